This is an optimization exercise on Yosys and OpenROAD, whose aim is small area, not a production implementation.
Function was checked by simulation only, so behaviour that the tests miss may differ from the original.
Runs are listed by start time; runs that overlapped did not see each other's results, and the first one shown may already differ from the original design.
Some runs may be left out. An edit can pass the tests and still lose a function that they never use.
Power figures rest on the tool's default switching activity, not on a simulated workload.

File: flow/run.sh
#!/bin/bash
# synth_recipe.tcl (not shown) runs the flow's synth.tcl, then flattens the netlist and writes it again
# the make line also repeats each setting of config.mk as NAME=value (left out here)
make -C /OpenROAD-flow-scripts/flow DESIGN_CONFIG=/design/flow/config.mk WORK_HOME=/design/flow/orfs CLKGATE_MAP_FILE= SYNTH_SCRIPT=/design/flow/synth_recipe.tcl finish
File: flow/design.v
typedef enum logic [6:0] {
  OP_LOAD   = 7'b0000011,
  OP_ITYPE  = 7'b0010011,
  OP_STORE  = 7'b0100011,
  OP_RTYPE  = 7'b0110011,
  OP_BRANCH = 7'b1100011,
  OP_JALR   = 7'b1100111,
  OP_JAL    = 7'b1101111
} opcode_t;
typedef struct packed {
  logic [24:0] upper;
  opcode_t     opcode;
} common_fields_t;
typedef struct packed {
  logic [6:0] funct7;
  logic [4:0] rs2;
  logic [4:0] rs1;
  logic [2:0] funct3;
  logic [4:0] rd;
  logic [6:0] opcode;
} r_type_t;
typedef struct packed {
  logic [11:0] imm;
  logic [4:0]  rs1;
  logic [2:0]  funct3;
  logic [4:0]  rd;
  logic [6:0]  opcode;
} i_type_t;
typedef struct packed {
  logic [6:0] imm_11_5;
  logic [4:0] rs2;
  logic [4:0] rs1;
  logic [2:0] funct3;
  logic [4:0] imm_4_0;
  logic [6:0] opcode;
} s_type_t;
typedef struct packed {
  logic       imm_12;
  logic [5:0] imm_10_5;
  logic [4:0] rs2;
  logic [4:0] rs1;
  logic [2:0] funct3;
  logic [3:0] imm_4_1;
  logic       imm_11;
  logic [6:0] opcode;
} b_type_t;
typedef struct packed {
  logic [19:0] imm;
  logic [4:0]  rd;
  logic [6:0]  opcode;
} u_type_t;
typedef struct packed {
  logic       imm_20;
  logic [9:0] imm_10_1;
  logic       imm_11;
  logic [7:0] imm_19_12;
  logic [4:0] rd;
  logic [6:0] opcode;
} j_type_t;
typedef union packed {
  logic [31:0]    raw;
  common_fields_t common;
  r_type_t        r_type;
  i_type_t        i_type;
  s_type_t        s_type;
  b_type_t        b_type;
  u_type_t        u_type;
  j_type_t        j_type;
} insn_t;
function automatic logic [31:0] get_i_imm(insn_t insn);
  get_i_imm = {{20{insn.i_type.imm[11]}}, insn.i_type.imm};
endfunction
function automatic logic [31:0] get_s_imm(insn_t insn);
  get_s_imm = {{20{insn.s_type.imm_11_5[6]}}, insn.s_type.imm_11_5, insn.s_type.imm_4_0};
endfunction
function automatic logic [31:0] get_b_imm(insn_t insn);
  get_b_imm = {
    {19{insn.b_type.imm_12}},
    insn.b_type.imm_12,
    insn.b_type.imm_11,
    insn.b_type.imm_10_5,
    insn.b_type.imm_4_1,
    1'b0
  };
endfunction
function automatic logic [31:0] get_u_imm(insn_t insn);
  get_u_imm = {insn.u_type.imm, 12'b0};
endfunction
function automatic logic [31:0] get_j_imm(insn_t insn);
  get_j_imm = {
    {11{insn.j_type.imm_20}},
    insn.j_type.imm_20,
    insn.j_type.imm_19_12,
    insn.j_type.imm_11,
    insn.j_type.imm_10_1,
    1'b0
  };
endfunction
typedef enum logic [1:0] {
  ALUOP_ADD     = 2'b00,
  ALUOP_SLTU    = 2'b01,
  ALUOP_FUNCT   = 2'b10,
  ALUOP_INVALID = 2'b11
} alu_ctrl_t;
typedef enum logic [3:0] {
  OP_ADD     = 4'b0000,
  OP_SLL     = 4'b0001,
  OP_SLT     = 4'b0010,
  OP_SLTU    = 4'b0011,
  OP_XOR     = 4'b0100,
  OP_SRL     = 4'b0101,
  OP_OR      = 4'b0110,
  OP_AND     = 4'b0111,
  OP_SUB     = 4'b1000,
  OP_SRA     = 4'b1101,
  OP_INVALID = 4'b1111
} alu_op_t;
typedef enum logic {
  ALUSRC_IMM = 1'b0,
  ALUSRC_REG = 1'b1
} alu_src_t;
typedef struct packed {logic is_jal;} cpu_ctrl_p2_t;
typedef struct packed {
  alu_ctrl_t alu_ctrl;
  alu_src_t  alu_src;
} cpu_ctrl_p3_t;
typedef struct packed {
  logic is_branch;
  logic mem_rd_en;
  logic mem_wr_en;
  logic is_mem_to_reg;
} cpu_ctrl_p4_t;
typedef struct packed {logic reg_wr_en;} cpu_ctrl_p5_t;
typedef struct packed {
  cpu_ctrl_p2_t p2;
  cpu_ctrl_p3_t p3;
  cpu_ctrl_p4_t p4;
  cpu_ctrl_p5_t p5;
} cpu_ctrl_t;
typedef struct packed {
  logic [31:0] pc;
  logic [31:0] pc_plus_4;
} p1p2_t;
typedef struct packed {
  logic [31:0] pc;
  logic [31:0] pc_plus_4;
  logic [31:0] reg_rd_data1;
  logic [31:0] reg_rd_data2;
  cpu_ctrl_t   ctrl;
  insn_t       insn;
} p2p3_t;
typedef struct packed {
  logic [31:0] pc_next;
  logic [31:0] reg_rd_data2;
  logic [31:0] alu_out;
  cpu_ctrl_t   ctrl;
  insn_t       insn;
} p3p4_t;
typedef struct packed {
  logic [31:0] reg_wr_data;
  cpu_ctrl_t   ctrl;
  insn_t       insn;
} p4p5_t;
module alu (
    input  logic    [31:0] i_alu_a,
    input  logic    [31:0] i_alu_b,
    input  alu_op_t        i_alu_ctrl,
    output logic    [31:0] o_alu_out,
    output logic           o_alu_exception
);
  logic [31:0] diff;
  logic [ 4:0] shamt;
  logic [31:0] result;
  assign diff  = i_alu_a - i_alu_b;
  assign shamt = i_alu_b[4:0];
  always_comb begin : alu_result
    case (i_alu_ctrl)
      OP_ADD: result = i_alu_a + i_alu_b;
      OP_SUB: result = diff;
      OP_SLT: begin
        if (i_alu_a[31] ^ i_alu_b[31]) begin
          result = {31'b0, i_alu_a[31]};
        end else begin
          result = {31'b0, diff[31]};
        end
      end
      OP_SLTU: result = {31'b0, (i_alu_a < i_alu_b)};
      OP_AND: result = i_alu_a & i_alu_b;
      OP_OR: result = i_alu_a | i_alu_b;
      OP_XOR: result = i_alu_a ^ i_alu_b;
      OP_SLL: result = i_alu_a << shamt;
      OP_SRL: result = i_alu_a >> shamt;
      OP_SRA: result = $signed(i_alu_a) >>> shamt;
      OP_INVALID: result = '0;
      default: result = '0;
    endcase
  end
  always_comb begin : alu_controller
    if (i_alu_ctrl == OP_INVALID) begin
      o_alu_exception = '1;
    end else begin
      o_alu_exception = '0;
    end
  end
  assign o_alu_out = result;
endmodule
module aluctrl (
    input  alu_ctrl_t       i_aluop,
    input  logic      [2:0] i_funct3,
    input  logic            i_funct7_5,
    output alu_op_t         o_alu_ctrl
);
  alu_op_t ctrl;
  always_comb begin
    case (i_aluop)
      ALUOP_ADD: begin
        ctrl = OP_ADD;
      end
      ALUOP_SLTU: begin
        ctrl = OP_SLTU;
      end
      ALUOP_FUNCT: begin
        ctrl = alu_op_t'({i_funct7_5, i_funct3});
      end
      ALUOP_INVALID: begin
        ctrl = OP_INVALID;
      end
    endcase
  end
  assign o_alu_ctrl = ctrl;
endmodule
module control (
    input  opcode_t   i_opcode,
    output cpu_ctrl_t o_ctrl
);
  alu_ctrl_t aluop;
  logic      mem_rd_en;
  logic      mem_wr_en;
  logic      reg_wr_en;
  logic      is_mem_to_reg;
  logic      is_branch;
  logic      is_jal;   
  logic      is_jalr;   
  alu_src_t  alu_src;
  always_comb begin
    mem_rd_en     = '0;
    mem_wr_en     = '0;
    reg_wr_en     = '0;
    is_mem_to_reg = '0;
    is_branch     = '0;
    is_jal        = '0;
    is_jalr       = '0;
    alu_src       = ALUSRC_IMM;
    aluop         = ALUOP_ADD;
    case (i_opcode)
      OP_RTYPE: begin
        reg_wr_en = '1;
        alu_src   = ALUSRC_REG;
        aluop     = ALUOP_FUNCT;
      end
      OP_ITYPE: begin
        reg_wr_en = '1;
        aluop     = ALUOP_FUNCT;
      end
      OP_LOAD: begin
        mem_rd_en     = '1;
        reg_wr_en     = '1;
        is_mem_to_reg = '1;
      end
      OP_STORE: begin
        mem_wr_en = '1;
      end
      OP_BRANCH: begin
        is_branch = '1;
      end
      OP_JAL: begin
        is_jal    = '1;
        reg_wr_en = '1;
      end
      OP_JALR: begin
        is_jalr   = '1;
        reg_wr_en = '1;
      end
    endcase
    o_ctrl                  = '0;
    o_ctrl.p2.is_jal        = is_jal;
    o_ctrl.p3.alu_ctrl      = aluop;
    o_ctrl.p3.alu_src       = alu_src;
    o_ctrl.p4.is_branch     = is_branch;
    o_ctrl.p4.mem_rd_en     = mem_rd_en;
    o_ctrl.p4.mem_wr_en     = mem_wr_en;
    o_ctrl.p4.is_mem_to_reg = is_mem_to_reg;
    o_ctrl.p5.reg_wr_en     = reg_wr_en;
  end
endmodule
module regfile #(
    parameter int XW = 32
) (
    input  logic          i_clk,
    input  logic          i_rst_n,
    input  logic [   4:0] i_rd_addr1,   
    input  logic [   4:0] i_rd_addr2,   
    output logic [XW-1:0] o_rd_data1,
    output logic [XW-1:0] o_rd_data2,
    input  logic [XW-1:0] i_wr_data,
    input  logic [   4:0] i_wr_addr,    
    input  logic          i_wr_en
);
  logic   [XW-1:0] x        [31];
  logic   [XW-1:0] rd_data1;
  logic   [XW-1:0] rd_data2;
  integer          i;
  always_ff @(posedge i_clk or negedge i_rst_n) begin
    if (~i_rst_n) begin
      for (i = 0; i < 31; i++) begin
        x[i] <= '0;
      end
      rd_data1 <= '0;
      rd_data2 <= '0;
    end else begin
      if (i_wr_en) begin
        if (i_wr_addr != 5'b0) begin   
          x[i_wr_addr-1] <= i_wr_data;
        end
      end
      rd_data1 <= i_rd_addr1 == 0 ? '0 : x[i_rd_addr1-1];
      rd_data2 <= i_rd_addr2 == 0 ? '0 : x[i_rd_addr2-1];
    end
  end
  assign o_rd_data1 = rd_data1;
  assign o_rd_data2 = rd_data2;
endmodule
module insnmem #(
    parameter int SIZE = 512
) (
    input  logic         i_clk,
    input  logic         i_rst_n,
    input  logic  [31:0] i_pc,
    output insn_t        o_insn,
    output logic         o_imem_exception,
    output logic  [31:0] o_imem_addr,
    input  logic  [31:0] i_imem_rdata
);
  logic [31:0] next_insn;
  logic [31:0] addr;
  logic [ 1:0] align_bits;
  assign align_bits = i_pc[1:0];
  always_comb begin : imem_controller
    if (align_bits == 2'b0) begin
      o_imem_exception = 1'b0;
      addr             = i_pc;
    end else begin
      o_imem_exception = 1'b1;
      addr             = '0;
    end
  end
  always_ff @(posedge i_clk or negedge i_rst_n) begin : fetch_insn
    if (~i_rst_n) begin
      next_insn <= 32'h00000013;   
    end else begin
      next_insn <= i_imem_rdata;
    end
  end
  assign o_insn      = next_insn;
  assign o_imem_addr = addr;
endmodule
module memory (
    input         i_rst_n,
    input         i_clk,
    input         i_ctrl_mem_rd_en,
    input         i_ctrl_mem_wr_en,
    input  [31:0] i_mem_addr,
    input  [31:0] i_mem_wdata,
    output [31:0] o_mem_rdata,
    output [31:0] o_dmem_addr,
    output [31:0] o_dmem_wdata,
    output        o_dmem_rd_en,
    output        o_dmem_wr_en,
    input  [31:0] i_dmem_rdata
);
  logic [31:0] next_rdata;
  always_ff @(posedge i_clk or negedge i_rst_n) begin
    if (~i_rst_n) begin
      next_rdata <= 0;
    end else begin
      if (i_ctrl_mem_rd_en) begin
        next_rdata <= i_dmem_rdata;
      end
    end
  end
  assign o_mem_rdata  = next_rdata;
  assign o_dmem_addr  = i_mem_addr;
  assign o_dmem_wdata = i_mem_wdata;
  assign o_dmem_rd_en = i_ctrl_mem_rd_en;
  assign o_dmem_wr_en = i_ctrl_mem_wr_en & ~i_ctrl_mem_rd_en;
endmodule
module p1p2 (
    input  logic  i_clk,
    input  logic  i_rst_n,
    input  p1p2_t i_p1p2,
    output p1p2_t o_p1p2
);
  p1p2_t p1p2_next;
  always_ff @(posedge i_clk or negedge i_rst_n) begin
    if (~i_rst_n) begin
      p1p2_next <= '0;
    end else begin
      p1p2_next <= i_p1p2;
    end
  end
  assign o_p1p2 = p1p2_next;
endmodule
module p2p3 (
    input  logic  i_clk,
    input  logic  i_rst_n,
    input  p2p3_t i_p2p3,
    output p2p3_t o_p2p3
);
  p2p3_t p2p3_next;
  always_ff @(posedge i_clk or negedge i_rst_n) begin
    if (~i_rst_n) begin
      p2p3_next      <= '0;
      p2p3_next.insn <= 32'h00000013;   
    end else begin
      p2p3_next <= i_p2p3;
    end
  end
  assign o_p2p3 = p2p3_next;
endmodule
module p3p4 (
    input         i_clk,
    input         i_rst_n,
    input  p3p4_t i_p3p4,
    output p3p4_t o_p3p4
);
  p3p4_t p3p4_next;
  always @(posedge i_clk or negedge i_rst_n) begin
    if (~i_rst_n) begin
      p3p4_next      <= '0;
      p3p4_next.insn <= 32'h00000013;   
    end else begin
      p3p4_next <= i_p3p4;
    end
  end
  assign o_p3p4 = p3p4_next;
endmodule
module p4p5 (
    input         i_clk,
    input         i_rst_n,
    input  p4p5_t i_p4p5,
    output p4p5_t o_p4p5
);
  p4p5_t p4p5_next;
  always @(posedge i_clk or negedge i_rst_n) begin
    if (~i_rst_n) begin
      p4p5_next      <= '0;
      p4p5_next.insn <= 32'h00000013;   
    end else begin
      p4p5_next <= i_p4p5;
    end
  end
  assign o_p4p5 = p4p5_next;
endmodule
module cpu_core #(
    parameter int HAZARD_TECHNIQUE           = 0,
    parameter int ENABLE_LOAD_USE_FORWARDING = 1
) (
    input i_clk,
    input i_rst_n,
    output logic [31:0] o_imem_addr,
    input  logic [31:0] i_imem_rdata,
    output logic [31:0] o_dmem_addr,
    output logic [31:0] o_dmem_wdata,
    output logic        o_dmem_rd_en,
    output logic        o_dmem_wr_en,
    input  logic [31:0] i_dmem_rdata,
    output logic        o_wb_en,
    output logic [ 4:0] o_wb_addr,
    output logic [31:0] o_wb_data
);
  p1p2_t p1p2, p1p2_q;
  p2p3_t p2p3, p2p3_q;
  p3p4_t p3p4, p3p4_q;
  p4p5_t p4p5, p4p5_q;
  insn_t p2_insn, p3_insn;
  logic [31:0] p2_pc_next;   
  assign p3_insn = p2p3_q.insn;
  logic    [31:0] p3_imm_se;
  logic    [31:0] p3_pc_next;   
  logic    [31:0] p4_reg_wr_data;
  logic    [31:0] alu_in1;
  logic    [31:0] alu_in2;
  alu_op_t        alu_ctrl;
  logic    [31:0] alu_in2_pre;
  logic    [31:0] p3_alu_out;
  logic    [31:0] mem_wdata;
  logic    [31:0] mem_rdata;
  logic    [31:0] mem_wdata_forwarded;
  logic stall_if, stall_id, stall_ex;
  logic flush_id, flush_ex;
  logic        enable_forwarding;
  logic [31:0] pc;
  logic [31:0] pc_plus_4_next;
  logic [31:0] pc_plus_4_q;
  logic        p2_pc_jal;
  logic [31:0] alu_in1_forwarded;
  logic [31:0] alu_in2_forwarded;
  always_comb begin
    pc = pc_plus_4_q;
    if (p2p3.ctrl.p2.is_jal) begin
      pc = p2_pc_next;
    end else if (p3p4_q.ctrl.p4.is_branch) begin
      pc = p3p4_q.pc_next;
    end
  end
  always_ff @(posedge i_clk or negedge i_rst_n) begin
    if (~i_rst_n) begin
      pc_plus_4_q <= '0;
    end else begin
      pc_plus_4_q <= pc_plus_4_next;
    end
  end
  assign pc_plus_4_next = pc + 4;
  insnmem #(
      .SIZE(4096)
  ) insnmem_u (
      .i_clk           (i_clk),
      .i_rst_n         (i_rst_n),
      .i_pc            (pc),
      .o_insn          (p2_insn),
      .o_imem_exception(   ),
      .o_imem_addr     (o_imem_addr),
      .i_imem_rdata    (i_imem_rdata)
  );
  assign p1p2.pc        = pc;
  assign p1p2.pc_plus_4 = pc_plus_4_q;
  p1p2 p1p2_u (
      .i_clk  (i_clk),
      .i_rst_n(i_rst_n),
      .i_p1p2 (p1p2),
      .o_p1p2 (p1p2_q)
  );
  regfile regfile_u (
      .i_clk     (i_clk),
      .i_rst_n   (i_rst_n),
      .i_rd_addr1(p2_insn.r_type.rs1),
      .i_rd_addr2(p2_insn.r_type.rs2),
      .o_rd_data1(p2p3.reg_rd_data1),
      .o_rd_data2(p2p3.reg_rd_data2),
      .i_wr_addr (p4p5_q.insn.r_type.rd),
      .i_wr_data (p4p5_q.reg_wr_data),
      .i_wr_en   (p4p5_q.ctrl.p5.reg_wr_en)
  );
  control control_u (
      .i_opcode(p2_insn.common.opcode),
      .o_ctrl  (p2p3.ctrl)
  );
  always_comb begin
    p2p3.pc        = p1p2_q.pc;
    p2p3.pc_plus_4 = p1p2_q.pc_plus_4;
    p2p3.insn      = p2_insn;
  end
  p2p3 p2p3_u (
      .i_clk  (i_clk),
      .i_rst_n(i_rst_n),
      .i_p2p3 (p2p3),
      .o_p2p3 (p2p3_q)
  );
  always_comb begin : sign_extend_immediate
    case (p2p3_q.insn.common.opcode)
      OP_ITYPE, OP_LOAD, OP_JALR: p3_imm_se = get_i_imm(p3_insn);
      OP_STORE:                   p3_imm_se = get_s_imm(p3_insn);
      OP_BRANCH:                  p3_imm_se = get_b_imm(p3_insn);
      OP_JAL:                     p3_imm_se = get_j_imm(p3_insn);
      default:                    p3_imm_se = get_i_imm(p3_insn);
    endcase
  end
  aluctrl alucontrol_u (
      .i_aluop   (p2p3_q.ctrl.p3.alu_ctrl),
      .i_funct3  (p2p3_q.insn.r_type.funct3),
      .i_funct7_5(p2p3_q.insn.r_type.funct7[5]),
      .o_alu_ctrl(alu_ctrl)
  );
  alu alu_u (
      .i_alu_a        (alu_in1),
      .i_alu_b        (alu_in2),
      .i_alu_ctrl     (alu_ctrl),
      .o_alu_out      (p3_alu_out),
      .o_alu_exception(   )
  );
  always_comb begin
    p3p4.pc_next      = p3_pc_next;
    p3p4.alu_out      = p3_alu_out;
    p3p4.reg_rd_data2 = p2p3_q.reg_rd_data2;
    p3p4.ctrl         = p2p3_q.ctrl;
    p3p4.insn         = p2p3_q.insn;
  end
  p3p4 p3p4_u (
      .i_clk  (i_clk),
      .i_rst_n(i_rst_n),
      .i_p3p4 (p3p4),
      .o_p3p4 (p3p4_q)
  );
  memory memory_u (
      .i_rst_n         (i_rst_n),
      .i_clk           (i_clk),
      .i_ctrl_mem_rd_en(p3p4_q.ctrl.p4.mem_rd_en),
      .i_ctrl_mem_wr_en(p3p4_q.ctrl.p4.mem_wr_en),
      .i_mem_addr      (p3_alu_out),
      .i_mem_wdata     (mem_wdata),
      .o_mem_rdata     (mem_rdata),
      .o_dmem_addr     (o_dmem_addr),
      .o_dmem_wdata    (o_dmem_wdata),
      .o_dmem_rd_en    (o_dmem_rd_en),
      .o_dmem_wr_en    (o_dmem_wr_en),
      .i_dmem_rdata    (i_dmem_rdata)
  );
  always_comb begin
    p4p5.reg_wr_data = p4_reg_wr_data;
    p4p5.ctrl        = p3p4_q.ctrl;
    p4p5.insn        = p3p4_q.insn;
  end
  p4p5 p4p5_u (
      .i_clk  (i_clk),
      .i_rst_n(i_rst_n),
      .i_p4p5 (p4p5),
      .o_p4p5 (p4p5_q)
  );
  assign enable_forwarding   = 1'b0;
  assign alu_in1_forwarded   = p2p3_q.reg_rd_data1;
  assign alu_in2_forwarded   = alu_in2_pre;
  assign mem_wdata_forwarded = p3p4_q.reg_rd_data2;
  assign o_wb_en   = p4p5_q.ctrl.p5.reg_wr_en;
  assign o_wb_addr = p4p5_q.insn.r_type.rd;
  assign o_wb_data = p4p5_q.reg_wr_data;
  assign p4_reg_wr_data = p3p4_q.ctrl.p4.is_mem_to_reg ? mem_rdata : p3p4_q.alu_out;
  assign alu_in1        = enable_forwarding ? alu_in1_forwarded : p2p3_q.reg_rd_data1;
  assign alu_in2        = enable_forwarding ? alu_in2_forwarded : alu_in2_pre;
  assign alu_in2_pre    = p2p3_q.ctrl.p3.alu_src == ALUSRC_REG ? p2p3_q.reg_rd_data2 : p3_imm_se;
  assign mem_wdata      = mem_wdata_forwarded;
  assign p2_pc_next     = p1p2_q.pc + get_j_imm(p2_insn);
  assign p3_pc_next     = p2p3_q.pc + p3_imm_se;
endmodule
File: flow/constraint.sdc
create_clock -name core_clock -period 12.0 [get_ports {i_clk}]
set_input_delay 2.4000 -clock core_clock [delete_from_list [all_inputs] [get_ports {i_clk}]]
set_output_delay 2.4000 -clock core_clock [all_outputs]
set_load 0.01 [all_outputs]
File: flow/config.mk
export PLATFORM = sky130hd
export DESIGN_NAME = cpu_core
export DESIGN_NICKNAME = cpu_core
export VERILOG_FILES = /design/flow/design.v
export SDC_FILE = /design/flow/constraint.sdc
export NUM_CORES = 4
export LEC_CHECK = 0
export CAP_MARGIN = 20
export CORE_MARGIN = 2
export CORE_UTILIZATION = 40
export PLACE_DENSITY = 0.6
export SLEW_MARGIN = 20
==> impl.org, run 1 <==
** Synth
- Avg Cell Area, Syn :: 11.1 sq um
- The Yosys step of the flow raised 12 warnings.
- Among all flip-flop cells after synthesis, the most frequent one is sky130_fd_sc_hd__dfrtp_1.
- Number of synthesized flops with an enable pin :: 0
- The netlist uses 98 different library cells.
- Number of storage elements in the synthesis netlist :: 1459
- Synthesized instance count :: 6837
- For this run, the register share of the synthesized area comes to 0.481.
- Asr flop ratio synth :: 1.00
- Cell Area, Synth :: ~76000 sq um

** Setup path
- Crit-path cells :: and4b_1 > mux2i_1 > and2_1 > buf_4 > inv_2 > ha_1 > nor2b_1 > a31oi_1 > a211oi_1 > o211ai_1 > a2111oi_1 > buf_4 > nand2_1 > nand3_1 > a221oi_1 > fa_1 > o22ai_1 > a211oi_1 > o21ai_0 > a221oi_1 > o21ai_0 > clkdlybuf4s50_1
- The slowest stage of the critical path belongs to the cell sky130_fd_sc_hd__and4b_1.
- The critical path is of the reg2out type.
- In this run the register-to-register setup slack is 5320 ps.
- The worst register-to-register path ends at p3p4_u.p3p4_next[72].
- Depth of the most critical reg-to-reg path :: 21
- Delay of the slowest cell on the worst path :: 660 ps
- Combined buffer and inverter count along the critical path :: 4
- Critical path peak fanout :: 46
- Top Family by Delay on Critical Path :: compound AO/OA/AOI/OAI gates
- In this run the critical register-to-register path is launched from p2p3_u.p2p3_next[1].
- Critical Path RT :: 9600 ps
- Arr. time, crit path :: 7870 ps
- STA classifies the critical path endpoint as an output pin.
- The worst setup path is launched from a register.

** Floorplan
- Measured along the x axis, the die boundary spans 440 um.
- The die covers 193000 sq um.
- Core Rows :: ~160
- For this configuration, the core starts out at a cell density of 0.404.
- Count of boundary I/O pins :: 202
- In this run the vertical extent of the chip is 440 um.
- Area of the core region :: 188000 sq um

** Finish
- Area delta synth->final :: 13.4%
- Number of nets in the final layout :: about 7000
- Post-route core utilization :: 0.458
- Number of filler instances in the final layout :: 17400
- Fraction of layout cells with a size suffix above 1 :: 0.247

** Timing
- At the pin with the least slew margin, the transition time is 1170 ps.
- Crit path setup slack, layout :: around 1700 ps
- For the finished layout, the period the worst path requires is 10270 ps.
- Sum of negative setup slack :: 0 ps
- Final hold analysis gives a worst-case slack of 342 ps.
- Measured against its own limit, the worst slew margin works out to 0.214.
- The final number of hold-violating endpoints is 0.
- Final clock skew :: around 47 ps
- Tcrit/Tclk final :: 0.856
- Number of pins with negative max-slew slack in the final report :: 0
- Timing would allow up to 97.4 MHz.
- Setup violations remaining at the end of the flow were counted as 0.
- Setup repair after global routing left no endpoint under its margin.

** Hold path
- The worst hold path passes through 0 cells.
- Hold path start :: regfile_u.rd_data1[24]
- Class of the worst hold path :: reg2reg
- Worst min-delay path endpoint :: p2p3_u.p2p3_next[97]

** Clock network
- Clock tree from TritonCTS :: yes
- For this design, the CTS-stage hold fixing added 0 buffers.
- Clock Pin Slew Worst Setup and Hold Paths :: approximately 60 ps
- H-tree lvl count :: 4
- Buffers inserted during post-CTS setup optimization :: 0
- The clock drives 1459 sinks.
- Clock latency on the worst-skew pair, taken at its later pin, is 850 ps.
- CTS buffer count :: between 150 and 200
- Number of resized instances in the post-cts repair step :: 0
- Worst-case clock buffer depth :: 3
- The tree is rooted in a sky130_fd_sc_hd__clkbuf_16.

** Global routing
- Pin count of the biggest net entering global routing :: ~160
- For this run, the total global-route usage over all layers was measured as 0.353.
- Wire length of the first global-routing pass :: 486000 um
- The number of antenna violations at the first check in global routing is 16.
- The number of global-route vias before repair is 62700.
- After global routing the overflow that remains totals 0.

** Routing
- Vias per Instance :: 6.99
- Number of violations reported at the end of detailed-routing iteration 0 :: 12000
- Final Routed Wirelength :: 351000 um
- After detailed routing, the number of remaining DRC violations is 0.
- Post-DRT Antenna Nets :: 0
- The detailed router placed 65700 vias in this run.
- Routed wirelength normalized by instance count :: 37.4 um
- The first detailed-routing pass ran for 10 iterations.

** Placement
- Worst setup timing slack at the placement stage :: approximately 2800 ps
- Number of port buffers :: 199
- Placed wire-length estimate after detailed placement :: 209000 um
- Gp weighted congestion :: around 0.99

** Power and ir drop
- Total power consumption of the routed design :: 13300 uW
- The analysis attributes to cell leakage a power of roughly 0.04 uW.
- IR analysis of the VDD net gives a maximum drop of between 0.15 and 0.2 mV.
- For this design the ratio of total power to cell area is 154 nW/um^2.

** Outcome
- Result of the run :: complete, no violations

** Job
- The tool flagged a number of max-cap violations equal to 0.
==> per-layer routing <==
layer / track usage / up-vias / wire length (um)
met1: 0.457 / 33200 / 134000
met3: 0.134 / 1483 / 47400
li1: - / 25700 / -
met5: 0.00298 / - / 157
met4: 0.199 / 14 / 24400
met2: 0.506 / 5273 / 145000
==> synthesized netlist by cell type, drive strengths merged (44+ instances only) <==
cell	n	share of area
mux2	1078	0.16
nand3	138	0.0091
nor3	143	0.0096
ha	152	0.025
nor4	48	0.0041
a22oi	372	0.037
buf	141	0.011
clkbuf	503	0.025
dfrtp	1453	0.48
a22o	263	0.030
mux2i	170	0.022
xnor2	73	0.0084
a221oi	242	0.028
nor2	353	0.017
a21oi	302	0.020
a222oi	44	0.0058
nand4	143	0.012
nand2	252	0.012
a21o	49	0.0048
a211oi	75	0.0074
inv	136	0.0067
o22ai	50	0.0041
o21ai	198	0.013
==> flip-flops by register name (all words and copies together) (netlist names) <==
| signal | count |
|---|---|
| p2p3_u.p2p3_next | 132 |
| regfile_u.rd_data1 | 32 |
| pc_plus_4_q | 30 |
| insnmem_u.next_insn | 32 |
| p4p5_u.p4p5_next | 38 |
| regfile_u.rd_data2 | 32 |
| regfile_u.x | 992 |
| p1p2_u.p1p2_next | 34 |
| p3p4_u.p3p4_next | 105 |
| memory_u.next_rdata | 32 |
==> cell type report <==
type,count,area [sq um],share of cell area
Multi-Input combinational cell,4596,36900,0.428
Clock buffer,222,4550,0.0528
Timing Repair Buffer,408,3660,0.0425
Tap cell,2495,3120,0.0362
Antenna cell,10,25.0,0.000290
Inverter,139,527,0.00611
Clock inverter,67,886,0.0103
Sequential cell,1459,36500,0.424
==> worst max-delay path by stage <==
stage | slack, ps | startpoint | cells after the start | to
final | 1730 | p2p3_u.p2p3_next[1] | 22 | o_dmem_addr[31]
after global routing | 1370 | p2p3_u.p2p3_next[1] | 22 | o_dmem_addr[31]
after CTS | 1830 | p2p3_u.p2p3_next[1] | 22 | o_dmem_addr[31]
after detailed placement | 2760 | p2p3_u.p2p3_next[1] | 22 | o_dmem_addr[31]
after global placement | 2690 | p2p3_u.p2p3_next[1] | 22 | o_dmem_addr[31]
after floorplan | 3670 | p2p3_u.p2p3_next[4] | 27 | o_dmem_addr[0]
==> report_power, final <==
group | internal (uW) | leakage [uW] | switching [uW]
Combinational | 897 | 0.0168 | 1510
Clock | 2970 | 0.00265 | 2180
Sequential | 5320 | 0.0196 | 384
Total | 9190 | 0.0390 | 4070
==> cells in the final DEF, fill, tap and decap left out, types with 22 or more instances in the layout <==
cell / count
sky130_fd_sc_hd__dfrtp_1: 1439
sky130_fd_sc_hd__mux2_2: 1077
sky130_fd_sc_hd__a22oi_1: 372
sky130_fd_sc_hd__a21oi_1: 301
sky130_fd_sc_hd__nor2_1: 294
sky130_fd_sc_hd__a22o_1: 263
sky130_fd_sc_hd__nand2_1: 246
sky130_fd_sc_hd__a221oi_1: 242
sky130_fd_sc_hd__buf_4: 199
sky130_fd_sc_hd__clkdlybuf4s50_1: 198
sky130_fd_sc_hd__o21ai_0: 176
sky130_fd_sc_hd__mux2i_1: 170
sky130_fd_sc_hd__clkbuf_16: 161
sky130_fd_sc_hd__ha_1: 152
sky130_fd_sc_hd__nand4_1: 142
sky130_fd_sc_hd__nand3_1: 134
sky130_fd_sc_hd__nor3_1: 133
sky130_fd_sc_hd__inv_1: 131
sky130_fd_sc_hd__a211oi_1: 75
sky130_fd_sc_hd__xnor2_1: 72
sky130_fd_sc_hd__nor2_4: 58
sky130_fd_sc_hd__o22ai_1: 50
sky130_fd_sc_hd__a21o_1: 49
sky130_fd_sc_hd__a222oi_1: 44
sky130_fd_sc_hd__nor4_1: 40
sky130_fd_sc_hd__nor2b_1: 40
sky130_fd_sc_hd__a31oi_1: 33
sky130_fd_sc_hd__clkbuf_1: 32
sky130_fd_sc_hd__clkbuf_8: 29
sky130_fd_sc_hd__o211ai_1: 26
sky130_fd_sc_hd__clkinv_2: 23
sky130_fd_sc_hd__o21bai_1: 22
==> metrics by stage <==
stage          cell area [sq um]  instances
6_report                   86200       9396
5_1_grt                    86200       9387
4_1_cts                    86100       9386
3_5_place_dp               80700       9097
3_3_place_gp               80700       9094
2_1_floorplan              76000       6838
==> cells by family after synthesis <==
group                    share of synthesized area
AO/OA/AOI/OAI                                0.179
XOR/XNOR                                    0.0105
adder cells (fa/ha/maj)                     0.0260
buffers and inverters                       0.0423
flip-flops                                   0.481
multiplexers                                 0.182
other                                    0.0000494
AND/OR/NAND/NOR                             0.0796
==> inputs of run 2 (changes only) <==
==> flow/design.v (replaced) <==
module add_bk #(
    parameter int N = 32
) (
    input  logic [N-1:0] i_a,
    input  logic [N-1:0] i_b,
    input  logic         i_cin,
    output logic [N-1:0] o_s,
    output logic         o_cout,
    output logic [N-1:0] o_p,
    output logic [N-1:0] o_g
);
  localparam int M = N + 1;   
  localparam int L = (M > 32) ? 6 : (M > 16) ? 5 : (M > 8) ? 4 : (M > 4) ? 3 : 2;
  logic [M-1:0] gs[0:2*L];
  logic [M-1:0] ps[0:2*L];
  assign o_p = i_a ^ i_b;
  assign o_g = i_a & i_b;
  always_comb begin
    gs[0] = {o_g, i_cin};
    ps[0] = {o_p, 1'b0};
    for (int l = 0; l < L; l++) begin
      gs[l+1] = gs[l];
      ps[l+1] = ps[l];
      for (int i = 0; i < M; i++)
        if ((i + 1) % (2 << l) == 0) begin
          gs[l+1][i] = gs[l][i] | (ps[l][i] & gs[l][i-(1<<l)]);
          ps[l+1][i] = ps[l][i] & ps[l][i-(1<<l)];
        end
    end
    for (int l = L - 1; l >= 0; l--) begin
      gs[2*L-l] = gs[2*L-l-1];
      ps[2*L-l] = ps[2*L-l-1];
      for (int i = 0; i < M; i++)
        if ((i + 1) % (2 << l) == (1 << l) && i >= (2 << l)) begin
          gs[2*L-l][i] = gs[2*L-l-1][i] | (ps[2*L-l-1][i] & gs[2*L-l-1][i-(1<<l)]);
          ps[2*L-l][i] = ps[2*L-l-1][i] & ps[2*L-l-1][i-(1<<l)];
        end
    end
  end
  assign o_s    = o_p ^ gs[2*L][N-1:0];
  assign o_cout = gs[2*L][N];
endmodule
module alu (
    input  logic [31:0] i_a,
    input  logic [31:0] i_b,
    input  logic [ 3:0] i_op,
    output logic [31:0] o_y
);
  logic        sub;
  logic [31:0] sum, p, g;
  logic        cout, lt, ltu;
  logic        left, fill;
  logic [31:0] sh_in, sh_out, sh_rev;
  assign sub = (i_op[2:1] == 2'b01) | i_op[3];
  add_bk #(.N(32)) add_u (
      .i_a   (i_a),
      .i_b   (i_b ^ {32{sub}}),
      .i_cin (sub),
      .o_s   (sum),
      .o_cout(cout),
      .o_p   (p),
      .o_g   (g)
  );
  assign ltu = ~cout;
  assign lt  = (i_a[31] ^ i_b[31]) ? i_a[31] : sum[31];
  assign left = ~i_op[2];
  always_comb for (int i = 0; i < 32; i++) sh_in[i] = left ? i_a[31-i] : i_a[i];
  assign fill   = i_op[3] & i_a[31];
  assign sh_out = $signed({fill, sh_in}) >>> i_b[4:0];
  always_comb for (int i = 0; i < 32; i++) sh_rev[i] = sh_out[31-i];
  always_comb begin
    case (i_op)
      4'b0000, 4'b1000: o_y = sum;
      4'b0001:          o_y = sh_rev;
      4'b0010:          o_y = {31'b0, lt};
      4'b0011:          o_y = {31'b0, ltu};
      4'b0100:          o_y = p;
      4'b0101, 4'b1101: o_y = sh_out;
      4'b0110:          o_y = p | g;
      4'b0111:          o_y = g;
      default:          o_y = '0;
    endcase
  end
endmodule
module regfile (
    input  logic        i_clk,
    input  logic        i_rst_n,
    input  logic [ 4:0] i_ra1_next,
    input  logic [ 4:0] i_ra2_next,
    output logic [31:0] o_rd1,
    output logic [31:0] o_rd2,
    input  logic        i_we,
    input  logic [ 4:0] i_wa,
    input  logic [31:0] i_wd
);
  logic [31:0] x[1:31];
  logic [31:1] valid;
  logic [31:1] wsel, sel1, sel2;
  always_comb
    for (int k = 1; k < 32; k++) wsel[k] = i_we & (i_wa == 5'(k));
  always_ff @(posedge i_clk or negedge i_rst_n)
    if (~i_rst_n) valid <= '0;
    else valid <= valid | wsel;
  always_ff @(posedge i_clk)
    for (int k = 1; k < 32; k++) if (wsel[k]) x[k] <= i_wd;
  always_ff @(posedge i_clk)
    for (int k = 1; k < 32; k++) begin
      sel1[k] <= (i_ra1_next == 5'(k)) & (valid[k] | wsel[k]);
      sel2[k] <= (i_ra2_next == 5'(k)) & (valid[k] | wsel[k]);
    end
  always_comb begin
    o_rd1 = '0;
    o_rd2 = '0;
    for (int k = 1; k < 32; k++) begin
      o_rd1 = o_rd1 | ({32{sel1[k]}} & x[k]);
      o_rd2 = o_rd2 | ({32{sel2[k]}} & x[k]);
    end
  end
endmodule
module cpu_core #(
    parameter int HAZARD_TECHNIQUE           = 0,
    parameter int ENABLE_LOAD_USE_FORWARDING = 1
) (
    input i_clk,
    input i_rst_n,
    output logic [31:0] o_imem_addr,
    input  logic [31:0] i_imem_rdata,
    output logic [31:0] o_dmem_addr,
    output logic [31:0] o_dmem_wdata,
    output logic        o_dmem_rd_en,
    output logic        o_dmem_wr_en,
    input  logic [31:0] i_dmem_rdata,
    output logic        o_wb_en,
    output logic [ 4:0] o_wb_addr,
    output logic [31:0] o_wb_data
);
  localparam logic [6:0] OP_LOAD = 7'b0000011;
  localparam logic [6:0] OP_ITYPE = 7'b0010011;
  localparam logic [6:0] OP_STORE = 7'b0100011;
  localparam logic [6:0] OP_RTYPE = 7'b0110011;
  localparam logic [6:0] OP_BRANCH = 7'b1100011;
  localparam logic [6:0] OP_JALR = 7'b1100111;
  localparam logic [6:0] OP_JAL = 7'b1101111;
  logic [31:0] f_insn;   
  logic [31:0] f_pc;   
  logic [31:0] pc;
  logic [31:0] tgt;
  logic        d_jal;
  logic        p4_br;
  logic [31:0] p4_data;
  assign d_jal = f_insn[6:0] == OP_JAL;
  logic [31:0] f_jimm, f_bimm;
  assign f_jimm = {{12{f_insn[31]}}, f_insn[19:12], f_insn[20], f_insn[30:21], 1'b0};
  assign f_bimm = {{20{f_insn[31]}}, f_insn[7], f_insn[30:25], f_insn[11:8], 1'b0};
  add_bk #(.N(32)) tgt_add_u (
      .i_a   (f_pc),
      .i_b   (d_jal ? f_jimm : f_bimm),
      .i_cin (1'b0),
      .o_s   (tgt),
      .o_cout(),
      .o_p   (),
      .o_g   ()
  );
  always_comb begin
    if (d_jal) pc = tgt;
    else if (p4_br) pc = p4_data;
    else pc = f_pc + 32'd4;
  end
  assign o_imem_addr = (pc[1:0] == 2'b00) ? pc : 32'd0;
  always_ff @(posedge i_clk or negedge i_rst_n)
    if (~i_rst_n) f_pc <= 32'hFFFF_FFFC;
    else f_pc <= pc;
  always_ff @(posedge i_clk or negedge i_rst_n)
    if (~i_rst_n) begin
      f_insn[31:20] <= '0;
      f_insn[14:0]  <= 15'h0013;   
    end else begin
      f_insn[31:20] <= i_imem_rdata[31:20];
      f_insn[14:0]  <= i_imem_rdata[14:0];
    end
  always_ff @(posedge i_clk) f_insn[19:15] <= i_imem_rdata[19:15];
  logic [6:0] d_op;
  logic d_r, d_i, d_ld, d_st, d_br, d_jalr;
  assign d_op   = f_insn[6:0];
  assign d_r    = d_op == OP_RTYPE;
  assign d_i    = d_op == OP_ITYPE;
  assign d_ld   = d_op == OP_LOAD;
  assign d_st   = d_op == OP_STORE;
  assign d_br   = d_op == OP_BRANCH;
  assign d_jalr = d_op == OP_JALR;
  logic p3_wr, p3_ld, p3_st, p3_br;   
  logic p3_fn, p3_sr, p3_j;
  logic [31:7] p3_insn;
  logic [31:0] p3_tgt;
  always_ff @(posedge i_clk or negedge i_rst_n)
    if (~i_rst_n) begin
      p3_wr <= 1'b0;
      p3_ld <= 1'b0;
      p3_st <= 1'b0;
      p3_br <= 1'b0;
    end else begin
      p3_wr <= d_r | d_i | d_ld | d_jal | d_jalr;
      p3_ld <= d_ld;
      p3_st <= d_st;
      p3_br <= d_br;
    end
  always_ff @(posedge i_clk) begin
    p3_fn   <= d_r | d_i;
    p3_sr   <= d_r;
    p3_j    <= d_jal;
    p3_insn <= f_insn[31:7];
    p3_tgt  <= tgt;
  end
  logic [31:0] imm;
  always_comb begin
    if (p3_st) imm = {{21{p3_insn[31]}}, p3_insn[30:25], p3_insn[11:7]};
    else if (p3_br) imm = {{20{p3_insn[31]}}, p3_insn[7], p3_insn[30:25], p3_insn[11:8], 1'b0};
    else if (p3_j) imm = {{12{p3_insn[31]}}, p3_insn[19:12], p3_insn[20], p3_insn[30:21], 1'b0};
    else imm = {{21{p3_insn[31]}}, p3_insn[30:20]};
  end
  logic [31:0] rs1v, rs2v;
  logic        w2_en;
  logic [ 4:0] w2_rd;
  logic [31:0] w2_data;
  regfile regfile_u (
      .i_clk  (i_clk),
      .i_rst_n(i_rst_n),
      .i_ra1_next(p3_insn[19:15]),
      .i_ra2_next(p3_insn[24:20]),
      .o_rd1  (rs1v),
      .o_rd2  (rs2v),
      .i_we   (w2_en),
      .i_wa   (w2_rd),
      .i_wd   (w2_data)
  );
  logic [31:0] alu_y;
  alu alu_u (
      .i_a (rs1v),
      .i_b (p3_sr ? rs2v : imm),
      .i_op(p3_fn ? {p3_insn[30], p3_insn[14:12]} : 4'b0000),
      .o_y (alu_y)
  );
  assign o_dmem_addr = alu_y;
  logic p4_wr, p4_ld, p4_st;   
  logic [4:0] p4_rd;
  always_ff @(posedge i_clk or negedge i_rst_n)
    if (~i_rst_n) begin
      p4_wr <= 1'b0;
      p4_ld <= 1'b0;
      p4_st <= 1'b0;
      p4_br <= 1'b0;
    end else begin
      p4_wr <= p3_wr;
      p4_ld <= p3_ld;
      p4_st <= p3_st;
      p4_br <= p3_br;
    end
  always_ff @(posedge i_clk) begin
    p4_rd   <= p3_insn[11:7];
    p4_data <= p3_br ? p3_tgt : (p3_st ? rs2v : alu_y);
  end
  assign o_dmem_rd_en = p4_ld;
  assign o_dmem_wr_en = p4_st;
  assign o_dmem_wdata = p4_data;
  logic [31:0] ld_data;
  logic        ld_valid;
  always_ff @(posedge i_clk or negedge i_rst_n)
    if (~i_rst_n) ld_valid <= 1'b0;
    else if (p4_ld) ld_valid <= 1'b1;
  always_ff @(posedge i_clk) if (p4_ld) ld_data <= i_dmem_rdata;
  logic        p5_wr;
  logic [ 4:0] p5_rd;
  logic [31:0] p5_data;
  logic        w1_en;
  logic [ 4:0] w1_rd;
  logic [31:0] w1_data;
  always_ff @(posedge i_clk or negedge i_rst_n)
    if (~i_rst_n) begin
      p5_wr <= 1'b0;
      w1_en <= 1'b0;
      w2_en <= 1'b0;
    end else begin
      p5_wr <= p4_wr;
      w1_en <= p5_wr;
      w2_en <= w1_en;
    end
  always_ff @(posedge i_clk) begin
    p5_rd   <= p4_rd;
    p5_data <= p4_ld ? (ld_valid ? ld_data : 32'd0) : p4_data;
    w1_rd   <= p5_rd;
    w1_data <= p5_data;
    w2_rd   <= w1_rd;
    w2_data <= w1_data;
  end
  assign o_wb_en   = p5_wr;
  assign o_wb_addr = p5_rd;
  assign o_wb_data = p5_data;
endmodule
==> run 2 against run 1 <==
Against the previous run: combinational power is 55% lower; final cell count is 26% lower; routed wire length is 16% lower; die area is 20% lower; synthesized cell count is 32% lower; hold slack worse by 21 ps; first-iteration DRC count is 6.5% higher.
==> impl.org, run 2 <==
** Timing
- Final Hold Viols :: 0
- Unrepaired setup endpoints after global routing :: false
- Sum of negative setup slack :: 0 ps
- Maximum clock rate :: around 90 MHz
- Headroom to the max-slew limit came out at 0.106.
- In the finished design, the share of the clock period the worst path needs comes to 0.914.
- Setup violations remaining at the end of the flow were counted as 0.
- At the pin with the least slew margin, the transition time is between 1000 and 1500 ps.
- Post-layout min period :: about 11000 ps
- Smallest hold slack :: 321 ps
- The number of pins exceeding their max-slew limit in the final report is 0.
- Final clock skew :: 63.1 ps

** Floorplan
- Core Rows :: 142
- Count of boundary I/O pins :: around 200
- For this configuration, the core starts out at a cell density of 0.403.
- The floorplan step defined a die boundary enclosing 154000 sq um.
- Height of the die :: 393 um
- The total area inside the core boundary comes to around 150000 sq um.
- The die is 393 um wide.

** Clock network
- H-tree lvl count :: 4
- TritonCTS built the clock tree.
- Hold Buf Count CTS :: 0
- CTS buffer count :: 148
- The clock drives 1401 sinks.
- After clock tree synthesis, the clock-pin slew on the worst setup and hold paths is 60 ps.
- CTS root buffer :: sky130_fd_sc_hd__clkbuf_16
- Buffers inserted during post-CTS setup optimization :: 0
- Worst-case clock buffer depth :: 3
- Latest clock arrival within the worst-skew pair :: roughly 830 ps
- Number of resized instances in the post-cts repair step :: 0

** Synth
- The share of the Yosys chip area taken by registers is 0.643.
- Synthesis handed over a netlist of 4633 instances.
- Biggest area consumer among synthesized cells :: sky130_fd_sc_hd__edfxtp_1
- Counting flops with an async set or reset pin after synthesis yields a share of 0.0728.
- Area share of the largest cell type after synthesis :: 0.509
- Avg Cell Area, Syn :: 13.0 sq um
- By instance count, the leading cell after synthesis is sky130_fd_sc_hd__edfxtp_1.
- In the synthesized netlist the dominant register cell turns out to be sky130_fd_sc_hd__edfxtp_1.
- Synth top area cells :: sky130_fd_sc_hd__edfxtp_1 (51%), sky130_fd_sc_hd__dfxtp_1 (9.1%), sky130_fd_sc_hd__a22oi_1 (7.8%)
- Cell Area, Synth :: 60500 sq um
- Number of synthesized flops with an enable pin :: 1024
- Most frequent cells after synthesis :: sky130_fd_sc_hd__edfxtp_1 (1024), sky130_fd_sc_hd__a22oi_1 (629), sky130_fd_sc_hd__dfxtp_1 (275)
- During synthesis, Yosys emitted a total of 7 warnings.
- Distinct cells, synth :: 95
- Number of storage elements in the synthesis netlist :: around 1400

** Routing
- Detailed-route via count :: 50600
- Using the TritonRoute via totals, the vias-per-cell ratio works out to 7.24.
- Number of violations reported at the end of detailed-routing iteration 0 :: 12700
- Pre-Repair DR Iteration Count :: 17
- Post-DRT Antenna Nets :: 0
- Final Routed Wirelength :: around 300000 um
- Dividing the detail-routed wire length by the instance count gives 42.1 um.
- Total DRC errors in the routed layout :: 0

** Finish
- Area occupied by multi-input gates :: 19900 sq um
- Of the cells placed in the final design, the portion with a size suffix greater than 1 is 0.121.
- Across the whole layout, storage elements account for 38900 sq um.
- The layout has 13300 filler cells.
- Commonest non-fill, non-tap cell in the layout :: sky130_fd_sc_hd__edfxtp_1
- Area delta synth->final :: 16.1%
- Number of nets in the final layout :: between 5000 and 6000
- Post-route core utilization :: 0.468
- Number of flip-flops in the largest register :: 992
- Register bank with the most flops :: regfile_u.x
- In the layout the commonest cells are sky130_fd_sc_hd__edfxtp_1 (1024), sky130_fd_sc_hd__a22oi_1 (629), sky130_fd_sc_hd__nand2_1 (224), sky130_fd_sc_hd__dfxtp_1 (204), sky130_fd_sc_hd__clkdlybuf4s50_1 (198).

** Setup path
- Startpoint of the worst-slack reg-to-reg timing path :: regfile_u.sel2[27]
- Counting both buffers and inverters, the worst setup path holds a total of 3.
- Critical Path RT :: 9600 ps
- Critical path peak fanout :: 33
- Walking the worst path, the cells encountered are a22oi_1 > nand4_1 > nor2_1 > a31o_2 > buf_4 > xnor2_1 > ha_1 > a21o_1 > a21o_1 > a21oi_1 > o21ai_1 > a31oi_1 > o211ai_1 > a21o_1 > a41o_1 > a41oi_1 > a21oi_1 > fa_1 > inv_1 > maj3_1 > nor4b_1 > a211oi_1 > o21ai_0 > clkdlybuf4s50_1.
- Top Family by Delay on Critical Path :: compound AO/OA/AOI/OAI gates
- STA classifies the critical path endpoint as an output pin.
- Critical path class :: reg2out
- Cell depth of the worst setup path :: 24
- Start point of the critical path :: regfile_u.sel2[27]
- The slowest stage of the critical path is the sky130_fd_sc_hd__dfxtp_2 cell.
- For this run, the slowest stage of the critical path takes 700 ps.
- In this design, the critical path's most frequently occurring cell is sky130_fd_sc_hd__a21o_1.
- Startpoint type of the worst setup path :: register
- Internal reg-to-reg setup slack :: 4470 ps
- Arr. time, crit path :: 8570 ps
- Counting cells, the worst reg-to-reg path comes to 24.

** Global routing
- For this run, global-route usage on met1 was measured as 0.477.
- Global Route met3 Usage :: 0.165
- Across every metal layer, demand over resource in global routing totals 0.373.
- The first global-routing pass estimated 392000 um of wire.
- The layer flagged by global routing as most heavily used is met2.
- In the global route stage, met2 resource usage came out at 0.515.
- Antenna violations before repair :: 21
- The number of global-route vias before repair is 47100.
- Pin count of the biggest net entering global routing :: between 60 and 70
- GRT overflow :: 0

** Power and ir drop
- Ratio of total power to cell area :: between 150 and 200 nW/um^2
- For this design the static power due to leakage is 0.0244 uW.
- IR analysis of the VDD net gives a maximum drop of 0.159 mV.

** Placement
- After legalization and detailed placement, the total HPWL measured 180000 um.
- Gp weighted congestion :: 1.02
- Buffers placed on the I/O ports in this run total 199.

** Hold path
- In this run the most critical hold path is launched from w1_data[28].
- Cell depth of the worst min-delay path :: 0
- Class of the worst hold path :: reg2reg

** Job
- The tool flagged a number of max-cap violations equal to 0.

** Outcome
- The run finished with no timing, DRC or antenna violations.
[run 2: changes by cell type in the layout (fill, tap and decap cells not counted), sizes merged, moves of 48 or more]
cell	previous run	this run
mux2i	170	91
dfxtp	0	275
a221oi	242	145
buf	210	162
mux2	1078	6
a21oi	302	101
a22o	263	142
dfrtp	1453	69
a22oi	372	629
nor3	143	85
edfxtp	0	1024
a211oi	75	18
ha	152	94
nor2	353	196
[run 2: routing by layer]
layer | vias to the layer above | share of wire
li1 | 18900 | -
met1 | 24500 | 0.35
met5 | - | 0.00097
met3 | 1512 | 0.17
met4 | 21 | 0.083
met2 | 5631 | 0.40
[run 2: kinds of logic after synthesis]
family,Yosys count,share of synthesized area
other,1,0.0000620
xor gates and xnor gates,75,0.0110
DFF,1401,0.643
adders and majority gates,126,0.0299
muxes,100,0.0182
AOI/OAI and AO/OA,1477,0.185
buffers and inverters,476,0.0331
and+or+nand+nor,977,0.0805
[run 2: worst reg2reg max path: cells and delay by family (launching register included)]
| kind | cells | cell delay (ps) |
|---|---|---|
| fa+ha+maj | 3 | 1350 |
| flops | 1 | 700 |
| xor+xnor | 1 | 160 |
| simple gates | 3 | 1100 |
| compound gates | 15 | 3690 |
| buf+inv | 2 | 470 |
[run 2: per-stage QoR]
stage	total power [uW]	setup WS [ps]	cells	instance area, sq um
floorplan	6320	3930	4634	60500
global placement	6930	2010	6702	65200
detailed placement	6940	2280	6703	65200
CTS	11500	1380	6977	70200
global route	11900	888	6977	70200
finish	11600	1030	6986	70200
[run 2: report_power, final]
part | total, uW | internal (uW) | switching [uW]
clock network | 4680 | 2680 | 2000
logic | 1070 | 448 | 620
registers | 5810 | 5500 | 311
total | 11600 | 8620 | 2930
[run 2: area by class of cell]
type,instances,area share
Tap cell,2016,0.0359
Sequential cell,1401,0.555
Timing Repair Buffer,360,0.0457
Clock buffer,201,0.0584
Multi-Input combinational cell,2757,0.284
Clock inverter,73,0.0121
Antenna cell,9,0.000321
Inverter,169,0.00904
[run 2: final timing paths]
kind | to
worst max-delay path | o_dmem_addr[0]
worst min-delay path | w2_data[28]
worst max register to register | p4_data[0]
worst min register to register | w2_data[28]
max in group asynchronous | p4_ld
min in group asynchronous | regfile_u.valid[19]
==> inputs of run 3 (changes only) <==
==> flow/flow/run.sh (new file) <==
#!/bin/bash
# The standard layout (standard.sh) with these changes to how the
# layout is made:
# - synthesis: the standard flow's synthesis script unchanged, except that its one call
#   of abc (the cell mapping of the combinational logic; registers are mapped
#   before it and are not touched) uses flow/area.abc, an area-oriented
#   mapping with a delay target, instead of ORFS's speed script;
# - port buffers are the smallest buffer (buf_1) instead of the default cell;
# - clock tree: clkbuf_4/clkbuf_8 only, sink clusters of up to 12 flops within
#   60 um, and no dummy loads.
# The make output goes to flow_finish.log; ORFS's own per-step logs stay under
# orfs/logs/.
set -euo pipefail
here=$(pwd)
{
  cat <<'TCL'
proc abc {args} {
  set i [lsearch -exact $args -script]
  if {$i >= 0} { lset args [expr {$i + 1}] $::env(FLOW_ABC_SCRIPT) }
  yosys abc {*}$args
}
TCL
  cat synth_recipe.tcl
} > flow_synth.tcl
export FLOW_ABC_SCRIPT="$here/flow/area.abc"
bash standard.sh \
  "SYNTH_SCRIPT=$here/flow_synth.tcl" \
  "BUFFER_PORTS_ARGS=-buffer_cell sky130_fd_sc_hd__buf_1" \
  "CTS_ARGS=-sink_clustering_enable -repair_clock_nets -dont_use_dummy_load -buf_list {sky130_fd_sc_hd__clkbuf_4 sky130_fd_sc_hd__clkbuf_8} -sink_clustering_size 12 -sink_clustering_max_diameter 60" \
  finish > flow_finish.log 2>&1
==> flow/flow/area.abc (new file) <==
strash
&get -n
&st
&dch
&nf -R 1000
&st
&dch
&nf -R 1000
&st
&dch
&nf -R 1000
&put
topo
stime -c
upsize -D 4000
dnsize -D 4000
==> flow/standard.sh (new file) <==
#!/bin/bash
# synth_recipe.tcl (not shown) runs the flow's synth.tcl, then flattens the netlist and writes it again
# the make line also repeats each setting of config.mk as NAME=value (left out here)
make -C /OpenROAD-flow-scripts/flow DESIGN_CONFIG=/design/flow/config.mk WORK_HOME=/design/flow/orfs CLKGATE_MAP_FILE= SYNTH_SCRIPT=/design/flow/synth_recipe.tcl "${@:-finish}"
removed: flow/run.sh
==> run 3 against run 2 <==
Against the previous run: global-route usage decreased by 0.63 points; clock power decreased by 43%; still clean on timing, DRC and antenna; clock skew up 50 ps; highest routed layer unchanged.
==> impl.org, run 3 <==
** Timing
- Clock skew on the completed layout was measured at approximately 110 ps.
- Crit path setup slack, layout :: 1370 ps
- Based on the critical path, the design can be clocked at up to 94.0 MHz.
- Tcrit/Tclk final :: 0.886
- Post-layout min period :: between 10000 and 15000 ps
- Headroom to the max-slew limit :: 0.107
- Endpoints failing setup :: 0
- Final Hold Viols :: 0
- Setup repair after global routing left no endpoint under its margin.
- Number of pins with negative max-slew slack in the final report :: 0
- Sum of negative setup slack :: 0 ps
- Least-Margin Pin Slew :: 1330 ps

** Setup path
- The worst setup path is of the reg2out kind.
- The slowest stage of the critical path is the sky130_fd_sc_hd__nor3_1 cell.
- Critical path peak fanout :: 29
- Category of the worst setup path capture point :: output pin
- Critical Path RT :: 9600 ps
- STA classifies the critical path startpoint as a register.
- The cell that appears most often on the critical path is sky130_fd_sc_hd__nor2_1.
- Arr. time, crit path :: 8230 ps
- In this design, the stage delay of the slowest critical-path cell is ~860 ps.

** Floorplan
- For this configuration, the core starts out at a cell density of 0.402.
- The floorplan step defined a die boundary enclosing 147000 sq um.
- Count of boundary I/O pins :: roughly 200
- Die X-Extent :: 383 um
- From bottom edge to top edge, the die measures 383 um.
- Core Rows :: roughly 140
- Area of the core region :: roughly 140000 sq um

** Clock network
- CTS root buffer :: sky130_fd_sc_hd__clkbuf_8
- Clock Pin Slew Worst Setup and Hold Paths :: 80 ps
- CTS buffer count :: 143
- Buffers inserted during post-CTS setup optimization :: 0
- The H-tree was split into 4 levels.
- The clock passes through at most 3 buffers.
- Post-CTS repair changed the size of 0 cells.
- Clock tree from TritonCTS :: yes
- # clock sinks :: 1401
- At the later pin of the worst-skew pair, clock insertion delay measures 950 ps.
- Hold Buf Count CTS :: 0

** Synth
- Number of synthesized flops with an enable pin :: 1024
- Among all flip-flop cells after synthesis, the most frequent one is sky130_fd_sc_hd__edfxtp_1.
- Area share of the largest cell type after synthesis :: 0.534
- Distinct cells, synth :: between 60 and 70
- During synthesis, Yosys emitted a total of 7 warnings.
- Cell Area, Synth :: 57500 sq um
- sky130_fd_sc_hd__edfxtp_1 takes more of the synthesized area than any other cell.
- Synth top area cells :: sky130_fd_sc_hd__edfxtp_1 (53%), sky130_fd_sc_hd__dfxtp_1 (9.6%), sky130_fd_sc_hd__a222oi_1 (6.0%)
- The average instance in the mapped netlist occupies approximately 14 sq um.
- After technology mapping, the gate count stands at a little over 4000.
- Number of storage elements in the synthesis netlist :: 1401
- Counting flops with an async set or reset pin after synthesis yields a share of 0.0728.
- Most frequent cells after synthesis :: sky130_fd_sc_hd__edfxtp_1 (1024), sky130_fd_sc_hd__nand2_1 (364), sky130_fd_sc_hd__a222oi_1 (346)
- Most used standard cell by instance count after synthesis :: sky130_fd_sc_hd__edfxtp_1
- Of the synthesized area, sequential elements account for 0.675.

** Global routing
- The number of global-route vias before repair is 45100.
- Entering global routing, the biggest net connects 69 pins.
- The number of antenna violations at the first check in global routing came to 15.
- The first global-routing pass estimated 371000 um of wire.
- Global routing usage summed across all routing layers :: 0.366
- GRT overflow :: 0

** Routing
- After detailed routing, the average wire length per cell comes to 42.1 um.
- The final layout contains routed wiring with a total length of approximately 280000 um.
- In the routed layout, each cell is associated on average with a via count of about 7.4.
- Detailed-route via count :: between 40000 and 50000
- For this run, design rule violations remaining after detail routing come to 0.
- The detailed router finished its first iteration with 14800 violations.
- The first detailed-routing pass took 22 iterations.
- Post-DRT Antenna Nets :: 0

** Finish
- Number of flip-flops in the largest register :: 992
- Top library cells by usage in the layout, fill and taps aside :: sky130_fd_sc_hd__edfxtp_1 (1024), sky130_fd_sc_hd__nand2_1 (363), sky130_fd_sc_hd__a222oi_1 (346), sky130_fd_sc_hd__a22oi_1 (318), sky130_fd_sc_hd__dfxtp_1 (210)
- Commonest non-fill, non-tap cell in the layout :: sky130_fd_sc_hd__edfxtp_1
- Compared with the post-synthesis result, the final layout area differs by 11.9%.
- Number of filler instances in the final layout :: between 10000 and 15000
- Number of nets in the final layout :: roughly 4800
- Register bank with the most flops :: regfile_u.x
- Of the cells placed in the final design, the portion with a size suffix greater than 1 is 0.102.
- In the final layout, the multi-input gates occupy 18500 sq um.
- Summing all flip-flop and latch instances after layout gives a little under 40000 sq um.

** Power and ir drop
- Largest voltage drop on the vdd net :: ~0.084 mV
- Leakage :: 0.0214 uW
- Ratio of total power to cell area :: 146 nW/um^2

** Placement
- In this run the tool buffered the top-level ports with around 200 buffer cells.
- The congestion estimate from routability-driven global placement came to between 0.9 and 1.
- Placed wire-length estimate after detailed placement :: ~160000 um
- Before CTS, the worst setup slack after placement is about 2400 ps.

** Outcome
- The flow ran to the end and the layout has no timing, DRC or antenna violations.

** Job
- Across the run, the number of max-cap violations was 0.

** Hold path
- Class of the worst hold path :: reg2reg
## run 3: cell count changes in the layout (fill, tap and decap cells not counted), sizes merged, moves of 88 or more
cell	delta
a21oi	+88
a222oi	+282
a22o	-94
a22oi	-311
buf	+192
clkdlybuf4s50	-198
clkinv	+94
inv	-171
nand2	+140
## run 3: kinds of logic (layout without fill, tap and decap cells)
group / after synthesis / in the layout / share of synthesized area
flip-flops: 1401 / 1401 / 0.675
AO/OA/AOI/OAI: 1312 / 1312 / 0.175
AND/OR/NAND/NOR: 991 / 991 / 0.0837
buffers and inverters: 148 / 644 / 0.00979
adder cells (fa/ha/maj): 125 / 125 / 0.0312
multiplexers: 83 / 83 / 0.0146
XOR/XNOR: 68 / 68 / 0.0104
other: 1 / 45 / 0.0000652
## run 3: cell type report
| type | instances | share of cell area |
|---|---|---|
| Antenna cell | 43 | 0.00167 |
| Multi-Input combinational cell | 2581 | 0.287 |
| Clock buffer | 143 | 0.0306 |
| Timing Repair Buffer | 355 | 0.0306 |
| Tap cell | 1903 | 0.0370 |
| Inverter | 146 | 0.00851 |
| Sequential cell | 1401 | 0.605 |
## run 3: power breakdown
part	total [uW]	leakage (uW)	switching [uW]	internal (uW)
Combinational	939	0.00761	605	334
Sequential	5820	0.0128	305	5510
Clock	2650	0.00103	1590	1060
Total	9410	0.0214	2500	6910
## run 3: worst paths after layout
| check | start | cells past startpoint | slack (ps) | end |
|---|---|---|---|---|
| max | regfile_u.sel2[24] | 30 | 1370 | o_dmem_addr[0] |
| min in group asynchronous | i_rst_n | 1 | 1530 | f_insn[31] |
| min reg2reg | w1_data[20] | 0 | 300 | w2_data[20] |
| max reg2reg | regfile_u.sel2[24] | 31 | 4430 | p4_data[30] |
| min | w1_data[20] | 0 | 300 | w2_data[20] |
| max in group asynchronous | i_rst_n | 2 | 9080 | p4_ld |
## run 3: metrics by stage
step	util	hold WS, ps	instances	area, sq um	total power [uW]
after floorplan	-	310	4130	57500	6330
after global placement	0.434	311	6380	62200	6810
after detailed placement	0.434	312	6381	62200	6820
after CTS	0.448	321	6524	64200	9370
after global routing	0.449	334	6553	64300	9690
final	0.450	302	6572	64400	9410
## run 3: worst max-delay path, delay by kind of cell (launching register included)
family / cells / cell delay [ps]
simple gates: 9 / 1710
fa+ha+maj: 2 / 870
buf+inv: 4 / 1000
xor+xnor: 1 / 150
flops: 1 / 470
compound gates: 14 / 3100
## run 3: routing by layer
| metal | share of wire | vias up | global-route usage | wire (um) |
|---|---|---|---|---|
| li1 | - | 18200 | - | - |
| met1 | 0.34 | 23200 | 0.482 | 95100 |
| met2 | 0.39 | 5546 | 0.498 | 108000 |
| met3 | 0.18 | 1526 | 0.153 | 49100 |
| met4 | 0.088 | 6 | 0.225 | 24400 |
| met5 | 0.00031 | - | 0.00298 | 85 |
==> inputs of run 4 (changes only) <==
--- a/flow/design.v
+++ b/flow/design.v
@@ -85,8 +85,8 @@
 module regfile (
     input  logic        i_clk,
     input  logic        i_rst_n,
-    input  logic [ 4:0] i_ra1_next,
-    input  logic [ 4:0] i_ra2_next,
+    input  logic [ 4:0] i_ra1,
+    input  logic [ 4:0] i_ra2,
     output logic [31:0] o_rd1,
     output logic [31:0] o_rd2,
     input  logic        i_we,
@@ -97,17 +97,16 @@
   logic [31:1] valid;
   logic [31:1] wsel, sel1, sel2;
   always_comb
-    for (int k = 1; k < 32; k++) wsel[k] = i_we & (i_wa == 5'(k));
+    for (int k = 1; k < 32; k++) begin
+      wsel[k] = i_we & (i_wa == 5'(k));
+      sel1[k] = valid[k] & (i_ra1 == 5'(k));
+      sel2[k] = valid[k] & (i_ra2 == 5'(k));
+    end
   always_ff @(posedge i_clk or negedge i_rst_n)
     if (~i_rst_n) valid <= '0;
     else valid <= valid | wsel;
   always_ff @(posedge i_clk)
     for (int k = 1; k < 32; k++) if (wsel[k]) x[k] <= i_wd;
-  always_ff @(posedge i_clk)
-    for (int k = 1; k < 32; k++) begin
-      sel1[k] <= (i_ra1_next == 5'(k)) & (valid[k] | wsel[k]);
-      sel2[k] <= (i_ra2_next == 5'(k)) & (valid[k] | wsel[k]);
-    end
   always_comb begin
     o_rd1 = '0;
     o_rd2 = '0;
@@ -218,6 +217,7 @@
     else if (p3_j) imm = {{12{p3_insn[31]}}, p3_insn[19:12], p3_insn[20], p3_insn[30:21], 1'b0};
     else imm = {{21{p3_insn[31]}}, p3_insn[30:20]};
   end
+  logic [4:0] p4_rs1, p4_rs2;
   logic [31:0] rs1v, rs2v;
   logic        w2_en;
   logic [ 4:0] w2_rd;
@@ -225,8 +225,8 @@
   regfile regfile_u (
       .i_clk  (i_clk),
       .i_rst_n(i_rst_n),
-      .i_ra1_next(p3_insn[19:15]),
-      .i_ra2_next(p3_insn[24:20]),
+      .i_ra1  (p4_rs1),
+      .i_ra2  (p4_rs2),
       .o_rd1  (rs1v),
       .o_rd2  (rs2v),
       .i_we   (w2_en),
@@ -257,6 +257,8 @@
     end
   always_ff @(posedge i_clk) begin
     p4_rd   <= p3_insn[11:7];
+    p4_rs1  <= p3_insn[19:15];
+    p4_rs2  <= p3_insn[24:20];
     p4_data <= p3_br ? p3_tgt : (p3_st ? rs2v : alu_y);
   end
   assign o_dmem_rd_en = p4_ld;
==> run 4 against run 3 <==
Against the previous run: clock power is 3% lower; sequential share of layout area is 0.99 points lower; final cell count fell by 1.6%; synthesized cell count shrank 2.0%; maximum frequency shrank 6.7%; largest cell class unchanged; die area is 1.4% lower; register-to-register slack got worse by 810 ps; via count shrank 2.1%.
==> impl.org, run 4 <==
** Timing
- Smallest hold slack :: 290 ps
- Setup violations remaining at the end of the flow were counted as 0.
- Tcrit/Tclk final :: 0.950
- The final number of hold-violating endpoints was 0.
- Headroom to the max-slew limit :: 0.0918
- Sum of negative setup slack :: 0 ps
- Unrepaired setup endpoints after global routing :: false
- Derived from the worst setup path, the maximum achievable clock frequency is 87.7 MHz.
- Least-Margin Pin Slew :: 1350 ps
- Final clock skew :: 126 ps
- Number of pins with negative max-slew slack in the final report :: 0
- Post-layout min period :: 11400 ps

** Finish
- Commonest non-fill, non-tap cell in the layout :: sky130_fd_sc_hd__edfxtp_1
- Once layout is complete, the cells apart from fillers number 6467.
- Number of flip-flops in the largest register :: about 1000
- Number of nets in the final layout :: 4746
- From synthesis to final layout, the design area changed by 12.0%.
- Counting the fill cells in the layout gives around 13000.
- Post-route standard cell area excluding fillers :: about 64000 sq um
- Fraction of layout cells with a size suffix above 1 :: 0.104
- Ranked by flip-flop count, first place goes to regfile_u.x.
- In the layout the commonest cells are sky130_fd_sc_hd__edfxtp_1 (1024), sky130_fd_sc_hd__nand2_1 (350), sky130_fd_sc_hd__a222oi_1 (346), sky130_fd_sc_hd__a22oi_1 (325), sky130_fd_sc_hd__dfxtp_1 (216).

** Floorplan
- Core Rows :: between 100 and 150
- Die X-Extent :: approximately 380 um
- The die covers 145000 sq um.
- Height of the die :: 381 um
- 202 I/O pins were placed.
- Area of the core region :: 141000 sq um
- Initial Util :: 0.402

** Clock network
- Counting along the longest clock path gives a buffer depth of 3.
- H-tree lvl count :: 4
- # clock sinks :: 1349
- Clock-pin slew was measured on the worst setup and hold paths at ~80 ps.
- The number of clock buffers added by TritonCTS is 139.
- CTS root buffer :: sky130_fd_sc_hd__clkbuf_8
- TritonCTS built the clock tree.
- Latest clock arrival within the worst-skew pair :: between 900 and 1000 ps

** Setup path
- At the worst endpoint, the required time is 9600 ps.
- The critical path is of the reg2out type.
- The worst setup path is captured at an output pin.
- STA puts the critical path data arrival time at 9000 ps.
- Startpoint of the worst-slack reg-to-reg timing path :: p4_rs2[3]
- Depth of the most critical reg-to-reg path :: 29
- For this design, the slowest cell found on the critical path is sky130_fd_sc_hd__nor3_4.
- In this design, the stage delay of the slowest critical-path cell is approximately 1100 ps.
- Internal reg-to-reg setup slack :: 3620 ps
- Along the worst path, the maximum fanout reaches 38.
- The worst register-to-register path ends at p4_data[0].
- Startpoint type of the worst setup path :: register

** Synth
- Counting flops with a built-in enable in the synthesized netlist gives around 1000.
- In the post-synthesis netlist, the biggest area contributors are sky130_fd_sc_hd__edfxtp_1 (54%), sky130_fd_sc_hd__dfxtp_1 (7.9%), sky130_fd_sc_hd__a222oi_1 (6.1%).
- Synthesis inferred 1349 register bits.
- Distinct cells, synth :: 71
- Share of cell area taken by muxes after synthesis :: 0.0204
- Avg Cell Area, Syn :: roughly 14 sq um
- The area fraction in compound gates after synthesis was 0.172.
- After synthesis, the most frequently instantiated cells are sky130_fd_sc_hd__edfxtp_1 (1024), sky130_fd_sc_hd__nand2_1 (351), sky130_fd_sc_hd__a222oi_1 (346).
- Area share of xor/xnor cells in the synthesized design :: 0.0105
- Yosys printed 7 warnings.
- Most used standard cell by instance count after synthesis :: sky130_fd_sc_hd__edfxtp_1
- In the synthesized netlist the dominant register cell turns out to be sky130_fd_sc_hd__edfxtp_1.
- Counting every instance in the synthesized netlist gives 4047.
- Largest family of logic cells by synthesized area :: compound AO/OA/AOI/OAI gates
- In the synthesized netlist the async set-or-reset flop fraction comes to 0.0756.
- The share of synthesized area in the top cell type comes to 0.542.
- Of the total synthesized cell area, the portion taken by full adders, half adders and majority gates is 0.0317.
- After synthesis the cells add up to between 50000 and 60000 sq um.
- Of the total synthesized cell area, the portion taken by AND, OR, NAND and NOR gates is 0.0892.
- Sequential fraction of the synthesis area :: 0.666
- Summed over all instances, the cell type with the most area after synthesis is sky130_fd_sc_hd__edfxtp_1.

** Global routing
- Global routing usage summed across all routing layers :: 0.366
- The first global-routing pass estimated 366000 um of wire.
- The number of antenna violations at the first check in global routing is 11.
- In the global route stage, met2 resource usage came out at 0.501.
- Pin count of the biggest net entering global routing :: about 70
- Met1 demand-to-capacity share in global routing :: 0.483
- Highest-utilization routing layer at the global route stage :: met2
- GRT overflow :: 0
- The number of global-route vias before repair came to 44600.
- Global Route met3 Usage :: 0.149

** Routing
- Post-DRT Antenna Nets :: 0
- The first detailed-routing pass ran for 22 iterations.
- In the final routed layout, each cell accounts on average for around 42 um.
- Number of violations reported at the end of detailed-routing iteration 0 :: 14100
- The final route contains 47500 vias.
- For this run, design rule violations remaining after detail routing come to 0.
- Vias per Instance :: 7.34
- Final Routed Wirelength :: 275000 um

** Placement
- Once placement completed, the tool counted placed cells totaling 6304.
- Gp weighted congestion :: around 0.99
- The wire-length estimate of the detail-placed layout is 164000 um.
- Post-place instance area :: 61600 sq um
- In this run the tool buffered the top-level ports with 199 buffer cells.

** Hold path
- Class of the worst hold path :: reg2reg
- Cell depth of the worst min-delay path :: 0
- Worst min-delay path endpoint :: w2_data[21]
- Hold path start :: w1_data[21]

** Power and ir drop
- Ratio of total power to cell area :: between 100 and 150 nW/um^2
- For this design the static power due to leakage is 0.0216 uW.
- Largest voltage drop on the vdd net :: 0.0994 mV
- The completed layout was analyzed and its total power is 9130 uW.

** Job
- Total of max-cap violations :: 0

** Outcome
- The run finished with no timing, DRC or antenna violations.
[run 4: changes by cell type in the layout (fill, tap and decap cells not counted), moves of 26 or more]
cell	change
sky130_fd_sc_hd__o21ai_0	-36
sky130_fd_sc_hd__nor2_1	-28
sky130_fd_sc_hd__mux2i_1	+27
sky130_fd_sc_hd__and3_2	+26
sky130_fd_sc_hd__a21oi_1	-30
sky130_fd_sc_hd__dfxtp_2	-59
[run 4: kinds of logic after synthesis]
family          after synthesis
fa+ha+maj                   125
buf+inv                     151
compound gates             1254
simple gates                985
mux                         114
xor+xnor                     68
flops                      1349
other cells                   1
[run 4: worst max path at each step]
| stage | from | end | slack, ps | depth (start not counted) |
|---|---|---|---|---|
| after floorplan | p4_rs2[4] | o_dmem_addr[30] | 2120 | 28 |
| final | p4_rs2[3] | o_dmem_addr[30] | 600 | 30 |
| after global routing | p4_rs2[3] | o_dmem_addr[30] | 110 | 30 |
| after detailed placement | p4_rs2[4] | o_dmem_addr[30] | 1590 | 30 |
| after global placement | p4_rs2[4] | o_dmem_addr[30] | 1550 | 30 |
| after CTS | p4_rs2[4] | o_dmem_addr[30] | 580 | 30 |
[run 4: through the flow]
| step | util | worst slack (ps) |
|---|---|---|
| floorplan | - | 2120 |
| global placement | 0.436 | 1550 |
| detailed placement | 0.436 | 1590 |
| CTS | 0.450 | 579 |
| global route | 0.450 | 113 |
| finish | 0.450 | 601 |
[run 4: cell type report]
| cell class | count | area, sq um | share of cell area |
|---|---|---|---|
| antenna | 24 | 60.1 | 0.000945 |
| sequential | 1349 | 37800 | 0.595 |
| clock buffer | 139 | 1910 | 0.0301 |
| tap | 1890 | 2360 | 0.0372 |
| inverter | 149 | 559 | 0.00880 |
| multi-input combinational | 2548 | 18800 | 0.296 |
| timing repair buffer | 368 | 2030 | 0.0319 |
[run 4: per-layer routing]
layer,share of wire,wire length [um]
met3,0.16,45000
met5,0.00053,146
met1,0.36,99000
met4,0.078,21500
met2,0.40,109000
[run 4: critical path, delay by kind of cell, from the launching register on]
family,cells,cell delay [ps]
AOI/OAI and AO/OA,13,2790
xor gates and xnor gates,1,140
adders and majority gates,1,430
buffers and inverters,5,1460
DFF,1,330
muxes,1,390
and+or+nand+nor,9,2520
[run 4: what timing repair did]
item / 4_1_cts / 5_1_grt
setup endpoints to repair: 0 / 1
setup buffers: 0 / 0
hold buffers: 0 / 0
resized for setup: 0 / 1
[run 4: report_power, final]
part / internal (uW) / total [uW] / switching (uW)
clock: 1030 / 2570 / 1540
combinational: 326 / 914 / 588
sequential: 5340 / 5650 / 304
total: 6700 / 9130 / 2430
==> inputs of run 5 (changes only) <==
--- a/flow/design.v
+++ b/flow/design.v
@@ -85,8 +85,8 @@
 module regfile (
     input  logic        i_clk,
     input  logic        i_rst_n,
-    input  logic [ 4:0] i_ra1,
-    input  logic [ 4:0] i_ra2,
+    input  logic [ 4:0] i_ra1_next,
+    input  logic [ 4:0] i_ra2_next,
     output logic [31:0] o_rd1,
     output logic [31:0] o_rd2,
     input  logic        i_we,
@@ -97,16 +97,17 @@
   logic [31:1] valid;
   logic [31:1] wsel, sel1, sel2;
   always_comb
-    for (int k = 1; k < 32; k++) begin
-      wsel[k] = i_we & (i_wa == 5'(k));
-      sel1[k] = valid[k] & (i_ra1 == 5'(k));
-      sel2[k] = valid[k] & (i_ra2 == 5'(k));
-    end
+    for (int k = 1; k < 32; k++) wsel[k] = i_we & (i_wa == 5'(k));
   always_ff @(posedge i_clk or negedge i_rst_n)
     if (~i_rst_n) valid <= '0;
     else valid <= valid | wsel;
   always_ff @(posedge i_clk)
     for (int k = 1; k < 32; k++) if (wsel[k]) x[k] <= i_wd;
+  always_ff @(posedge i_clk)
+    for (int k = 1; k < 32; k++) begin
+      sel1[k] <= (i_ra1_next == 5'(k)) & (valid[k] | wsel[k]);
+      sel2[k] <= (i_ra2_next == 5'(k)) & (valid[k] | wsel[k]);
+    end
   always_comb begin
     o_rd1 = '0;
     o_rd2 = '0;
@@ -217,7 +218,6 @@
     else if (p3_j) imm = {{12{p3_insn[31]}}, p3_insn[19:12], p3_insn[20], p3_insn[30:21], 1'b0};
     else imm = {{21{p3_insn[31]}}, p3_insn[30:20]};
   end
-  logic [4:0] p4_rs1, p4_rs2;
   logic [31:0] rs1v, rs2v;
   logic        w2_en;
   logic [ 4:0] w2_rd;
@@ -225,8 +225,8 @@
   regfile regfile_u (
       .i_clk  (i_clk),
       .i_rst_n(i_rst_n),
-      .i_ra1  (p4_rs1),
-      .i_ra2  (p4_rs2),
+      .i_ra1_next(p3_insn[19:15]),
+      .i_ra2_next(p3_insn[24:20]),
       .o_rd1  (rs1v),
       .o_rd2  (rs2v),
       .i_we   (w2_en),
@@ -257,8 +257,6 @@
     end
   always_ff @(posedge i_clk) begin
     p4_rd   <= p3_insn[11:7];
-    p4_rs1  <= p3_insn[19:15];
-    p4_rs2  <= p3_insn[24:20];
     p4_data <= p3_br ? p3_tgt : (p3_st ? rs2v : alu_y);
   end
   assign o_dmem_rd_en = p4_ld;
--- a/flow/flow/run.sh
+++ b/flow/flow/run.sh
@@ -6,8 +6,8 @@
 #   before it and are not touched) uses flow/area.abc, an area-oriented
 #   mapping with a delay target, instead of ORFS's speed script;
 # - port buffers are the smallest buffer (buf_1) instead of the default cell;
-# - clock tree: clkbuf_4/clkbuf_8 only, sink clusters of up to 12 flops within
-#   60 um, and no dummy loads.
+# - clock tree: clkbuf_4/clkbuf_8 only, sink clusters of up to 14 flops within
+#   70 um, and no dummy loads.
 # The make output goes to flow_finish.log; ORFS's own per-step logs stay under
 # orfs/logs/.
 set -euo pipefail
@@ -26,5 +26,5 @@
 bash standard.sh \
   "SYNTH_SCRIPT=$here/flow_synth.tcl" \
   "BUFFER_PORTS_ARGS=-buffer_cell sky130_fd_sc_hd__buf_1" \
-  "CTS_ARGS=-sink_clustering_enable -repair_clock_nets -dont_use_dummy_load -buf_list {sky130_fd_sc_hd__clkbuf_4 sky130_fd_sc_hd__clkbuf_8} -sink_clustering_size 12 -sink_clustering_max_diameter 60" \
+  "CTS_ARGS=-sink_clustering_enable -repair_clock_nets -dont_use_dummy_load -buf_list {sky130_fd_sc_hd__clkbuf_4 sky130_fd_sc_hd__clkbuf_8} -sink_clustering_size 14 -sink_clustering_max_diameter 70" \
   finish > flow_finish.log 2>&1
==> run 5 against run 4 <==
Against the previous run: clock power is 7% lower; power is 0.25% higher; register-to-register slack better by 950 ps; global-route usage is 0.099 points lower; via count is 1.6% higher; final cell count is 1.1% higher; synthesized cell count is 2.0% higher; sequential cell count is 52 higher; still clean; area after synthesis is 1.4% higher; hold slack better by 14 ps.
==> impl.org, run 5 <==
** Finish
- Number of nets in the final layout :: 4792
- The library cell used most frequently in the layout, excluding fill and tap cells, is sky130_fd_sc_hd__edfxtp_1.
- Register bank with the most flops :: regfile_u.x
- Number of flip-flops in the largest register :: 992
- Number of filler instances in the final layout :: 12900
- Leaving out filler cells and counting taps, the final layout contains 6535.
- In the final layout, the share of cells above drive strength 1 is 0.0959.
- The library cells used most frequently in the layout, excluding fill and tap cells, are sky130_fd_sc_hd__edfxtp_1 (1024), sky130_fd_sc_hd__nand2_1 (363), sky130_fd_sc_hd__a222oi_1 (346), sky130_fd_sc_hd__a22oi_1 (318), sky130_fd_sc_hd__dfxtp_1 (210).
- Area delta synth->final :: 11.2%

** Clock network
- CTS root buffer :: sky130_fd_sc_hd__clkbuf_8
- Clock Pin Slew Worst Setup and Hold Paths :: 90 ps
- Buffers inserted during post-CTS setup optimization :: 0
- TritonCTS built the clock tree.
- In this run the number of H-tree levels came out at 3.
- # clock sinks :: between 1000 and 1500
- Latest clock arrival within the worst-skew pair :: about 900 ps
- Gates resized during post-CTS repair numbered 0.
- Clock tree synthesis inserted a total of 116 buffers.
- The clock passes through at most 3 buffers.
- Hold Buf Count CTS :: 0

** Global routing
- For this run, the total global-route usage over all layers was measured as 0.365.
- Pin count of the biggest net entering global routing :: 69
- Wire length of the first global-routing pass :: 370000 um
- The total overflow left after global routing is 0.
- Antenna violations before repair :: 14
- The number of global-route vias before repair came to around 45000.

** Routing
- After detailed routing, the number of remaining DRC violations is 0.
- Final Routed Wirelength :: 276000 um
- For this block, the initial DRC count from the detailed router was 15000.
- Routed wirelength normalized by instance count :: 42.2 um
- Post-DRT Antenna Nets :: 0
- Before antenna repair, the detailed router went through 22 iterations.
- Using the TritonRoute via totals, the vias-per-cell ratio works out to 7.38.
- Detailed-route via count :: 48200

** Hold path
- Class of the worst hold path :: reg2reg
- Cell depth of the worst min-delay path :: 0
- The worst hold path terminates at w2_data[12].
- In this run the most critical hold path is launched from w1_data[12].

** Timing
- Tcrit/Tclk final :: 0.873
- Final clock skew :: between 100 and 150 ps
- Smallest hold slack :: 304 ps
- The number of pins exceeding their max-slew limit in the final report was 0.
- Headroom to the max-slew limit :: 0.0933
- Maximum clock rate :: 95.5 MHz
- Final Hold Viols :: 0
- Once routing completed, OpenROAD measured the worst setup slack at 1520 ps.
- For the pin with the worst max-slew slack, the measured transition is 1350 ps.
- The routed design could run at a clock period as short as ~10000 ps.
- Setup repair after global routing left no endpoint under its margin.
- Setup violations remaining at the end of the flow were counted as 0.
- Sum of negative setup slack :: 0 ps

** Setup path
- Cell with the largest stage delay on the worst path :: sky130_fd_sc_hd__dfxtp_2
- The endpoint identified for the worst register-to-register timing path is p4_data[30].
- Depth of the most critical reg-to-reg path :: 31
- Delay of the slowest cell on the worst path :: 980 ps
- Tracing the worst setup path back leads to its startpoint at regfile_u.sel2[14].
- Startpoint type of the worst setup path :: register
- Internal reg-to-reg setup slack :: 4570 ps
- STA classifies the critical path endpoint as an output pin.
- Startpoint of the worst-slack reg-to-reg timing path :: regfile_u.sel2[14]
- The critical path is of the reg2out type.
- Critical path peak fanout :: 33
- Arr. time, crit path :: about 8100 ps
- The most numerous cell type found on the critical path is sky130_fd_sc_hd__nor2_1.
- STA puts the critical path data required time at 9600 ps.

** Synth
- Sequential fraction of the synthesis area :: 0.675
- In the synthesized netlist the async set-or-reset flop fraction comes to 0.0728.
- Yosys instantiated no cell more often than sky130_fd_sc_hd__edfxtp_1.
- Count of warnings emitted by yosys :: 7
- Of the total synthesized cell area, the portion taken by full adders, half adders and majority gates is 0.0312.
- Counting every instance in the synthesized netlist gives 4129.
- Share of cell area taken by muxes after synthesis :: 0.0146
- Number of synthesized flops with an enable pin :: approximately 1000
- Synth top area cells :: sky130_fd_sc_hd__edfxtp_1 (53%), sky130_fd_sc_hd__dfxtp_1 (9.6%), sky130_fd_sc_hd__a222oi_1 (6.0%)
- By area, the combinational part of the netlist is dominated by compound AO/OA/AOI/OAI gates.
- Of the total synthesized cell area, the portion taken by AND, OR, NAND and NOR gates is 0.0837.
- Distinct cells, synth :: between 60 and 70
- The synthesized design contains 1401 register bits.
- By count the netlist is led by sky130_fd_sc_hd__edfxtp_1 (1024), sky130_fd_sc_hd__nand2_1 (364), sky130_fd_sc_hd__a222oi_1 (346).
- Biggest area consumer among synthesized cells :: sky130_fd_sc_hd__edfxtp_1
- Fraction of the mapped netlist area in compound gates :: 0.175
- Cell Area, Synth :: roughly 58000 sq um
- Area share of xor/xnor cells in the synthesized design :: 0.0104
- The most used flip-flop cell after synthesis is sky130_fd_sc_hd__edfxtp_1.
- The share of synthesized area in the top cell type comes to 0.534.
- Averaged over all synthesized cells, the footprint is ~14 sq um.

** Power and ir drop
- Ratio of total power to cell area :: 143 nW/um^2
- IR analysis of the VDD net gives a maximum drop of 0.0990 mV.
- For this design the static power due to leakage is 0.0212 uW.

** Floorplan
- Total die area :: 147000 sq um
- Measured along the x axis, the die boundary spans about 380 um.
- 202 I/O pins were placed.
- Height of the die :: 383 um
- After floorplanning, the core was sized to cover roughly 140000 sq um.
- The initial utilization of the core area, before any placement, comes to 0.402.
- Row generation in the floorplan step produced ~140 rows.

** Placement
- At the end of routability-driven placement, the weighted congestion stood at 0.977.
- Worst setup timing slack at the placement stage :: about 2400 ps
- Cell total after placement :: 6381
- Placed wire-length estimate after detailed placement :: around 160000 um
- Number of port buffers :: 199

** Job
- The tool flagged a number of max-cap violations equal to 0.

** Outcome
- The flow ran to the end and the layout has no timing, DRC or antenna violations.
## run 5: cell types whose count changed after synthesis, sizes merged, moves of 18 or more
cell,delta
and3,-19
nand3,-18
nor2,+26
o21ai,+26
dfxtp,+52
or2,-22
mux2i,-27
nor4,+30
a21oi,+26
## run 5: final cells by class
type | count | area [sq um] | share of cell area
diodes | 33 | 82.6 | 0.00129
clock buffers | 116 | 1600 | 0.0250
inverters | 146 | 548 | 0.00857
multi-input cells | 2581 | 18500 | 0.288
repair buffers | 355 | 1970 | 0.0309
well taps | 1903 | 2380 | 0.0372
flip-flops and latches | 1401 | 38900 | 0.609
## run 5: how the worst max path moves through the flow
stage                       to  slack [ps]  cells past startpoint
6_report       o_dmem_addr[30]        1520                     30
5_1_grt        o_dmem_addr[30]        1130                     30
4_1_cts        o_imem_addr[30]        1420                     29
3_5_place_dp   o_imem_addr[30]        2420                     29
3_3_place_gp   o_imem_addr[30]        2390                     29
2_1_floorplan  o_dmem_addr[30]        3510                     24
## run 5: metrics by stage
stage	cell area (sq um)	total power, uW	utilization
after floorplan	57500	6330	-
after global placement	62200	6810	0.434
after detailed placement	62200	6820	0.434
after CTS	63800	9120	0.446
after global routing	64000	9420	0.447
final	64000	9150	0.447
## run 5: routing by layer
metal / global-route usage / vias to the layer above / routed length (um)
met1: 0.482 / 23100 / 94500
met3: 0.145 / 1465 / 49300
met4: 0.220 / 12 / 23600
li1: - / 18100 / -
met5: 0.00827 / - / 195
met2: 0.498 / 5563 / 108000
## run 5: kinds of logic after synthesis
kind of cell,count (synthesis)
XOR/XNOR,68
other,1
adder cells (fa/ha/maj),125
flip-flops,1401
buffers and inverters,148
multiplexers,83
AND/OR/NAND/NOR,991
AO/OA/AOI/OAI,1312
## run 5: critical path, delay by kind of cell (launching register included)
kind                     cells  cell delay, ps
XOR/XNOR                     2             420
adder cells (fa/ha/maj)      2             750
AO/OA/AOI/OAI               14            2830
flip-flops                   1             980
AND/OR/NAND/NOR              6             620
buffers and inverters        6            1540
## run 5: power breakdown
part | internal (uW) | switching, uW | total (uW)
logic | 334 | 606 | 940
clock network | 856 | 1540 | 2390
registers | 5510 | 304 | 5820
total | 6700 | 2450 | 9150
==> inputs of run 6 (changes only) <==
--- a/flow/design.v
+++ b/flow/design.v
@@ -85,8 +85,8 @@
 module regfile (
     input  logic        i_clk,
     input  logic        i_rst_n,
-    input  logic [ 4:0] i_ra1_next,
-    input  logic [ 4:0] i_ra2_next,
+    input  logic [ 4:0] i_ra1,
+    input  logic [ 4:0] i_ra2,
     output logic [31:0] o_rd1,
     output logic [31:0] o_rd2,
     input  logic        i_we,
@@ -97,17 +97,16 @@
   logic [31:1] valid;
   logic [31:1] wsel, sel1, sel2;
   always_comb
-    for (int k = 1; k < 32; k++) wsel[k] = i_we & (i_wa == 5'(k));
+    for (int k = 1; k < 32; k++) begin
+      wsel[k] = i_we & (i_wa == 5'(k));
+      sel1[k] = valid[k] & (i_ra1 == 5'(k));
+      sel2[k] = valid[k] & (i_ra2 == 5'(k));
+    end
   always_ff @(posedge i_clk or negedge i_rst_n)
     if (~i_rst_n) valid <= '0;
     else valid <= valid | wsel;
   always_ff @(posedge i_clk)
     for (int k = 1; k < 32; k++) if (wsel[k]) x[k] <= i_wd;
-  always_ff @(posedge i_clk)
-    for (int k = 1; k < 32; k++) begin
-      sel1[k] <= (i_ra1_next == 5'(k)) & (valid[k] | wsel[k]);
-      sel2[k] <= (i_ra2_next == 5'(k)) & (valid[k] | wsel[k]);
-    end
   always_comb begin
     o_rd1 = '0;
     o_rd2 = '0;
@@ -218,6 +217,7 @@
     else if (p3_j) imm = {{12{p3_insn[31]}}, p3_insn[19:12], p3_insn[20], p3_insn[30:21], 1'b0};
     else imm = {{21{p3_insn[31]}}, p3_insn[30:20]};
   end
+  logic [4:0] p4_rs1, p4_rs2;
   logic [31:0] rs1v, rs2v;
   logic        w2_en;
   logic [ 4:0] w2_rd;
@@ -225,8 +225,8 @@
   regfile regfile_u (
       .i_clk  (i_clk),
       .i_rst_n(i_rst_n),
-      .i_ra1_next(p3_insn[19:15]),
-      .i_ra2_next(p3_insn[24:20]),
+      .i_ra1  (p4_rs1),
+      .i_ra2  (p4_rs2),
       .o_rd1  (rs1v),
       .o_rd2  (rs2v),
       .i_we   (w2_en),
@@ -257,6 +257,8 @@
     end
   always_ff @(posedge i_clk) begin
     p4_rd   <= p3_insn[11:7];
+    p4_rs1  <= p3_insn[19:15];
+    p4_rs2  <= p3_insn[24:20];
     p4_data <= p3_br ? p3_tgt : (p3_st ? rs2v : alu_y);
   end
   assign o_dmem_rd_en = p4_ld;
==> run 6 against run 5 <==
Against the previous run: clock power down 2%; via count down 2.1%; worst setup slack worse by 900 ps; hold slack worse by 2.5 ps; sequential power down 3%; global-route usage down 0.12 points; critical endpoint unchanged; highest routed layer unchanged.
==> impl.org, run 6 <==
** Job
- Total of max-cap violations :: 0

** Synth
- Counting instances in the post-synthesis netlist gives the leading cell types as sky130_fd_sc_hd__edfxtp_1 (1024), sky130_fd_sc_hd__nand2_1 (351), sky130_fd_sc_hd__a222oi_1 (346).
- Count of warnings emitted by yosys :: 7
- Avg Cell Area, Syn :: 14.0 sq um
- Yosys instantiated no cell more often than sky130_fd_sc_hd__edfxtp_1.
- Biggest area consumer among synthesized cells :: sky130_fd_sc_hd__edfxtp_1
- Fraction of the mapped netlist area in adder cells :: 0.0317
- Of the synthesized area, sequential elements account for 0.666.
- Synth Area in Simple Gates :: 0.0892
- The cell area that synthesis handed to floorplanning was between 50000 and 60000 sq um.
- Of the post-synthesis cell area, the dominant cell type holds 0.542.
- Most common flop cell mapped by yosys :: sky130_fd_sc_hd__edfxtp_1
- Ranked by total cell area, the synthesized netlist is headed by sky130_fd_sc_hd__edfxtp_1 (54%), sky130_fd_sc_hd__dfxtp_1 (7.9%), sky130_fd_sc_hd__a222oi_1 (6.1%).
- The portion of synthesized area spent on multiplexers is 0.0204.
- Area share of xor/xnor cells in the synthesized design :: 0.0105
- Number of storage elements in the synthesis netlist :: around 1300
- Synthesized instance count :: 4047
- The area fraction in compound gates after synthesis came to 0.172.
- Largest family of logic cells by synthesized area :: compound AO/OA/AOI/OAI gates
- Yosys mapped a number of flops with a built-in enable equal to 1024.
- Of all flip-flops after synthesis, the portion carrying an async set or reset was 0.0756.
- The number of different library cells used by synthesis comes to 71.

** Setup path
- Startpoint type of the worst setup path :: register
- In this design, the critical path's most frequently occurring cell is sky130_fd_sc_hd__nor2_1.
- STA classifies the critical path endpoint as an output pin.
- Critical path peak fanout :: 47
- Critical Path RT :: 9600 ps
- The largest single stage delay on the critical path is ~1100 ps.
- The setup path with the least slack is of type reg2out.
- On the critical path, the stage with the largest delay is an instance of sky130_fd_sc_hd__nor4b_4.
- Data arrives at the worst endpoint at roughly 9000 ps.

** Routing
- In the final routed layout, each cell accounts on average for 42.4 um.
- Post-DRT Antenna Nets :: 0
- Detailed-route via count :: approximately 47000
- Routed wl met2 :: 108000 um
- The highest metal layer carrying signal wires in the routed design is met5.
- Wires add up to 273000 um.
- The first TritonRoute pass finished after 22 iterations.
- Number of violations reported at the end of detailed-routing iteration 0 :: 14500
- Detailed routing placed a total of approximately 44000 um of wire on met3.
- Total DRC errors in the routed layout :: 0
- For this block, wires on met1 add up to 98600 um.
- After detailed routing, the number of vias per cell comes to 7.32.

** Global routing
- In the global route stage, overall resource usage came out at 0.363.
- Pin count of the biggest net entering global routing :: between 70 and 80
- Antenna violations before repair :: 17
- Via count of the first global-routing pass :: 44500
- Wire length of the first global-routing pass :: 365000 um
- GRT overflow :: 0

** Timing
- Sum of negative setup slack :: 0 ps
- Clock skew on the completed layout was measured at 125 ps.
- Headroom to the max-slew limit came out at 0.109.
- Setup violations remaining at the end of the flow were counted as 0.
- Setup repair after global routing left no endpoint under its margin.
- Maximum clock rate :: between 80 and 90 MHz
- Final Hold Viols :: 0
- Least-Margin Pin Slew :: around 1300 ps
- Tcrit/Tclk final :: 0.948
- Counting I/O delays and the setup requirement, the final critical path takes roughly 11000 ps.
- The number of pins exceeding their max-slew limit in the final report was 0.

** Power and ir drop
- Leakage :: 0.0214 uW
- Ratio of total power to cell area :: between 100 and 150 nW/um^2
- Largest voltage drop on the vdd net :: about 0.11 mV

** Finish
- Fraction of layout cells with a size suffix above 1 :: 0.100
- The area growth from synthesis to layout is 11.5%.
- Post-route standard cell area excluding fillers :: between 60000 and 70000 sq um
- Commonest non-fill, non-tap cell in the layout :: sky130_fd_sc_hd__edfxtp_1
- Number of nets in the final layout :: 4725
- Top library cells by usage in the layout, fill and taps aside :: sky130_fd_sc_hd__edfxtp_1 (1024), sky130_fd_sc_hd__nand2_1 (350), sky130_fd_sc_hd__a222oi_1 (346), sky130_fd_sc_hd__a22oi_1 (325), sky130_fd_sc_hd__dfxtp_1 (216)
- Register bank with the most flops :: regfile_u.x
- Number of flip-flops in the largest register :: between 900 and 1000

** Floorplan
- Initial Util :: 0.402
- From bottom edge to top edge, the die measures about 380 um.
- After floorplanning, the core was sized to cover 141000 sq um.
- The die covers 145000 sq um.
- During I/O placement, the number of pins put on the boundary was 202.
- The initialized floorplan defines around 140 standard-cell rows.
- Die X-Extent :: 381 um

** Hold path
- The worst hold path belongs to the class reg2reg.

** Clock network
- CTS buffer count :: 114
- H-tree lvl count :: 3
- Worst-case clock buffer depth :: 3
- For this design, the CTS-stage hold fixing added 0 buffers.
- The tree built by TritonCTS fans out to approximately 1300 sinks.
- Clock Pin Slew Worst Setup and Hold Paths :: 90 ps
- CTS placed an instance of sky130_fd_sc_hd__clkbuf_8 at the clock tree root.
- The clock reaches the later pin of the worst-skew pair after 920 ps.
- TritonCTS built the clock tree.

** Outcome
- Result of the run :: complete, no violations

** Placement
- Number of port buffers :: 199
- Gp weighted congestion :: 0.993
- Post-place instance area :: 61600 sq um
- Once detailed placement completed, the half-perimeter wirelength came to 164000 um.
run 6: cell count changes in the layout (fill, tap and decap cells not counted), sizes merged, moves of 26 or more:
cell and change:
a21oi -26, dfxtp -52, mux2i +27, nor2 -26, nor4 -30, o21ai -26
run 6: per-layer routing:
metal / vias to the layer above / track usage
met4: 14 / 0.220
met3: 1384 / 0.140
met2: 5164 / 0.497
met1: 22800 / 0.484
met5: - / 0.00430
li1: 17800 / -
run 6: cell families (layout without fill, tap and decap cells):
group           after synthesis  in the layout
other cells                   1             30
xor+xnor                     68             68
flops                      1349           1349
simple gates                985            985
compound gates             1254           1254
fa+ha+maj                   125            125
mux                         114            114
buf+inv                     151            635
run 6: per-stage QoR:
| stage | std cells | util | power, uW | hold slack (ps) | setup slack (ps) |
|---|---|---|---|---|---|
| 2_1_floorplan | 4048 | - | 6150 | 310 | 2120 |
| 3_3_place_gp | 6303 | 0.436 | 6610 | 311 | 1550 |
| 3_5_place_dp | 6304 | 0.436 | 6630 | 312 | 1590 |
| 4_1_cts | 6418 | 0.447 | 8870 | 299 | 619 |
| 5_1_grt | 6447 | 0.448 | 9150 | 307 | 51.3 |
| 6_report | 6450 | 0.448 | 8890 | 302 | 628 |
run 6: worst max-delay path: cells and delay by family (launching register included):
kind,cells,cell delay [ps]
xor gates and xnor gates,2,390
DFF,1,330
adders and majority gates,2,740
buffers and inverters,5,1320
AOI/OAI and AO/OA,14,2810
and+or+nand+nor,9,2520
run 6: worst paths after layout:
check                       startpoint         endpoint  slack (ps)  cells past startpoint
setup / recovery             p4_rs2[2]  o_dmem_addr[30]         630                     32
hold / removal             w1_data[21]      w2_data[21]         300                      0
setup reg to reg             p4_rs2[2]      p4_data[29]        3600                     32
hold reg to reg            w1_data[21]      w2_data[21]         300                      0
max in group asynchronous      i_rst_n            p4_ld        9020                      2
min in group asynchronous      i_rst_n       f_insn[31]        1550                      1
run 6: repair_timing:
| action | 4_1_cts | 5_1_grt |
|---|---|---|
| resized for setup | 0 | 0 |
| setup buffers | 0 | 4 |
| setup endpoints to repair | 0 | 1 |
run 6: cell type report:
class,count,area [sq um]
well taps,1890,2360
fillers,12800,78000
diodes,28,70.1
inverters,149,559
flip-flops and latches,1349,37800
repair buffers,372,2070
multi-input cells,2548,18800
clock buffers,114,1570
run 6: power by group:
part | leakage [uW] | internal (uW) | switching, uW
Clock | 0.000820 | 841 | 1500
Combinational | 0.00826 | 325 | 586
Sequential | 0.0123 | 5340 | 303
Total | 0.0214 | 6510 | 2390

-- port drivers added, routing unchanged --
How much do the figures lean on ideal ports? The routed layouts below were timed once more, with nothing changed but the port constraints.
Step 1, drivers: a clkbuf_16 drives i_clk and a buf_2 each remaining input, both assumed.
Step 2 adds t to the input delays and takes it off the output delays; t is the mean of the earliest and latest rising clock arrival at the registers after step 1. Input paths then give back, and output paths get back, about the clock's delay inside the block.
Slacks: ideal ports / drivers / drivers and shift; pairs: ideal ports / drivers.
run | shift t [ns] | slack for setup (ns) | clock arrival spread, ns
run 1 | 0.923 | 1.731 / 1.633 / 2.556 | 0.058 / 0.058
run 2 | 0.883 | 1.029 / 0.949 / 1.831 | 0.063 / 0.063
run 3 | 0.941 | 1.366 / 1.299 / 2.240 | 0.145 / 0.144
run 4 | 0.977 | 0.601 / 0.515 / 1.492 | 0.128 / 0.128
run 5 | 0.932 | 1.524 / 1.446 / 2.378 | 0.119 / 0.119
run 6 | 0.929 | 0.628 / 0.550 / 1.479 | 0.129 / 0.129
After both steps every run listed still meets setup and hold.
